This is an optimization exercise on Yosys and OpenROAD, whose aim is small area, not a production implementation.
RTL that was checked went through simulation tests only; none was proved equivalent to the original.
Runs are listed by start time; runs that overlapped did not see each other's results, and the first one shown may already differ from the original design.
The series may have gaps, and a smaller design here may also do less where the tests do not look.
The RTL of runs 1 and 2 was laid out without a check of its function.
In runs 7, 9 and 10 the design's own scripts or RTL, not TritonCTS, make the clock network.
The clock port is modelled as an ideal driver, which makes a skipped or thinned clock tree look cheaper than it is; a real chip needs a root buffer or a tree.
Power and IR drop assume default switching activity.

## flow/design.v

```verilog
module data_checker
(
    input clock, resetn,
    output reg[19:0] ERRORS,
    output reg[ 9:0] SECONDS,
    input[255:0] AXIS_TDATA,
    input        AXIS_TVALID
);
    localparam TICK_LAST = 999;
    genvar x;
    reg[31:0] second_timer;
    always @(posedge clock) begin
        if (resetn == 0) begin
            ERRORS       <= 0;
            SECONDS      <= 0;
            second_timer <= 0;
        end else begin
            second_timer <= second_timer + 1;
            if (second_timer == TICK_LAST) begin
                second_timer <= 0;
                SECONDS      <= SECONDS + 1;
            end
            if (AXIS_TVALID) begin
                if (AXIS_TDATA[ 31: 16] != AXIS_TDATA[15:0]) ERRORS <= ERRORS + 1;
                if (AXIS_TDATA[ 47: 32] != AXIS_TDATA[15:0]) ERRORS <= ERRORS + 1;
                if (AXIS_TDATA[ 63: 48] != AXIS_TDATA[15:0]) ERRORS <= ERRORS + 1;
                if (AXIS_TDATA[ 79: 64] != AXIS_TDATA[15:0]) ERRORS <= ERRORS + 1;
                if (AXIS_TDATA[ 95: 80] != AXIS_TDATA[15:0]) ERRORS <= ERRORS + 1;
                if (AXIS_TDATA[111: 96] != AXIS_TDATA[15:0]) ERRORS <= ERRORS + 1;
                if (AXIS_TDATA[127:112] != AXIS_TDATA[15:0]) ERRORS <= ERRORS + 1;
                if (AXIS_TDATA[143:128] != AXIS_TDATA[15:0]) ERRORS <= ERRORS + 1;
                if (AXIS_TDATA[159:144] != AXIS_TDATA[15:0]) ERRORS <= ERRORS + 1;
                if (AXIS_TDATA[175:160] != AXIS_TDATA[15:0]) ERRORS <= ERRORS + 1;
                if (AXIS_TDATA[191:176] != AXIS_TDATA[15:0]) ERRORS <= ERRORS + 1;
                if (AXIS_TDATA[207:192] != AXIS_TDATA[15:0]) ERRORS <= ERRORS + 1;
                if (AXIS_TDATA[223:208] != AXIS_TDATA[15:0]) ERRORS <= ERRORS + 1;
                if (AXIS_TDATA[239:224] != AXIS_TDATA[15:0]) ERRORS <= ERRORS + 1;
                if (AXIS_TDATA[255:240] != AXIS_TDATA[15:0]) ERRORS <= ERRORS + 1;
            end
        end
    end
endmodule
```

## flow/run.sh

```bash
#!/bin/bash
# synth_recipe.tcl (not shown) runs the flow's synth.tcl, then flattens the netlist and writes it again
# the make line also repeats each setting of config.mk as NAME=value (left out here)
make -C /OpenROAD-flow-scripts/flow DESIGN_CONFIG=/design/flow/config.mk WORK_HOME=/design/flow/orfs CLKGATE_MAP_FILE= SYNTH_SCRIPT=/design/flow/synth_recipe.tcl finish
```

## flow/config.mk

```make
export PLATFORM = sky130hd
export DESIGN_NAME = data_checker
export DESIGN_NICKNAME = data_checker
export VERILOG_FILES = /design/flow/design.v
export SDC_FILE = /design/flow/constraint.sdc
export NUM_CORES = 4
export LEC_CHECK = 0
export CAP_MARGIN = 20
export CORE_MARGIN = 2
export CORE_UTILIZATION = 40
export SLEW_MARGIN = 20
```

## flow/constraint.sdc

```tcl
create_clock -name core_clock -period 3.5 [get_ports {clock}]
set_input_delay 0.7000 -clock core_clock [delete_from_list [all_inputs] [get_ports {clock}]]
set_output_delay 0.7000 -clock core_clock [all_outputs]
set_load 0.01 [all_outputs]
```

==> results.cfg, run 1 <==
[status]
outcome = complete, no violations

[routing]
via_per_inst = 5.77
dr.pass1.iters = 5
wire_per_inst_um = 19.3
wirelength_um = 21200
drtIter0Drc = 390
ant_nets = 0
route.detailed.drc = 0
num_vias = 6363

[floorplanning]
dieArea_um2 = 13300
die_x_um = 115
io_pins = 289
die_h_um = 115
core-area_um2 = 12000
start_util = 0.411
rows = 40

[synthesis]
yosysMostFrequentCell = dfxtp_1
synth_ff_type = dfxtp_1
synth.area.mux_share = 0.0263
synth-edff-count = 0
yosys_warnings = 1
synth_commonest_cells = dfxtp_1, nor2_1, and3_1
synth_top_area_cell = dfxtp_1
synth_cells = 652
synth-compound-area-share = 0.132
async_reset_ff_frac = 0
synth_fp_nets = 914
syn_area_per_cell_um2 = 7.57
synth-seq-cells = 62
synth-simple-area-share = 0.410
syn_area_um2 = 4940
synth-adder-area-share = 0.00760
synth_top_family_by_area = simple AND/OR/NAND/NOR gates
synth_cell_type_count = 57
synthXorXnorAreaFrac = 0.124
synth_top_area_frac = 0.251
synth.area.top_cells = dfxtp_1, xor2_1, and3_1
ys_seq_area_frac = 0.251

[timing]
rsz0062_at_grt = false
finalWorstSetupSlack_ns = 0.258
clock-skew-final_ns = 0.00395
hold_violations = 0
fmax_mhz = 308
setup_viol = 0
tightestPinTransition_ns = 0.727
fin_crit_ns = 3.24
finalSetupTns_ns = 0
slew_viol_final = 0
relSlewSlack = 0.511
period_share = 0.926

[clock_tree]
cts_buffer_depth = 2
root_buffer = clkbuf_16
ctsHoldBuffers = 0
clk_pin_slew_ns = 0.05
post_cts_resized = 0
postCtsSetupBuffers = 0
numCtsBuffers = 9
cts_tree = yes
numClockSinks = 62
htreeDepth = 3
clock_latency_ns = 0.33

[critical_path]
critical_path_class = in -> reg
cp_num_buf_inv = 2
crit_start = AXIS_TDATA[5]
critPathArrivalTime_ns = 3.50
worstPathRequired_ns = 3.76
startpoint_type = primary input
crit_path_cell_trace = clkdlybuf4s50_1, buf_4, nor3_1, o22ai_1, a2111oi_0, nand2_1, nor4b_4, a31oi_4, nand4_1, mux2i_1
crit_fanout = 17
slowest_delay_ns = 0.55
critical-path-top-delay-family = simple AND/OR/NAND/NOR gates
r2r_start = ERRORS[3]
slowest_stage = clkdlybuf4s50_1
critPathCaptureType = flop

[hold_path]
hp-class = reg -> reg
worstHoldStart = second_timer[0]

[pwr]
vdd_ir_drop_max_v = 0.000264
total_power_mw = 2.11
p_per_area_nw_per_um2 = 253
leakagePower_nw = 3.09

[cells_and_area]
drive_gt1_frac = 0.0587
fin_util = 0.694
synthToLayoutAreaGrowth_pct = 68.8
layout.nets = 1211

[grt]
track_usage = 0.312
grt_max_degree = 33
grt_pass1_vias = 6221
grt_pass1_wl_um = 31700
overflow = 0
grt_antenna_before_repair = 2

[placed_design]
dp_hpwl_um = 18100
routabilityCongestion = 0.938
portBuffers = 288
place_ws_ns = -0.0634

[flow_run]
maxCapViolCount = 0
kinds of logic after synthesis:
family | after synthesis
buffers and inverters | 47
adders and majority gates | 3
DFF | 62
AOI/OAI and AO/OA | 96
xor gates and xnor gates | 70
and+or+nand+nor | 361
muxes | 13
state kept, by name, summed over array words and instances (netlist names):
signal        cells
SECONDS          10
second_timer     32
ERRORS           20
layout make-up:
| type | instances | area, µm² |
|---|---|---|
| fill | 1000 | 3680 |
| multi-input combinational | 543 | 3460 |
| timing repair buffer | 314 | 3090 |
| sequential | 62 | 1240 |
| clock buffer | 11 | 253 |
| tap | 147 | 184 |
| inverter | 19 | 71.3 |
| clock inverter | 5 | 33.8 |
| antenna | 1 | 2.50 |
report_power, final:
| group | total (mW) | leakage (nW) | switching [mW] | internal (mW) |
|---|---|---|---|---|
| registers | 0.718 | 0.500 | 0.00614 | 0.712 |
| logic | 0.555 | 2.45 | 0.205 | 0.350 |
| clock network | 0.833 | 0.138 | 0.318 | 0.515 |
| total | 2.11 | 3.09 | 0.530 | 1.58 |
metrics by stage:
step / hold WS [ns] / instances / cell area (µm²)
global route: 0.497 / 1102 / 8340
finish: 0.464 / 1102 / 8340
detailed placement: 0.446 / 1085 / 8040
CTS: 0.459 / 1101 / 8330
global placement: 0.430 / 1085 / 8040
floorplan: 0.418 / 652 / 4940
cell usage in the layout (no fill, tap or decap), types with 21 or more instances in the layout:
master | netlist | routed
dfxtp_1 | 62 | 62
nor3_1 | 41 | 41
nor2_1 | 61 | 61
nand3_1 | 41 | 41
clkdlybuf4s50_1 | 0 | 288
buf_4 | 0 | 25
xor2_1 | 44 | 44
xnor2_1 | 26 | 26
o22ai_1 | 21 | 21
nand2_1 | 39 | 39
nand4_1 | 39 | 39
and3_1 | 49 | 49
metal layers:
metal / share of wire / wire (µm) / track usage / up-vias
met3: 0.063 / 1340 / 0.0590 / 39
met2: 0.54 / 11400 / 0.602 / 265
met1: 0.37 / 7790 / 0.333 / 2985
met5: 0.00061 / 13 / 0 / -
met4: 0.032 / 673 / 0.120 / 2
li1: - / - / - / 3072
final timing paths:
kind | depth (start not counted) | to | slack (ns)
hold reg to reg | 1 | second_timer[0] | 0.46
setup / recovery | 10 | ERRORS[5] | 0.26
hold / removal | 1 | second_timer[0] | 0.46
setup reg to reg | 8 | ERRORS[17] | 0.92
==> run 2: changes to the inputs <==
==> flow/design.v (replaced) <==
module data_checker
(
    input clock, resetn,
    output reg[19:0] ERRORS,
    output reg[ 9:0] SECONDS,
    input[255:0] AXIS_TDATA,
    input        AXIS_TVALID
);
    wire [15:0] bit_differs;
    genvar i, k;
    generate
        for (i = 0; i < 16; i = i + 1) begin : g_bit
            wire [15:0] column;
            for (k = 0; k < 16; k = k + 1) begin : g_lane
                assign column[k] = AXIS_TDATA[16*k + i];
            end
            assign bit_differs[i] = (|column) & ~(&column);
        end
    endgenerate
    wire error_beat = AXIS_TVALID & (|bit_differs);
    reg [9:0] second_timer;
    wire tick = &{second_timer[9:5], second_timer[2:0]};
    always @(posedge clock) begin
        if (resetn == 0) begin
            ERRORS       <= 0;
            SECONDS      <= 0;
            second_timer <= 0;
        end else begin
            ERRORS       <= ERRORS + error_beat;
            SECONDS      <= SECONDS + tick;
            second_timer <= tick ? 10'd0 : second_timer + 10'd1;
        end
    end
endmodule
==> flow/flow/run.sh (new file) <==
#!/bin/bash
# Standard ORFS layout, except that the port buffers buffer_ports inserts are the
# smallest buffer (buf_1) rather than the cell buffer_ports picks by default.
set -euo pipefail
export BUFFER_PORTS_ARGS="-buffer_cell sky130_fd_sc_hd__buf_1"
bash standard.sh finish > standard_finish.log 2>&1
==> flow/standard.sh (new file) <==
#!/bin/bash
# synth_recipe.tcl (not shown) runs the flow's synth.tcl, then flattens the netlist and writes it again
# the make line also repeats each setting of config.mk as NAME=value (left out here)
make -C /OpenROAD-flow-scripts/flow DESIGN_CONFIG=/design/flow/config.mk WORK_HOME=/design/flow/orfs CLKGATE_MAP_FILE= SYNTH_SCRIPT=/design/flow/synth_recipe.tcl "${@:-finish}"
removed: flow/run.sh
==> results.cfg, run 2 <==
[routing]
via_per_inst = 5.74
ant_nets = 0
route.detailed.drc = 0
wire_per_inst_um = 18.1
dr.pass1.iters = 4
num_vias = 4287
drtIter0Drc = 187
wirelength_um = 13500

[critical_path]
critical-path-top-delay-family = simple AND/OR/NAND/NOR gates
worstPathRequired_ns = 3.69
critPathArrivalTime_ns = 3.19
critPathCaptureType = flop
crit_fanout = 4
startpoint_type = primary input
slowest_stage = or4_1
cp_num_buf_inv = 1
critical_path_class = in -> reg
crit_path_cell_trace = buf_1, nand4_1, or4_1, a22oi_1, nand4_1, o21a_1, ha_1, ha_1, nand2_1, and4bb_2, nand3_1, xnor2_1, and2_1
slowest_delay_ns = 0.53

[synthesis]
yosys_warnings = 1
synth_fp_nets = 614
synth-edff-count = 0
synth_cell_type_count = 30
async_reset_ff_frac = 0
synth_commonest_cells = nand4_1, nor4_1, dfxtp_1
ys_seq_area_frac = 0.285
synth_top_area_frac = 0.285
synth_ff_type = dfxtp_1
synth_cells = 350
synth.area.top_cells = dfxtp_1, nand4_1, nor4_1
syn_area_per_cell_um2 = 8.04
yosysMostFrequentCell = nand4_1
syn_area_um2 = 2810
synth_top_area_cell = dfxtp_1
synth-seq-cells = 40

[clock_tree]
numCtsBuffers = 5
clock_latency_ns = 0.29
clk_pin_slew_ns = 0.08
cts_tree = yes
cts_buffer_depth = 2
postCtsSetupBuffers = 0
numClockSinks = 40
post_cts_resized = 0
htreeDepth = 2
root_buffer = clkbuf_8
ctsHoldBuffers = 0

[pwr]
vdd_ir_drop_max_v = 0.000211
p_per_area_nw_per_um2 = 240
leakagePower_nw = 1.13
total_power_mw = 0.987

[cells_and_area]
final_cell_mix = buf_1, nand4_1, nor4_1, dfxtp_1, and2_1
synthToLayoutAreaGrowth_pct = 46.4
drive_gt1_frac = 0.0187
fin_util = 0.606
regMostFlops = ERRORS
largest_reg_flops = 20
layout.nets = 906
top_regs = ERRORS x20, SECONDS x10, second_timer x10
layout_commonest_cell = buf_1

[timing]
clock-skew-final_ns = 0.0139
finalSetupTns_ns = 0
fmax_mhz = 333
hold_violations = 0
period_share = 0.858
relSlewSlack = 0.595
slew_viol_final = 0
rsz0062_at_grt = false
fin_crit_ns = 3.00
tightestPinTransition_ns = 0.604
setup_viol = 0
finalWorstSetupSlack_ns = 0.498

[floorplanning]
die_h_um = 87.9
rows = 30
dieArea_um2 = 7720
io_pins = 289
start_util = 0.414
core-area_um2 = 6790
die_x_um = 87.9

[flow_run]
maxCapViolCount = 0

[grt]
overflow = 0
grt_pass1_wl_um = 18900
grt_pass1_vias = 3996
track_usage = 0.324
grt_max_degree = 33
grt_antenna_before_repair = 6

[placed_design]
routabilityCongestion = 0.974
portBuffers = 288
place_ws_ns = 0.165
dp_hpwl_um = 11800

[hold_path]
hp-class = reg -> reg

[status]
outcome = complete, no violations
==> run 2: cell families after synthesis <==
family / share of synthesized area
flops: 0.285
buf+inv: 0.0111
fa+ha+maj: 0.0222
xor+xnor: 0.0934
compound gates: 0.0445
simple gates: 0.544
==> run 2: routing by layer <==
| layer | part of all wire | up-vias | global-route usage | wire length (µm) |
|---|---|---|---|---|
| met5 | 0 | - | 0 | 0 |
| met4 | 0.050 | 0 | 0.215 | 671 |
| met3 | 0.067 | 45 | 0.0575 | 906 |
| met2 | 0.55 | 231 | 0.638 | 7410 |
| met1 | 0.33 | 1956 | 0.299 | 4520 |
| li1 | - | 2055 | - | - |
==> run 2: power by group <==
group | total (mW) | internal [mW] | switching [mW]
Combinational | 0.202 | 0.0887 | 0.114
Sequential | 0.464 | 0.460 | 0.00418
Clock | 0.320 | 0.160 | 0.160
==> run 2: worst reg2reg max path, cell delays in order, from the launching register on <==
cell and delay, ns:
dfxtp_1 0.36, ha_1 0.26, nand3_1 0.13, nor2_1 0.16, ha_1 0.23, ha_1 0.22
nand4_1 0.16, or3_1 0.36, a21boi_0 0.16
==> run 2: final timing paths <==
kind,depth (start not counted),from,slack [ns],end
setup / recovery,13,AXIS_TDATA[181],0.50,ERRORS[16]
hold / removal,1,second_timer[0],0.46,second_timer[0]
setup reg to reg,8,second_timer[0],1.40,SECONDS[8]
hold reg to reg,1,second_timer[0],0.46,second_timer[0]
==> run 2: area by class of cell <==
type | instances | area (µm²)
timing repair buffer | 289 | 1090
clock buffer | 7 | 86.3
sequential | 40 | 801
inverter | 4 | 15.0
tap | 96 | 120
clock inverter | 1 | 7.51
fill | 698 | 2670
multi-input combinational | 302 | 1980
antenna | 8 | 20.0
==> run 2: stage by stage <==
step	hold slack [ns]	instances	cell area, µm²
final	0.456	747	4120
after global routing	0.465	745	4120
after CTS	0.459	739	4100
after detailed placement	0.436	731	4010
after global placement	0.433	731	4010
after floorplan	0.418	350	2810
==> run 3: changes to the inputs <==
--- a/flow/design.v
+++ b/flow/design.v
@@ -19,15 +19,17 @@
     endgenerate
     wire error_beat = AXIS_TVALID & (|bit_differs);
-    reg [9:0] second_timer;
-    wire tick = &{second_timer[9:5], second_timer[2:0]};
+    localparam [9:0] TIMER_START = 10'd1014;
+    reg  [9:0] second_timer;
+    wire tick = &{second_timer[8:4], second_timer[2:0]};
+    wire [9:0] timer_next = {second_timer[8:0], ~(second_timer[9] ^ second_timer[2])};
     always @(posedge clock) begin
         if (resetn == 0) begin
             ERRORS       <= 0;
             SECONDS      <= 0;
-            second_timer <= 0;
+            second_timer <= TIMER_START;
         end else begin
             ERRORS       <= ERRORS + error_beat;
             SECONDS      <= SECONDS + tick;
-            second_timer <= tick ? 10'd0 : second_timer + 10'd1;
+            second_timer <= tick ? TIMER_START : timer_next;
         end
     end
==> results.cfg, run 3 <==
[floorplanning]
io_pins = 289
core-area_um2 = 6680
rows = 30
start_util = 0.407
die_x_um = 86.5
dieArea_um2 = 7480
die_h_um = 86.5

[critical_path]
crit_fanout = 5
critPathArrivalTime_ns = 3.32
critical_path_class = in -> reg
worstPathRequired_ns = 3.68
reg2reg_depth = 7
critPathCaptureType = flop
startpoint_type = primary input

[timing]
setup_viol = 0
period_share = 0.898
tightestPinTransition_ns = 0.748
clock-skew-final_ns = 0.00834
rsz0062_at_grt = false
finalSetupTns_ns = 0
hold-worst-slack_ns = 0.418
relSlewSlack = 0.502
fmax_mhz = 318
slew_viol_final = 0
hold_violations = 0
fin_crit_ns = 3.14

[cells_and_area]
synthToLayoutAreaGrowth_pct = 46.9
ff_latch_area_um2 = 801
fillerInstances = 719
largest_reg_flops = 20
final_cell_mix = buf_1, nand4_1, nor4_1, dfxtp_1, and2_1
multiInputGateArea_um2 = 1890
drive_gt1_frac = 0.0224
layout.nets = 889
layout_commonest_cell = buf_1
regMostFlops = ERRORS
top_regs = ERRORS x20, SECONDS x10, second_timer x10

[clock_tree]
cts_tree = yes
root_buffer = clkbuf_8
clk_pin_slew_ns = 0.07
htreeDepth = 2
numClockSinks = 40
clock_latency_ns = 0.29
numCtsBuffers = 5
postCtsSetupBuffers = 0
ctsHoldBuffers = 0
post_cts_resized = 0
cts_buffer_depth = 2

[grt]
track_usage = 0.355
grt_max_degree = 22
overflow = 0
grt_antenna_before_repair = 8
grt_pass1_wl_um = 19800
grt_pass1_vias = 3780

[synthesis]
synth-seq-cells = 40
synth-edff-count = 0
async_reset_ff_frac = 0
yosys_warnings = 1
syn_area_um2 = 2720
synth_ff_type = dfxtp_1
synth_top_area_cell = dfxtp_1
yosysMostFrequentCell = nand4_1
synth.area.top_cells = dfxtp_1, nand4_1, nor4_1
synth_cells = 333
synth_cell_type_count = 29
ys_seq_area_frac = 0.294
syn_area_per_cell_um2 = 8.18
synth_top_area_frac = 0.294
synth_commonest_cells = nand4_1, nor4_1, dfxtp_1
synth_fp_nets = 596

[routing]
wirelength_um = 14300
drtIter0Drc = 307
route.detailed.drc = 0
dr.pass1.iters = 5
via_per_inst = 5.95
wire_per_inst_um = 20.0
num_vias = 4240
ant_nets = 0

[status]
outcome = complete, no violations

[flow_run]
maxCapViolCount = 0

[pwr]
p_per_area_nw_per_um2 = 242
vdd_ir_drop_max_v = 0.000271
leakagePower_nw = 1.13

[hold_path]
min_delay_path_depth = 1
hp-class = reg -> reg

[placed_design]
routabilityCongestion = 0.927
portBuffers = 288
dp_hpwl_um = 12600
==> run 3: changes by cell type after synthesis, sizes merged, moves of 3 or more <==
cell and delta:
nand2 -3, nand2b +7, nand3 -9, nor2 -7, xnor2 -3, xor2 -4
==> run 3: kinds of logic (layout without fill, tap and decap cells) <==
| kind of cell | after synthesis | count (layout) | share of synthesized area |
|---|---|---|---|
| AO/OA/AOI/OAI | 18 | 18 | 0.0469 |
| XOR/XNOR | 23 | 23 | 0.0740 |
| adder cells (fa/ha/maj) | 4 | 4 | 0.0184 |
| buffers and inverters | 9 | 302 | 0.0124 |
| flip-flops | 40 | 40 | 0.294 |
| other | 0 | 7 | 0 |
| AND/OR/NAND/NOR | 239 | 239 | 0.554 |
==> run 3: worst paths after layout <==
check	start	endpoint	slack, ns
max reg2reg	second_timer[2]	SECONDS[8]	1.66
max	AXIS_TDATA[39]	ERRORS[13]	0.36
min reg2reg	second_timer[3]	second_timer[4]	0.42
min	second_timer[3]	second_timer[4]	0.42
==> run 3: cell type report <==
type / instances / share of cell area
Tap cell: 80 / 0.0250
Timing Repair Buffer: 290 / 0.274
Multi-Input combinational cell: 284 / 0.472
Inverter: 5 / 0.00469
Clock inverter: 1 / 0.00125
Antenna cell: 7 / 0.00438
Sequential cell: 40 / 0.200
Clock buffer: 6 / 0.0181
==> run 3: stage by stage <==
| stage | cell area, µm² | setup WS, ns | std cells | power [mW] | utilization |
|---|---|---|---|---|---|
| finish | 4000 | 0.358 | 713 | 0.969 | 0.599 |
| global route | 4000 | 0.296 | 713 | 1.01 | 0.599 |
| CTS | 3980 | 0.412 | 706 | 0.971 | 0.596 |
| detailed placement | 3900 | 0.113 | 699 | 0.686 | 0.584 |
| global placement | 3900 | 0.154 | 699 | 0.680 | 0.584 |
| floorplan | 2720 | 0.563 | 333 | 0.526 | - |
==> run 3: power by group <==
group / total [mW] / internal (mW) / switching, mW
clock network: 0.287 / 0.136 / 0.151
logic: 0.210 / 0.0932 / 0.117
registers: 0.473 / 0.466 / 0.00681
==> run 3: worst max-delay path: stages <==
cell	delay [ns]
buf_1	0.08
nor4_1	0.52
nand4_1	0.17
a22oi_1	0.28
nand4_1	0.19
o21a_1	0.22
ha_1	0.23
and3_1	0.21
and3_2	0.25
and3_1	0.20
xor2_1	0.13
and2_1	0.15
==> run 3: per-layer routing <==
| layer | vias up | track usage | wire, µm |
|---|---|---|---|
| li1 | 1996 | - | - |
| met1 | 1959 | 0.455 | 5720 |
| met4 | 2 | 0.159 | 425 |
| met3 | 33 | 0.0876 | 1510 |
| met2 | 250 | 0.564 | 6600 |
| met5 | - | 0 | 13 |
==> run 4: changes to the inputs <==
--- a/flow/design.v
+++ b/flow/design.v
@@ -19,18 +19,21 @@
     endgenerate
     wire error_beat = AXIS_TVALID & (|bit_differs);
-    localparam [9:0] TIMER_START = 10'd1014;
+    localparam [9:0] TIMER_INVERT = 10'b0101010101;
+    localparam [9:0] TIMER_START  = 10'd1014 ^ TIMER_INVERT;
     reg  [9:0] second_timer;
-    wire tick = &{second_timer[8:4], second_timer[2:0]};
-    wire [9:0] timer_next = {second_timer[8:0], ~(second_timer[9] ^ second_timer[2])};
+    wire tick = ~|{second_timer[8], second_timer[6], second_timer[4], second_timer[2], second_timer[0]}
+              & (&{second_timer[7], second_timer[5], second_timer[1]});
     always @(posedge clock) begin
         if (resetn == 0) begin
             ERRORS       <= 0;
             SECONDS      <= 0;
-            second_timer <= TIMER_START;
         end else begin
             ERRORS       <= ERRORS + error_beat;
             SECONDS      <= SECONDS + tick;
-            second_timer <= tick ? TIMER_START : timer_next;
         end
+        if (resetn == 0 || tick)
+            second_timer <= TIMER_START;
+        else
+            second_timer <= {~second_timer[8:0], ~(second_timer[9] ^ second_timer[2])};
     end
 endmodule
==> flow/flow/run.sh (replaced) <==
#!/bin/bash
# Standard ORFS layout with two changes:
#  - after the standard synthesis, flow/remap.py replaces its combinational logic with a
#    hand-mapped netlist of the same function (the flip-flops are kept as synthesis made them);
#  - the port buffers are the smallest buffer (buf_1) rather than buffer_ports' default cell.
set -euo pipefail
export BUFFER_PORTS_ARGS="-buffer_cell sky130_fd_sc_hd__buf_1"
RES="$(pwd)/orfs/results/sky130hd/data_checker/base"
bash standard.sh "$RES/1_2_yosys.v" > standard_synth.log 2>&1
cp "$RES/1_2_yosys.v" standard_1_2_yosys.v
python3 flow/remap.py standard_1_2_yosys.v "$RES/1_2_yosys.v" > remap.log 2>&1
bash standard.sh finish > standard_finish.log 2>&1
==> flow/flow/remap.py (new file) <==
#!/usr/bin/env python3
"""Replace the combinational logic of the standard synthesis netlist of data_checker with a
hand-mapped sky130hd netlist of the same function. The flip-flops (instance names, cell types,
Q nets) are kept exactly as the standard synthesis made them; only their D inputs are rewired.

usage: remap.py STANDARD_NETLIST OUT_NETLIST
"""
import re
import sys

src = open(sys.argv[1]).read()

# ---- flip-flops of the standard synthesis ----------------------------------------------------
FF = re.compile(r"(sky130_fd_sc_hd__df\w+)\s+(\\\S+\s|\S+)\s*\(\s*\.CLK\(clock\),\s*"
                r"\.D\(([^)]*)\),\s*\.Q\(([^)]*)\)\s*\);")
flops = {}
for cell, name, d, q in FF.findall(src):
    key = q.strip().lstrip("\\").strip()
    flops[key] = (cell, name.strip(), q.strip())
want = ([f"ERRORS[{i}]" for i in range(20)] + [f"SECONDS[{i}]" for i in range(10)]
        + [f"second_timer[{i}]" for i in range(10)])
assert sorted(flops) == sorted(want), sorted(flops)
n_cells = len(re.findall(r"^\s*sky130_fd_sc_hd__\w+\s", src, re.M))
assert len(re.findall(r"sky130_fd_sc_hd__df", src)) == 40

# ---- netlist builder -------------------------------------------------------------------------
cells = []
wires = []
count = [0]

OUTPIN = {"xor2": "X", "and2": "X", "and3": "X", "and4": "X", "ha": None}


def gate(kind, **pins):
    """Instantiate sky130_fd_sc_hd__<kind>_1 with input pins; return its output net."""
    count[0] += 1
    n = count[0]
    out = f"n{n}"
    wires.append(out)
    opin = "X" if kind.split("_")[0] in ("xor2", "and2", "and3", "and4", "or2") else "Y"
    conns = ", ".join(f".{p}({v})" for p, v in pins.items())
    cell = kind if re.search(r"_\d+$", kind) else kind + "_1"
    cells.append(f"  sky130_fd_sc_hd__{cell} g{n} ({conns}, .{opin}({out}));")
    return out


def qnet(reg, i):
    q = flops[f"{reg}[{i}]"][2]
    return q + " " if q.startswith("\\") else q


D = {}

# ---- reset -------------------------------------------------------------------------------------
rst = gate("inv", A="resetn")

# ---- lane comparison ---------------------------------------------------------------------------
# For each bit position, the 16 lanes agree iff the bits are all 0 or all 1.
ne = []
for i in range(16):
    z, a = [], []
    for g in range(4):
        xs = {p: f"AXIS_TDATA[{16 * (4 * g + j) + i}]" for j, p in enumerate("ABCD")}
        z.append(gate("nor4", **xs))   # group all 0
        a.append(gate("nand4", **xs))  # group not all 1
    all1 = gate("nor4", A=a[0], B=a[1], C=a[2], D=a[3])
    ne.append(gate("a41oi", A1=z[0], A2=z[1], A3=z[2], A4=z[3], B1=all1))  # bit i differs
y = [gate("nor4", A=ne[4 * j], B=ne[4 * j + 1], C=ne[4 * j + 2], D=ne[4 * j + 3]) for j in range(4)]
any_diff = gate("nand4", A=y[0], B=y[1], C=y[2], D=y[3])
enb = gate("nand2", A="AXIS_TVALID", B=any_diff)  # not an error beat
en = gate("inv", A=enb)


def ripple(reg, bits, carry):
    """Counter bits whose increment ripples from carry = ('pos'|'neg', net)."""
    pol, net = carry
    for k, i in enumerate(bits):
        q = qnet(reg, i)
        x = gate("xor2", A=q, B=net) if pol == "neg" else gate("xnor2", A=q, B=net)
        D[(reg, i)] = gate("nor2", A=rst, B=x)  # !rst & (q ^ carry)
        if k + 1 < len(bits):
            if pol == "neg":
                pol, net = "pos", gate("nor2b", A=net, B_N=q)
            else:
                pol, net = "neg", gate("nand2", A=q, B=net)


# ---- ERRORS: blocks of 4 bits; each block's carry-in is en & (all lower bits 1) -------------------
E = [qnet("ERRORS", i) for i in range(20)]
ripple("ERRORS", range(0, 4), ("neg", enb))
G = gate("and4", A=E[0], B=E[1], C=E[2], D=E[3])
for b in range(1, 5):
    ripple("ERRORS", range(4 * b, 4 * b + 4), ("neg", gate("nand2", A=en, B=G)))
    if b < 4:
        h = gate("nand4", A=E[4 * b], B=E[4 * b + 1], C=E[4 * b + 2], D=E[4 * b + 3])
        G = gate("nor2b", A=h, B_N=G)

# ---- interval timer (see the RTL) ---------------------------------------------------------------
r = [qnet("second_timer", i) for i in range(10)]
TIMER_START = 1014 ^ 0b0101010101
g1 = gate("nor4", A=r[0], B=r[2], C=r[4], D=r[6])
h = gate("nand3", A=r[1], B=r[5], C=r[7])
tick = gate("nor3b", A=r[8], B=h, C_N=g1)
clrb = gate("nor2", A=rst, B=tick)
clr = gate("inv", A=clrb)
fbx = gate("xor2", A=r[9], B=r[2])
for i in range(10):
    prev = fbx if i == 0 else r[i - 1]   # next value when not cleared: !prev
    if (TIMER_START >> i) & 1:
        D[("second_timer", i)] = gate("nand2", A=clrb, B=prev)
    else:
        D[("second_timer", i)] = gate("nor2", A=clr, B=prev)

# ---- SECONDS: ripple from tick (clr equals tick whenever reset is not asserted) ---------------
ripple("SECONDS", range(10), ("neg", clrb))

# ---- write -------------------------------------------------------------------------------------
out = ["module data_checker(clock, resetn, ERRORS, SECONDS, AXIS_TDATA, AXIS_TVALID);",
       "  input clock;", "  input resetn;", "  output [19:0] ERRORS;", "  output [9:0] SECONDS;",
       "  input [255:0] AXIS_TDATA;", "  input AXIS_TVALID;",
       "  wire clock;", "  wire resetn;", "  wire [19:0] ERRORS;", "  wire [9:0] SECONDS;",
       "  wire [255:0] AXIS_TDATA;", "  wire AXIS_TVALID;"]
for i in range(10):
    out.append(f"  wire {flops[f'second_timer[{i}]'][2]} ;")
out += [f"  wire {w};" for w in wires]
out += cells
for key in want:
    cell, name, q = flops[key]
    reg, i = key[:-1].split("[")
    out.append(f"  {cell} {name} ( .CLK(clock), .D({D[(reg, int(i))]}), .Q({q} ) );")
out.append("endmodule")
open(sys.argv[2], "w").write("\n".join(out) + "\n")
print(f"remap: {n_cells} cells in the standard netlist, {len(cells) + 40} in the new one")
==> results.cfg, run 4 <==
[status]
outcome = complete, no violations

[clock_tree]
numClockSinks = 40
postCtsSetupBuffers = 0
clk_pin_slew_ns = 0.09
htreeDepth = 2
root_buffer = clkbuf_8
clock_latency_ns = 0.30
numCtsBuffers = 5
cts_buffer_depth = 2
post_cts_resized = 0
cts_tree = yes
ctsHoldBuffers = 0

[routing]
wire_per_inst_um = 18.3
ant_nets = 0
via_per_inst = 5.78
drtIter0Drc = 175
route.detailed.drc = 0
dr.pass1.iters = 4
num_vias = 4020
wirelength_um = 12700

[timing]
slew_viol_final = 0
fmax_mhz = 364
clock-skew-final_ns = 0.00882
setup_viol = 0
period_share = 0.786
finalSetupTns_ns = 0
fin_crit_ns = 2.75
rsz0062_at_grt = false
relSlewSlack = 0.630
hold_violations = 0
tightestPinTransition_ns = 0.553

[cells_and_area]
largest_reg_flops = 20
final_cell_mix = buf_1, nor4_1, nand4_1, dfxtp_1, nor2_1
regMostFlops = ERRORS
final_design_area_no_fill_um2 = 3810
top_regs = ERRORS x20, SECONDS x10, second_timer x10
drive_gt1_frac = 0.0146
layout.nets = 874
synthToLayoutAreaGrowth_pct = 51.2
layout_commonest_cell = buf_1

[placed_design]
dp_hpwl_um = 11200
place_area_um2 = 3700
portBuffers = 288
routabilityCongestion = 0.905

[pwr]
leakagePower_nw = 0.981
vdd_ir_drop_max_v = 0.000228
p_per_area_nw_per_um2 = 274

[critical_path]
slowest_delay_ns = 0.35
r2r_start = second_timer[2]
cp_num_buf_inv = 0
crit_start = second_timer[2]
r2r-end = SECONDS[9]
crit_fanout = 8
path_common_cell = nor2b_1
critical_path_class = reg -> reg
crit_cells = 14
reg2reg_depth = 14
startpoint_type = flop
critical-path-top-delay-family = simple AND/OR/NAND/NOR gates
critPathCaptureType = flop
critPathArrivalTime_ns = 2.95
worstPathRequired_ns = 3.70
cp-endpoint = SECONDS[9]
reg2reg_slack_ns = 0.75
crit_path_cell_trace = nor4_1, nor3b_1, nor2_1, nor2b_1, nand2_1, nor2b_1, nand2_1, nor2b_1, nand2_1, nor2b_1, nand2_1, nor2b_1, xnor2_1, nor2_1
slowest_stage = dfxtp_1

[synthesis]
synth_fp_nets = 578
synth_cells = 319
syn_area_um2 = 2520
syn_area_per_cell_um2 = 7.90
yosys_warnings = 1

[floorplanning]
dieArea_um2 = 6950
rows = 28
io_pins = 289
die_h_um = 83.4
die_x_um = 83.4
core-area_um2 = 5990
start_util = 0.421

[grt]
grt_max_degree = 31
grt_pass1_vias = 3891
grt_antenna_before_repair = 3
grt_pass1_wl_um = 18900
track_usage = 0.351
overflow = 0

[flow_run]
maxCapViolCount = 0

[hold_path]
hp-class = reg -> reg
[run 4: worst min-delay path by stage]
stage	endpoint	slack, ns	from	cells after the start
after floorplan	second_timer[4]	0.36	second_timer[3]	1
after global placement	second_timer[7]	0.37	second_timer[6]	1
after detailed placement	second_timer[4]	0.37	second_timer[3]	1
after CTS	second_timer[4]	0.39	second_timer[3]	1
after global routing	second_timer[4]	0.40	second_timer[3]	1
final	second_timer[4]	0.38	second_timer[3]	1
[run 4: through the flow]
step                hold WS (ns)  instances  setup WS (ns)  utilization  power [mW]
floorplan                  0.363        319          0.543            -       0.550
finish                     0.384        695          0.750        0.636        1.04
global placement           0.368        683          0.615        0.618       0.708
CTS                        0.385        691          0.761        0.635        1.04
global route               0.400        694          0.405        0.636        1.10
detailed placement         0.374        683          0.577        0.618       0.714
[run 4: metal layers]
| layer | global-route usage | vias up | wire length [µm] |
|---|---|---|---|
| li1 | - | 1924 | - |
| met2 | 0.649 | 222 | 6530 |
| met5 | 0 | - | 0 |
| met3 | 0.0586 | 47 | 944 |
| met4 | 0.189 | 0 | 585 |
| met1 | 0.378 | 1827 | 4630 |
[run 4: power by group]
part           switching (mW)  internal (mW)
Combinational           0.127         0.0982
Sequential             0.0125          0.472
Clock                   0.174          0.160
[run 4: layout make-up]
class                   instances  area (µm²)
fillers                       612        2180
multi-input cells             276        1710
repair buffers                289        1090
flip-flops and latches         40         801
well taps                      75        93.8
clock buffers                   6        82.6
clock inverters                 2        15.0
inverters                       3        11.3
diodes                          4        10.0
==> run 5: changes to the inputs <==
--- a/flow/flow/run.sh
+++ b/flow/flow/run.sh
@@ -6,4 +6,5 @@
 set -euo pipefail
 export BUFFER_PORTS_ARGS="-buffer_cell sky130_fd_sc_hd__buf_1"
+export CTS_ARGS="-sink_clustering_enable -repair_clock_nets -buf_list sky130_fd_sc_hd__clkbuf_8 -root_buf sky130_fd_sc_hd__clkbuf_8 -sink_clustering_size 40 -sink_clustering_max_diameter 500 -dont_use_dummy_load"
 RES="$(pwd)/orfs/results/sky130hd/data_checker/base"
 bash standard.sh "$RES/1_2_yosys.v" > standard_synth.log 2>&1
==> results.cfg, run 5 <==
[status]
outcome = complete, no violations

[timing]
hold_violations = 0
period_share = 0.787
clock-skew-final_ns = 0.0168
slew_viol_final = 0
setup_viol = 0
relSlewSlack = 0.638
tightestPinTransition_ns = 0.542
fin_crit_ns = 2.75
rsz0062_at_grt = false
fmax_mhz = 363
finalSetupTns_ns = 0

[clock_tree]
root_buffer = clkbuf_8
cts_tree = yes
htreeDepth = 2
clock_latency_ns = 0.30
numClockSinks = 40
clk_pin_slew_ns = 0.08
ctsHoldBuffers = 0
numCtsBuffers = 5
post_cts_resized = 0
postCtsSetupBuffers = 0
cts_buffer_depth = 2

[critical_path]
cp_num_buf_inv = 0
critical_path_class = reg -> reg
crit_path_cell_trace = nor4_1, nor3b_1, nor2_1, nor2b_1, nand2_1, nor2b_1, nand2_1, nor2b_1, nand2_1, nor2b_1, nand2_1, nor2b_1, xnor2_1, nor2_1
startpoint_type = flop
crit_fanout = 8
worstPathRequired_ns = 3.69
critPathArrivalTime_ns = 2.94
slowest_stage = dfxtp_1
reg2reg_slack_ns = 0.75
critPathCaptureType = flop
slowest_delay_ns = 0.35
path_common_cell = nor2b_1
critical-path-top-delay-family = simple AND/OR/NAND/NOR gates

[routing]
via_per_inst = 5.81
num_vias = 4018
ant_nets = 0
drtIter0Drc = 209
wire_per_inst_um = 18.2
wirelength_um = 12600
route.detailed.drc = 0
dr.pass1.iters = 5

[cells_and_area]
regMostFlops = ERRORS
final_cell_mix = buf_1, nor4_1, nand4_1, dfxtp_1, nor2_1
largest_reg_flops = 20
fillerInstances = 620
synthToLayoutAreaGrowth_pct = 49.9
drive_gt1_frac = 0.00979
layout.nets = 874
layout_commonest_cell = buf_1
top_regs = ERRORS x20, SECONDS x10, second_timer x10

[grt]
overflow = 0
grtUsageMet3 = 0.0586
track_usage = 0.351
grt_max_degree = 31
grt_antenna_before_repair = 3
gr-usage-met2 = 0.648
top_usage_layer = met2
met1_usage = 0.379
grt_pass1_wl_um = 18900
grt_pass1_vias = 3909

[synthesis]
yosys_warnings = 1
synth_cells = 319
syn_area_per_cell_um2 = 7.90
syn_area_um2 = 2520
synth_fp_nets = 578

[pwr]
leakagePower_nw = 0.974
vdd_ir_drop_max_v = 0.000179
total_power_mw = 0.991
p_per_area_nw_per_um2 = 262

[floorplanning]
die_x_um = 83.4
start_util = 0.421
core-area_um2 = 5990
die_h_um = 83.4
dieArea_um2 = 6950
rows = 28
io_pins = 289

[hold_path]
hp-class = reg -> reg

[placed_design]
portBuffers = 288
routabilityCongestion = 0.905
dp_hpwl_um = 11200

[flow_run]
maxCapViolCount = 0
## run 5: layout make-up
cell class	instances	area (µm²)	area share
flip-flops and latches	40	801	0.212
inverters	3	11.3	0.00298
clock buffers	5	68.8	0.0182
diodes	3	7.51	0.00199
well taps	75	93.8	0.0248
repair buffers	289	1090	0.288
multi-input cells	276	1710	0.452
## run 5: power breakdown
group	switching, mW	internal, mW
clock network	0.153	0.129
registers	0.0123	0.472
logic	0.127	0.0982
## run 5: worst paths after layout
path                                 startpoint  cells past startpoint              end
worst min-delay path            second_timer[3]                      1  second_timer[4]
worst max register to register  second_timer[2]                     14       SECONDS[9]
worst min register to register  second_timer[3]                      1  second_timer[4]
worst max-delay path            second_timer[2]                     14       SECONDS[9]
## run 5: per-stage QoR
step	std cells	hold slack [ns]	worst slack (ns)	area, µm²	util
floorplan	319	0.363	0.543	2520	-
global placement	683	0.368	0.615	3700	0.618
finish	691	0.384	0.747	3780	0.631
detailed placement	683	0.374	0.577	3700	0.618
CTS	688	0.385	0.754	3770	0.630
global route	691	0.400	0.398	3780	0.631
## run 5: layer usage
metal	part of all wire	routed length, µm
met5	0	0
met4	0.045	561
met3	0.076	955
met2	0.52	6540
met1	0.36	4540
==> run 6: changes to the inputs <==
--- a/flow/flow/run.sh
+++ b/flow/flow/run.sh
@@ -1,7 +1,8 @@
 #!/bin/bash
-# Standard ORFS layout with two changes:
+# Standard ORFS layout with three changes:
 #  - after the standard synthesis, flow/remap.py replaces its combinational logic with a
 #    hand-mapped netlist of the same function (the flip-flops are kept as synthesis made them);
-#  - the port buffers are the smallest buffer (buf_1) rather than buffer_ports' default cell.
+#  - the port buffers are the smallest buffer (buf_1) rather than buffer_ports' default cell;
+#  - the clock tree uses clkbuf_8 only and no dummy loads.
 set -euo pipefail
 export BUFFER_PORTS_ARGS="-buffer_cell sky130_fd_sc_hd__buf_1"
--- a/flow/flow/remap.py
+++ b/flow/flow/remap.py
@@ -86,13 +86,42 @@
 
 
-# ---- ERRORS: blocks of 4 bits; each block's carry-in is en & (all lower bits 1) -------------------
+# ---- ERRORS: ripple blocks; each block's carry-in is en & (all lower bits 1) -------------------
 E = [qnet("ERRORS", i) for i in range(20)]
-ripple("ERRORS", range(0, 4), ("neg", enb))
-G = gate("and4", A=E[0], B=E[1], C=E[2], D=E[3])
-for b in range(1, 5):
-    ripple("ERRORS", range(4 * b, 4 * b + 4), ("neg", gate("nand2", A=en, B=G)))
-    if b < 4:
-        h = gate("nand4", A=E[4 * b], B=E[4 * b + 1], C=E[4 * b + 2], D=E[4 * b + 3])
-        G = gate("nor2b", A=h, B_N=G)
+BLOCKS = [6, 7, 7]
+
+
+def nands(bits):
+    """NAND gates over groups of at most 4 of bits: the bits are all 1 iff every output is 0."""
+    out = []
+    for j in range(0, len(bits), 4):
+        grp = bits[j:j + 4]
+        if len(grp) == 1:
+            out.append(gate("inv", A=grp[0]))
+        else:
+            kind = {2: "nand2", 3: "nand3", 4: "nand4"}[len(grp)]
+            out.append(gate(kind, **dict(zip("ABCD", grp))))
+    return out
+
+
+start = 0
+G = None  # all ERRORS bits below start are 1
+for b, size in enumerate(BLOCKS):
+    bits = list(range(start, start + size))
+    if G is None:
+        cin = ("neg", enb)
+    else:
+        cin = ("neg", gate("nand2", A=en, B=G))
+    ripple("ERRORS", bits, cin)
+    if b + 1 < len(BLOCKS):
+        hs = nands([E[i] for i in bits])
+        if G is None:
+            assert len(hs) == 2
+            G = gate("nor2", A=hs[0], B=hs[1])
+        elif len(hs) == 1:
+            G = gate("nor2b", A=hs[0], B_N=G)
+        else:
+            G = gate("nor3b", A=hs[0], B=hs[1], C_N=G)
+    start += size
+assert start == 20
 
 # ---- interval timer (see the RTL) ---------------------------------------------------------------
==> results.cfg, run 6 <==
[pwr]
p_per_area_nw_per_um2 = 259
leakagePower_nw = 0.977
vdd_ir_drop_max_v = 0.000156

[floorplanning]
die_x_um = 83.1
rows = 28
dieArea_um2 = 6910
core-area_um2 = 5990
io_pins = 289
die_h_um = 83.1
start_util = 0.418

[critical_path]
startpoint_type = primary input
critPathArrivalTime_ns = 3.01
worstPathRequired_ns = 3.68
reg2reg_depth = 14
crit_fanout = 3
slowest_stage = nor4_1
critical_path_class = in -> reg
critPathCaptureType = flop
reg2reg_slack_ns = 0.93
r2r_start = second_timer[2]
slowest_delay_ns = 0.44
r2r-end = SECONDS[9]
path_common_cell = nand2_1
crit_path_cell_trace = buf_1, nor4_1, a41oi_1, nor4_1, nand4_1, nand2_1, inv_1, nand2_1, nor2b_1, nand2_1, nor2b_1, nand2_1, nor2b_1, nand2_1, xor2_1, nor2_1

[routing]
ant_nets = 0
num_vias = 3993
wirelength_um = 12200
via_per_inst = 5.77
dr.pass1.iters = 6
drtIter0Drc = 165
wire_per_inst_um = 17.7
route.detailed.drc = 0

[timing]
period_share = 0.809
finalSetupTns_ns = 0
fin_crit_ns = 2.83
relSlewSlack = 0.684
hold_violations = 0
tightestPinTransition_ns = 0.469
slew_viol_final = 0
setup_viol = 0
clock-skew-final_ns = 0.0109
rsz0062_at_grt = false
fmax_mhz = 353

[cells_and_area]
regMostFlops = ERRORS
top_regs = ERRORS x20, SECONDS x10, second_timer x10
ff_latch_area_um2 = 801
multiInputGateArea_um2 = 1690
synthToLayoutAreaGrowth_pct = 50.6
final_cell_mix = buf_1, nor4_1, nand4_1, dfxtp_1, nor2_1
layout.nets = 874
largest_reg_flops = 20
fillerInstances = 615
final_design_area_no_fill_um2 = 3770
layout_commonest_cell = buf_1
drive_gt1_frac = 0.0114

[synthesis]
synth_cells = 318
syn_area_um2 = 2500
synth_fp_nets = 577
yosys_warnings = 1
syn_area_per_cell_um2 = 7.88

[placed_design]
portBuffers = 288
routabilityCongestion = 0.924
place_area_um2 = 3690
dp_hpwl_um = 10900

[status]
outcome = complete, no violations

[hold_path]
hp-class = reg -> reg
min_delay_path_depth = 1
worstHoldStart = second_timer[3]
holdPathEnd = second_timer[4]

[clock_tree]
numClockSinks = 40
ctsHoldBuffers = 0
cts_buffer_depth = 2
root_buffer = clkbuf_8
clk_pin_slew_ns = 0.07
numCtsBuffers = 5
clock_latency_ns = 0.29
postCtsSetupBuffers = 0
cts_tree = yes
post_cts_resized = 0
htreeDepth = 2

[grt]
grt_max_degree = 31
grt_antenna_before_repair = 4
track_usage = 0.345
grt_pass1_wl_um = 18600
overflow = 0
grt_pass1_vias = 3988

[flow_run]
maxCapViolCount = 0
==> run 6: area by class of cell <==
cell class                 count  share of cell area
multi-input combinational    275               0.449
timing repair buffer         290               0.290
sequential                    40               0.212
tap                           75              0.0249
clock buffer                   5              0.0182
inverter                       3             0.00298
antenna                        4             0.00265
==> run 6: report_power, final <==
part / internal [mW] / switching (mW)
clock network: 0.128 / 0.141
logic: 0.0999 / 0.124
registers: 0.472 / 0.0133
total: 0.701 / 0.279
==> run 6: worst max path at each step <==
stage | from | endpoint | slack (ns) | depth (start not counted)
2_1_floorplan | resetn | SECONDS[9] | 0.54 | 13
3_3_place_gp | AXIS_TDATA[64] | ERRORS[19] | 0.42 | 16
3_5_place_dp | AXIS_TDATA[64] | ERRORS[12] | 0.37 | 16
4_1_cts | AXIS_TDATA[64] | ERRORS[12] | 0.69 | 16
5_1_grt | AXIS_TDATA[64] | ERRORS[12] | 0.28 | 16
6_report | AXIS_TDATA[64] | ERRORS[12] | 0.67 | 16
==> run 6: metrics by stage <==
step	worst slack, ns	hold slack (ns)	utilization	cells	power, mW
2_1_floorplan	0.543	0.363	-	318	0.550
3_3_place_gp	0.421	0.368	0.617	683	0.708
3_5_place_dp	0.371	0.375	0.617	683	0.715
4_1_cts	0.688	0.384	0.628	688	0.980
5_1_grt	0.282	0.397	0.630	692	1.03
6_report	0.668	0.385	0.630	692	0.979
==> run 6: per-layer routing <==
layer	vias up	routed length (µm)	GRT usage
met4	0	869	0.265
met5	-	0	0
met3	61	781	0.0596
met2	205	6650	0.677
li1	1918	-	-
met1	1809	3940	0.304
==> run 6: worst max-delay path: cells and delay by family <==
kind                   cells  cell delay, ns
buffers and inverters      2            0.14
AO/OA/AOI/OAI              1            0.20
XOR/XNOR                   1            0.14
AND/OR/NAND/NOR           12            1.83
==> run 7: changes to the inputs <==
--- a/flow/flow/run.sh
+++ b/flow/flow/run.sh
@@ -1,8 +1,9 @@
 #!/bin/bash
-# Standard ORFS layout with three changes:
+# Standard ORFS layout with these changes:
 #  - after the standard synthesis, flow/remap.py replaces its combinational logic with a
 #    hand-mapped netlist of the same function (the flip-flops are kept as synthesis made them);
 #  - the port buffers are the smallest buffer (buf_1) rather than buffer_ports' default cell;
-#  - the clock tree uses clkbuf_8 only and no dummy loads.
+#  - after CTS, flow/clock_tree.tcl replaces the clock tree with four buffers driven from the
+#    clock port, one per cluster of flip-flops (the rest of the CTS step is kept).
 set -euo pipefail
 export BUFFER_PORTS_ARGS="-buffer_cell sky130_fd_sc_hd__buf_1"
@@ -12,3 +13,8 @@
 cp "$RES/1_2_yosys.v" standard_1_2_yosys.v
 python3 flow/remap.py standard_1_2_yosys.v "$RES/1_2_yosys.v" > remap.log 2>&1
+bash standard.sh "$RES/4_1_cts.odb" > standard_to_cts.log 2>&1
+cp "$RES/4_1_cts.odb" cts_standard.odb
+IN_ODB=cts_standard.odb IN_SDC="$RES/4_cts.sdc" OUT_ODB="$RES/4_1_cts.odb" \
+  PLATFORM_DIR="$FLOW_HOME/platforms/$FLOW_PLATFORM" NBUF=4 SLEW_TARGET=0.105 \
+  openroad -no_init -exit flow/clock_tree.tcl > clock_tree.log 2>&1
 bash standard.sh finish > standard_finish.log 2>&1
==> flow/flow/clock_tree.tcl (new file) <==
set pdir $::env(PLATFORM_DIR)
read_lef $pdir/lef/sky130_fd_sc_hd.tlef
read_lef $pdir/lef/sky130_fd_sc_hd_merged.lef
read_liberty $pdir/lib/sky130_fd_sc_hd__tt_025C_1v80.lib
read_db $::env(IN_ODB)
read_sdc $::env(IN_SDC)
source $pdir/setRC.tcl
set block [ord::get_db_block]
set db [ord::get_db]
set clk [$block findNet clock]

set sinks {}
foreach inst [$block getInsts] {
  set it [$inst findITerm CLK]
  if {$it ne "NULL" && $it ne ""} { lappend sinks $it }
}
set old {}
foreach inst [$block getInsts] {
  set m [[$inst getMaster] getName]
  if {[regexp {clkbuf|clkinv} $m] || [regexp {^clkload} [$inst getName]]} { lappend old $inst }
}
foreach it $sinks { $it disconnect; $it connect $clk }
foreach inst $old {
  foreach it [$inst getITerms] {
    set n [$it getNet]
    $it disconnect
    if {$n ne "NULL" && $n ne "" && $n ne $clk && [llength [$n getITerms]] == 0 && [llength [$n getBTerms]] == 0} {
      odb::dbNet_destroy $n
    }
  }
  odb::dbInst_destroy $inst
}
puts "clock_tree: removed [llength $old] clock tree cells; [llength $sinks] sinks"

set k $::env(NBUF)
set pts {}
foreach it $sinks { set l [[$it getInst] getLocation]; lappend pts $l }
set xs [lsort -real -index 0 $pts]
set cent {}
for {set i 0} {$i < $k} {incr i} { lappend cent [lindex $xs [expr {int(($i + 0.5) * [llength $pts] / $k)}]] }
for {set iter 0} {$iter < 100} {incr iter} {
  set asg {}
  foreach p $pts {
    set best 0; set bd 1e30
    for {set i 0} {$i < $k} {incr i} {
      set c [lindex $cent $i]
      set d [expr {abs([lindex $p 0] - [lindex $c 0]) + abs([lindex $p 1] - [lindex $c 1])}]
      if {$d < $bd} { set bd $d; set best $i }
    }
    lappend asg $best
  }
  set nc {}
  for {set i 0} {$i < $k} {incr i} {
    set sx 0; set sy 0; set n 0
    foreach p $pts a $asg {
      if {$a == $i} { set sx [expr {$sx + [lindex $p 0]}]; set sy [expr {$sy + [lindex $p 1]}]; incr n }
    }
    if {$n == 0} { lappend nc [lindex $cent $i] } else { lappend nc [list [expr {$sx / $n}] [expr {$sy / $n}]] }
  }
  set cent $nc
}

set small [$db findMaster sky130_fd_sc_hd__clkbuf_4]
set big [$db findMaster sky130_fd_sc_hd__clkbuf_8]
set bufs {}
for {set i 0} {$i < $k} {incr i} {
  set net [odb::dbNet_create $block clknet_leaf_$i]
  $net setSigType CLOCK
  set buf [odb::dbInst_create $block $small clkbuf_leaf_$i]
  [$buf findITerm A] connect $clk
  [$buf findITerm X] connect $net
  set c [lindex $cent $i]
  $buf setLocation [expr {int([lindex $c 0])}] [expr {int([lindex $c 1])}]
  $buf setPlacementStatus PLACED
  set n 0
  foreach it $sinks a $asg { if {$a == $i} { $it disconnect; $it connect $net; incr n } }
  lappend bufs $buf
  puts "clock_tree: clkbuf_leaf_$i drives $n flip-flops"
}
$clk setSigType CLOCK

set_placement_padding -global -left 0 -right 0
detailed_placement
check_placement -verbose
set_propagated_clock [all_clocks]

proc leaf_slew {buf} {
  set worst 0
  foreach it [[[$buf findITerm X] getNet] getITerms] {
    if {[[$it getMTerm] getName] ne "CLK"} { continue }
    set p [get_pins [[$it getInst] getName]/CLK]
    set worst [expr {max($worst, [get_property $p slew_max])}]
  }
  return $worst
}
estimate_parasitics -placement
foreach buf $bufs {
  set s [leaf_slew $buf]
  if {$s > $::env(SLEW_TARGET)} {
    $buf swapMaster $big
    puts "clock_tree: [$buf getName] slew $s -> clkbuf_8"
  }
}
detailed_placement
check_placement -verbose
estimate_parasitics -placement
foreach buf $bufs { puts "clock_tree: [$buf getName] [[$buf getMaster] getName] slew [leaf_slew $buf]" }
report_clock_skew
report_worst_slack -max
report_worst_slack -min
write_db $::env(OUT_ODB)
--- a/flow/flow/remap.py
+++ b/flow/flow/remap.py
@@ -52,6 +52,7 @@
 D = {}
 
-# ---- reset -------------------------------------------------------------------------------------
-rst = gate("inv", A="resetn")
+# ---- reset: one inverter for ERRORS, one for SECONDS and the timer -------------------------------
+rst_e = gate("inv_2", A="resetn")
+rst_s = gate("inv_2", A="resetn")
 
 # ---- lane comparison ---------------------------------------------------------------------------
@@ -72,5 +73,5 @@
 
 
-def ripple(reg, bits, carry):
+def ripple(reg, bits, carry, rst):
     """Counter bits whose increment ripples from carry = ('pos'|'neg', net)."""
     pol, net = carry
@@ -112,5 +113,5 @@
     else:
         cin = ("neg", gate("nand2", A=en, B=G))
-    ripple("ERRORS", bits, cin)
+    ripple("ERRORS", bits, cin, rst_e)
     if b + 1 < len(BLOCKS):
         hs = nands([E[i] for i in bits])
@@ -131,5 +132,5 @@
 h = gate("nand3", A=r[1], B=r[5], C=r[7])
 tick = gate("nor3b", A=r[8], B=h, C_N=g1)
-clrb = gate("nor2", A=rst, B=tick)
+clrb = gate("nor2", A=rst_s, B=tick)
 clr = gate("inv", A=clrb)
 fbx = gate("xor2", A=r[9], B=r[2])
@@ -142,5 +143,5 @@
 
 # ---- SECONDS: ripple from tick (clr equals tick whenever reset is not asserted) ---------------
-ripple("SECONDS", range(10), ("neg", clrb))
+ripple("SECONDS", range(10), ("neg", clrb), rst_s)
 
 # ---- write -------------------------------------------------------------------------------------
==> results.cfg, run 7 <==
[cells_and_area]
drive_gt1_frac = 0.00982
regMostFlops = ERRORS
multiInputGateArea_um2 = 1690
ff_latch_area_um2 = 801
layout.nets = 872
layout_commonest_cell = buf_1
synthToLayoutAreaGrowth_pct = 49.1
largest_reg_flops = 20
final_cell_mix = buf_1, nor4_1, nand4_1, dfxtp_1, nor2_1
top_regs = ERRORS x20, SECONDS x10, second_timer x10
fillerInstances = 629

[timing]
period_share = 0.851
finalSetupTns_ns = 0
fin_crit_ns = 2.98
relSlewSlack = 0.636
hold_violations = 0
slew_viol_final = 0
fmax_mhz = 336
rsz0062_at_grt = false
clock-skew-final_ns = 0.0112
setup_viol = 0
hold-worst-slack_ns = 0.386
tightestPinTransition_ns = 0.540

[grt]
grt_max_degree = 21
grt_antenna_before_repair = 10
overflow = 0
grt_pass1_wl_um = 19000
track_usage = 0.351
grt_pass1_vias = 4042

[routing]
route.detailed.drc = 0
dr.pass1.iters = 5
wl_met1_um = 3960
drtIter0Drc = 150
dr_wl_met3_um = 1280
ant_nets = 0
num_vias = 3994
via_per_inst = 5.77
top_layer_used = met5
wirelength_um = 12600
wl_met2_um = 6430
wire_per_inst_um = 18.2

[clock_tree]
clk_pin_slew_ns = 0.08
ctsHoldBuffers = 0
numClockSinks = 40
postCtsSetupBuffers = 0
post_cts_resized = 0
clock_latency_ns = 0.15

[critical_path]
critPathCaptureType = flop
worstPathRequired_ns = 3.53
critPathArrivalTime_ns = 3.01
critical_path_class = in -> reg
startpoint_type = primary input
crit_fanout = 3
reg2reg_depth = 14
r2r_start = second_timer[2]
reg2reg_slack_ns = 0.73
r2r-end = SECONDS[9]
crit_start = AXIS_TDATA[64]

[hold_path]
worstHoldStart = second_timer[3]
min_delay_path_depth = 1
hp-class = reg -> reg
holdPathEnd = second_timer[4]

[floorplanning]
die_h_um = 83.2
die_x_um = 83.2
io_pins = 289
core-area_um2 = 5990
dieArea_um2 = 6920
start_util = 0.419
rows = 28

[flow_run]
maxCapViolCount = 0

[synthesis]
syn_area_um2 = 2510
synth_fp_nets = 578
yosys_warnings = 1
syn_area_per_cell_um2 = 7.86
synth_cells = 319

[pwr]
p_per_area_nw_per_um2 = 240
leakagePower_nw = 0.958
vdd_ir_drop_max_v = 0.000214

[placed_design]
portBuffers = 288
dp_hpwl_um = 11300
routabilityCongestion = 0.954

[status]
outcome = complete, no violations
[run 7: changes by cell type in the layout (fill, tap and decap cells not counted), sizes merged]
cell    previous run  this run
buf              290       288
clkbuf             5         4
diode              4         6
inv                3         4
[run 7: metal layers]
layer  GRT usage  vias to the layer above
met3       0.138                       66
met2       0.655                      208
li1            -                     1930
met1       0.301                     1776
met4       0.240                       14
met5           0                        -
[run 7: worst max path at each step]
stage / to / slack (ns)
finish: ERRORS[12] / 0.52
global route: ERRORS[12] / 0.25
CTS: ERRORS[12] / 0.71
detailed placement: ERRORS[12] / 0.41
global placement: ERRORS[19] / 0.47
floorplan: ERRORS[12] / 1.03
[run 7: final cells by class]
type                       count  area share
tap                           75      0.0251
inverter                       4     0.00401
buffer                         4      0.0114
timing repair buffer         288       0.289
sequential                    40       0.214
multi-input combinational    275       0.453
antenna                        6     0.00401
[run 7: per-stage QoR]
| step | utilization | setup WS, ns | instance area [µm²] | cells | total power, mW |
|---|---|---|---|---|---|
| 2_1_floorplan | - | 1.03 | 2510 | 319 | 0.550 |
| 3_3_place_gp | 0.615 | 0.475 | 3680 | 682 | 0.707 |
| 3_5_place_dp | 0.615 | 0.410 | 3680 | 682 | 0.714 |
| 4_1_cts | 0.626 | 0.705 | 3750 | 687 | 0.978 |
| 5_1_grt | 0.623 | 0.251 | 3730 | 689 | 0.949 |
| 6_report | 0.624 | 0.520 | 3740 | 692 | 0.899 |
[run 7: worst max-delay path: stages]
cell     delay, ns
buf_1         0.08
nor4_1        0.44
a41oi_1       0.19
nor4_1        0.44
nand4_1       0.14
nand2_1       0.16
inv_1         0.07
nand2_1       0.09
nor2b_1       0.07
nand2_1       0.11
nor2b_1       0.08
nand2_1       0.10
nor2b_1       0.07
nand2_1       0.08
xor2_1        0.14
nor2_1        0.05
[run 7: where the power goes]
| part | switching (mW) | internal, mW |
|---|---|---|
| Sequential | 0.0124 | 0.472 |
| Clock | 0.111 | 0.0796 |
| Combinational | 0.126 | 0.0976 |
| Total | 0.250 | 0.649 |
==> run 8: changes to the inputs <==
--- a/flow/config.mk
+++ b/flow/config.mk
@@ -8,4 +8,4 @@
 export CAP_MARGIN = 20
 export CORE_MARGIN = 2
-export CORE_UTILIZATION = 40
+export CORE_UTILIZATION = 65
 export SLEW_MARGIN = 20
==> results.cfg, run 8 <==
[status]
outcome = stopped before the end
stop_stage = I/O pin placement (3_2_place_iop)
error = [ERROR PPL-0024] Number of IO pins (289) exceeds maximum number of available positions (230). Increase the die perimeter from 264.50um to 393.04um.

[synthesis]
synth_fp_nets = 578
synth_cells = 319
yosys_warnings = 1
syn_area_um2 = 2510
syn_area_per_cell_um2 = 7.86

[floorplanning]
die_x_um = 66.1
rows = 22
start_util = 0.680
die_h_um = 66.1
==> run 9: changes to the inputs <==
--- a/flow/flow/remap.py
+++ b/flow/flow/remap.py
@@ -70,5 +70,4 @@
 any_diff = gate("nand4", A=y[0], B=y[1], C=y[2], D=y[3])
 enb = gate("nand2", A="AXIS_TVALID", B=any_diff)  # not an error beat
-en = gate("inv", A=enb)
 
 
@@ -87,42 +86,11 @@
 
 
-# ---- ERRORS: ripple blocks; each block's carry-in is en & (all lower bits 1) -------------------
+# ---- ERRORS: two ripple blocks, bits 0..8 and 9..19; the second block's carry-in is
+# valid & any_diff & (bits 0..8 all 1) --------------------------------------------------------------
 E = [qnet("ERRORS", i) for i in range(20)]
-BLOCKS = [6, 7, 7]
-
-
-def nands(bits):
-    """NAND gates over groups of at most 4 of bits: the bits are all 1 iff every output is 0."""
-    out = []
-    for j in range(0, len(bits), 4):
-        grp = bits[j:j + 4]
-        if len(grp) == 1:
-            out.append(gate("inv", A=grp[0]))
-        else:
-            kind = {2: "nand2", 3: "nand3", 4: "nand4"}[len(grp)]
-            out.append(gate(kind, **dict(zip("ABCD", grp))))
-    return out
-
-
-start = 0
-G = None  # all ERRORS bits below start are 1
-for b, size in enumerate(BLOCKS):
-    bits = list(range(start, start + size))
-    if G is None:
-        cin = ("neg", enb)
-    else:
-        cin = ("neg", gate("nand2", A=en, B=G))
-    ripple("ERRORS", bits, cin, rst_e)
-    if b + 1 < len(BLOCKS):
-        hs = nands([E[i] for i in bits])
-        if G is None:
-            assert len(hs) == 2
-            G = gate("nor2", A=hs[0], B=hs[1])
-        elif len(hs) == 1:
-            G = gate("nor2b", A=hs[0], B_N=G)
-        else:
-            G = gate("nor3b", A=hs[0], B=hs[1], C_N=G)
-    start += size
-assert start == 20
+ripple("ERRORS", range(0, 9), ("neg", enb), rst_e)
+low_all1 = gate("nor3b", A=gate("nand4", A=E[0], B=E[1], C=E[2], D=E[3]),
+                B=gate("nand4", A=E[4], B=E[5], C=E[6], D=E[7]), C_N=E[8])
+ripple("ERRORS", range(9, 20), ("neg", gate("nand3", A="AXIS_TVALID", B=any_diff, C=low_all1)), rst_e)
 
 # ---- interval timer (see the RTL) ---------------------------------------------------------------
--- a/flow/config.mk
+++ b/flow/config.mk
@@ -8,4 +8,4 @@
 export CAP_MARGIN = 20
 export CORE_MARGIN = 2
-export CORE_UTILIZATION = 65
+export CORE_UTILIZATION = 40
 export SLEW_MARGIN = 20
==> results.cfg, run 9 <==
[timing]
finalSetupTns_ns = 0
period_share = 0.919
relSlewSlack = 0.649
rsz0062_at_grt = false
slew_viol_final = 0
fmax_mhz = 311
hold_violations = 0
tightestPinTransition_ns = 0.524
fin_crit_ns = 3.22
clock-skew-final_ns = 0.0139
setup_viol = 0

[placed_design]
dp_hpwl_um = 11200
portBuffers = 288
place_area_um2 = 3680
routabilityCongestion = 1.00

[floorplanning]
start_util = 0.419
core-area_um2 = 5960
io_pins = 289
rows = 28
dieArea_um2 = 6880
die_h_um = 83.0
die_x_um = 83.0

[routing]
route.detailed.drc = 0
wire_per_inst_um = 18.3
ant_nets = 0
wirelength_um = 12500
num_vias = 3957
drtIter0Drc = 142
via_per_inst = 5.77
dr.pass1.iters = 5

[clock_tree]
clock_latency_ns = 0.16
clk_pin_slew_ns = 0.09
ctsHoldBuffers = 0
numClockSinks = 40

[critical_path]
slowest_stage = nor2b_1
critPathArrivalTime_ns = 3.26
reg2reg_depth = 15
critical_path_class = in -> reg
crit_fanout = 2
critPathCaptureType = flop
startpoint_type = primary input
worstPathRequired_ns = 3.54
crit_path_cell_trace = clkbuf_2, nor4_1, buf_4, a41oi_1, nor4_1, nand4_1, nand3_1, nor2b_1, nand2_1, nor2b_1, nand2_1, nor2b_1, nand2_1, nor2b_1, nand2_1, nor2b_1, nand2_1, xor2_1, nor2_1
slowest_delay_ns = 0.20

[synthesis]
synth_fp_nets = 574
synth_cells = 315
yosys_warnings = 1
syn_area_per_cell_um2 = 7.92
syn_area_um2 = 2490

[cells_and_area]
regMostFlops = ERRORS
final_design_area_no_fill_um2 = 3720
top_regs = ERRORS x20, SECONDS x10, second_timer x10
drive_gt1_frac = 0.0148
multiInputGateArea_um2 = 1680
fillerInstances = 634
synthToLayoutAreaGrowth_pct = 49.3
largest_reg_flops = 20
final_cell_mix = buf_1, nor4_1, nand4_1, dfxtp_1, nor2_1
layout_commonest_cell = buf_1
ff_latch_area_um2 = 801
layout.nets = 869

[pwr]
leakagePower_nw = 0.961
p_per_area_nw_per_um2 = 239
vdd_ir_drop_max_v = 0.000207

[grt]
grt_max_degree = 21
grt_antenna_before_repair = 7
grt_pass1_vias = 3813
grt_pass1_wl_um = 18300
overflow = 0
track_usage = 0.342

[hold_path]
min_delay_path_depth = 1
hp-class = reg -> reg

[flow_run]
maxCapViolCount = 0

[status]
outcome = complete, no violations
-- run 9: power breakdown --
group          leakage [nW]  switching (mW)  internal, mW  total (mW)
registers             0.325          0.0135         0.472       0.486
clock network        0.0210           0.113        0.0674       0.180
logic                 0.615           0.127        0.0981       0.225
-- run 9: repair_timing --
item                                    in CTS  in global routing
gates resized for setup                      0                  2
endpoints found under the setup margin       0                  2
setup buffers                                0                  0
-- run 9: critical path: cells and delay by family --
kind | cells | cell delay, ns
and+or+nand+nor | 15 | 1.98
buffers and inverters | 2 | 0.29
AOI/OAI and AO/OA | 1 | 0.15
xor gates and xnor gates | 1 | 0.13
-- run 9: area by class of cell --
class                           count  share of cell area
Antenna cell                        3             0.00202
Buffer                              4             0.00975
Inverter                            3             0.00303
Multi-Input combinational cell    272               0.452
Sequential cell                    40               0.215
Tap cell                           75              0.0252
Timing Repair Buffer              289               0.293
-- run 9: per-stage QoR --
| step | std cells | hold WS [ns] | power (mW) | util | worst slack [ns] |
|---|---|---|---|---|---|
| finish | 686 | 0.395 | 0.891 | 0.625 | 0.283 |
| global route | 685 | 0.418 | 0.933 | 0.625 | 0.0180 |
| CTS | 684 | 0.384 | 0.984 | 0.629 | 0.303 |
| detailed placement | 679 | 0.380 | 0.715 | 0.617 | 0.0144 |
| global placement | 679 | 0.370 | 0.709 | 0.617 | 0.0924 |
| floorplan | 315 | 0.363 | 0.550 | - | 0.642 |
-- run 9: layer usage --
metal / up-vias / part of all wire / track usage / wire [µm]
met5: - / 0.0050 / 0 / 62
met2: 220 / 0.49 / 0.640 / 6160
met3: 63 / 0.10 / 0.140 / 1300
li1: 1907 / - / - / -
met1: 1759 / 0.33 / 0.302 / 4080
met4: 8 / 0.074 / 0.201 / 923
-- run 9: worst paths after layout --
path | to | slack, ns | startpoint
hold reg to reg | second_timer[4] | 0.39 | second_timer[3]
setup reg to reg | ERRORS[19] | 0.72 | ERRORS[1]
hold / removal | second_timer[4] | 0.39 | second_timer[3]
setup / recovery | ERRORS[19] | 0.28 | AXIS_TDATA[52]
==> run 10: changes to the inputs <==
--- a/flow/flow/remap.py
+++ b/flow/flow/remap.py
@@ -38,5 +38,6 @@
     out = f"n{n}"
     wires.append(out)
-    opin = "X" if kind.split("_")[0] in ("xor2", "and2", "and3", "and4", "or2") else "Y"
+    base = kind.split("_")[0]
+    opin = "X" if base.startswith(("and", "or", "xor", "buf")) else "Y"
     conns = ", ".join(f".{p}({v})" for p, v in pins.items())
     cell = kind if re.search(r"_\d+$", kind) else kind + "_1"
@@ -86,20 +87,19 @@
 
 
-# ---- ERRORS: two ripple blocks, bits 0..8 and 9..19; the second block's carry-in is
-# valid & any_diff & (bits 0..8 all 1) --------------------------------------------------------------
+# ---- ERRORS: two ripple blocks, bits 0..9 and 10..19; the second block's carry-in is
+# valid & any_diff & (bits 0..9 all 1) -------------------------------------------------------------
 E = [qnet("ERRORS", i) for i in range(20)]
-ripple("ERRORS", range(0, 9), ("neg", enb), rst_e)
-low_all1 = gate("nor3b", A=gate("nand4", A=E[0], B=E[1], C=E[2], D=E[3]),
-                B=gate("nand4", A=E[4], B=E[5], C=E[6], D=E[7]), C_N=E[8])
-ripple("ERRORS", range(9, 20), ("neg", gate("nand3", A="AXIS_TVALID", B=any_diff, C=low_all1)), rst_e)
+ripple("ERRORS", range(0, 10), ("neg", enb), rst_e)
+low_all1 = gate("nor3", A=gate("nand4", A=E[0], B=E[1], C=E[2], D=E[3]),
+                B=gate("nand4", A=E[4], B=E[5], C=E[6], D=E[7]), C=gate("nand2", A=E[8], B=E[9]))
+ripple("ERRORS", range(10, 20), ("neg", gate("nand3", A="AXIS_TVALID", B=any_diff, C=low_all1)), rst_e)
 
 # ---- interval timer (see the RTL) ---------------------------------------------------------------
 r = [qnet("second_timer", i) for i in range(10)]
 TIMER_START = 1014 ^ 0b0101010101
-g1 = gate("nor4", A=r[0], B=r[2], C=r[4], D=r[6])
-h = gate("nand3", A=r[1], B=r[5], C=r[7])
-tick = gate("nor3b", A=r[8], B=h, C_N=g1)
-clrb = gate("nor2", A=rst_s, B=tick)
-clr = gate("inv", A=clrb)
+# clr = reset or tick = !(resetn & (r0|r2|r4|r6 | r8 | !(r1&r5&r7)))
+clr = gate("o31ai", A1=gate("or4", A=r[0], B=r[2], C=r[4], D=r[6]), A2=r[8],
+           A3=gate("nand3", A=r[1], B=r[5], C=r[7]), B1="resetn")
+clrb = gate("inv", A=clr)
 fbx = gate("xor2", A=r[9], B=r[2])
 for i in range(10):
==> results.cfg, run 10 <==
[status]
outcome = complete, no violations

[hold_path]
min_delay_path_depth = 1
hp-class = reg -> reg
holdPathEnd = second_timer[4]
worstHoldStart = second_timer[3]

[critical_path]
reg2reg_depth = 14
r2r-end = SECONDS[9]
worstPathRequired_ns = 3.52
slowest_delay_ns = 0.48
critPathCaptureType = flop
reg2reg_slack_ns = 0.44
critical_path_class = in -> reg
startpoint_type = primary input
crit_path_cell_trace = buf_1, nor4_1, a41oi_1, nor4_1, nand4_1, nand2_1, nor2b_1, nand2_1, nor2b_1, nand2_1, nor2b_1, nand2_1, nor2b_1, nand2_1, nor2b_1, xnor2_1, nor2_1
crit_fanout = 2
slowest_stage = nor4_1
r2r_start = second_timer[2]
critPathArrivalTime_ns = 3.27

[pwr]
vdd_ir_drop_max_v = 0.000183
leakagePower_nw = 0.960
p_per_area_nw_per_um2 = 241

[placed_design]
routabilityCongestion = 0.885
place_area_um2 = 3680
dp_hpwl_um = 11100
place_ws_ns = 0.0927
portBuffers = 288
dpl.cell_count = 680

[floorplanning]
dieArea_um2 = 6880
io_pins = 289
start_util = 0.416
rows = 28
die_h_um = 83.0
core-area_um2 = 5990
die_x_um = 83.0

[cells_and_area]
synthToLayoutAreaGrowth_pct = 50.3
stdcell_count = 693
drive_gt1_frac = 0.0131
largest_reg_flops = 20
final_cell_mix = buf_1, nor4_1, nand4_1, dfxtp_1, nor2_1
layout_commonest_cell = buf_1
final_design_area_no_fill_um2 = 3750
fillerInstances = 635
layout.nets = 870
regMostFlops = ERRORS
top_regs = ERRORS x20, SECONDS x10, second_timer x10

[timing]
rsz0062_at_grt = false
tightestPinTransition_ns = 0.499
finalSetupTns_ns = 0
fin_crit_ns = 3.25
hold_violations = 0
finalWorstSetupSlack_ns = 0.247
setup_viol = 0
fmax_mhz = 307
clock-skew-final_ns = 0.0268
slew_viol_final = 0
period_share = 0.929
relSlewSlack = 0.664

[grt]
grt_antenna_before_repair = 10
gr-usage-met2 = 0.657
overflow = 0
top_usage_layer = met2
met1_usage = 0.315
grt_pass1_vias = 3906
grtUsageMet3 = 0.108
grt_pass1_wl_um = 19000
track_usage = 0.351
grt_max_degree = 21

[synthesis]
syn_area_um2 = 2490
syn_area_per_cell_um2 = 7.92
yosys_warnings = 1
synth_cells = 315
synth_fp_nets = 574

[routing]
wire_per_inst_um = 17.9
dr.pass1.iters = 5
num_vias = 3981
ant_nets = 0
route.detailed.drc = 0
wirelength_um = 12400
drtIter0Drc = 151
via_per_inst = 5.74

[clock_tree]
clk_pin_slew_ns = 0.09
postCtsSetupBuffers = 0
ctsHoldBuffers = 0
clock_latency_ns = 0.16
numClockSinks = 40
post_cts_resized = 0

[flow_run]
maxCapViolCount = 0
[run 10: cell types whose count changed in the layout (fill, tap and decap cells not counted), sizes merged]
cell    previous run  this run
nor3               0         1
xor2              17        16
nor3b              2         0
nor2b             14        15
clkbuf             6         4
or4                0         1
nor4              85        84
nor2              36        35
buf              287       290
diode              3         9
o31ai              0         1
xnor2             14        15
[run 10: stage by stage]
stage / util / power, mW / hold slack, ns
after floorplan: - / 0.549 / 0.361
after global placement: 0.615 / 0.708 / 0.369
after detailed placement: 0.615 / 0.715 / 0.374
after CTS: 0.627 / 0.982 / 0.384
after global routing: 0.625 / 0.952 / 0.409
final: 0.626 / 0.902 / 0.385
[run 10: where the power goes]
group | internal (mW) | switching (mW) | leakage (nW)
Combinational | 0.100 | 0.123 | 0.611
Clock | 0.0795 | 0.113 | 0.0236
Sequential | 0.472 | 0.0131 | 0.325
Total | 0.652 | 0.250 | 0.960
[run 10: worst max-delay path by stage]
stage,to,slack [ns],start
after global placement,ERRORS[19],0.08,AXIS_TDATA[64]
final,ERRORS[9],0.25,AXIS_TDATA[64]
after CTS,ERRORS[19],0.40,AXIS_TDATA[64]
after global routing,ERRORS[19],0.02,AXIS_TDATA[64]
after floorplan,SECONDS[9],0.48,second_timer[2]
after detailed placement,ERRORS[19],0.09,AXIS_TDATA[64]
[run 10: layout make-up]
class,count,area (µm²),share of cell area
Antenna cell,9,22.5,0.00601
Buffer,4,42.5,0.0113
Inverter,3,11.3,0.00300
Multi-Input combinational cell,272,1680,0.449
Sequential cell,40,801,0.214
Tap cell,75,93.8,0.0250
Timing Repair Buffer,290,1100,0.292
[run 10: critical path, delay by kind of cell]
| family | cells | cell delay (ns) |
|---|---|---|
| buffers and inverters | 1 | 0.09 |
| and+or+nand+nor | 14 | 2.14 |
| xor gates and xnor gates | 1 | 0.13 |
| AOI/OAI and AO/OA | 1 | 0.21 |
[run 10: layer usage]
metal	wire length, µm	vias to the layer above
met2	6620	219
met4	731	6
li1	-	1925
met3	1110	55
met1	3860	1776
met5	41	-

static timing again, ports no longer ideal:
Ports are ideal in the flow. The routed layouts listed here were re-timed in OpenROAD.
Step 1, drivers: a clkbuf_16 drives clock and a buf_2 each remaining input, both assumed.
Step 2 also shifts input and output timing later by t, the mid clock arrival at the registers, as if the neighbouring blocks saw the same clock.
a / b / c = ideal ports / drivers / drivers and shift; a / b = the first two.
run | t (ns) | setup slack, ns | clock arrival spread, ns | slew at the worst register clock pin (ns) | pins driven straight from the clock port
run 1 | 0.369 | 0.258 / 0.274 / -0.095 | 0.004 / 0.005 | 0.05 / 0.05 | 1
run 2 | 0.315 | 0.498 / 0.466 / 0.152 | 0.014 / 0.013 | 0.08 / 0.08 | 1
run 3 | 0.311 | 0.358 / 0.350 / 0.039 | 0.008 / 0.008 | 0.08 / 0.08 | 1
run 4 | 0.327 | 0.750 / 0.750 / 0.524 | 0.009 / 0.009 | 0.09 / 0.09 | 1
run 5 | 0.319 | 0.747 / 0.747 / 0.543 | 0.017 / 0.017 | 0.08 / 0.08 | 1
run 6 | 0.312 | 0.668 / 0.652 / 0.340 | 0.011 / 0.011 | 0.07 / 0.07 | 1
run 7 | 0.191 | 0.520 / 0.540 / 0.349 | 0.012 / 0.012 | 0.08 / 0.08 | 4
run 9 | 0.192 | 0.283 / 0.289 / 0.097 | 0.014 / 0.014 | 0.10 / 0.10 | 4
run 10 | 0.198 | 0.247 / 0.277 / 0.080 | 0.027 / 0.027 | 0.10 / 0.10 | 4
Met with ideal ports but missed after step 2: setup timing in run 1. For run 1, which loses most, drivers alone change the setup slack by +0.016 ns; drivers and shift together by -0.353 ns.
